From an optimization exercise on the open Yosys and OpenROAD flow, aimed at small area and a short achievable clock period; shortcuts taken in it are not production practice. Function was checked by simulation only, so behaviour that the tests miss may differ from the original. Order is by start time. A run may have started before the one above it ended, and the first run may already hold edits. Some runs may be left out. An edit can pass the tests and still lose a function that they never use. In runs 4 to 8 the design's own scripts or RTL, not TritonCTS, make the clock network. The clock port is modelled as an ideal driver, which makes a skipped or thinned clock tree look cheaper than it is; a real chip needs a root buffer or a tree. Power figures rest on the tool's default switching activity, not on a simulated workload.

===== design/flow/constraint.sdc =====
create_clock -name core_clock -period 18.0 [get_ports {clk}]
set_input_delay 3.6000 -clock core_clock [delete_from_list [all_inputs] [get_ports {clk}]]
set_output_delay 3.6000 -clock core_clock [all_outputs]
set_load 0.01 [all_outputs]

===== design/flow/design.v =====
module sorter_top (clk, keys, sorted, guard);
    input         clk;
    input  [63:0] keys;
    output [63:0] sorted;
    output        guard;
    reg  [63:0] kin;
    reg  [63:0] sorted;
    reg         guard;
    wire [63:0] v;
    wire        g;
    Sorter u_sorter (.clk(clk), .rst_n(1'b1), .guard(g), .value(v), .reg_0(kin));
    always @(posedge clk) begin
        kin    <= keys;
        sorted <= v;
        guard  <= g;
    end
endmodule

module Sorter (clk, rst_n, guard, value, reg_0);
integer index;  
input clk;
input rst_n;
output guard;
output [63:0] value;
input [63:0] reg_0;
wire  wire0 = 1'b0;
wire  wire1 = 1'b1;
wire  wire2 = 1'b0;
wire [63:0] wire3 = reg_0;
wire [31:0] wire4 = wire3[31:0];
wire [31:0] wire5 = wire3[63:32];
wire [31:0] wire6 = wire5[31:0];
wire [15:0] wire7 = wire4[15:0];
wire [15:0] wire8 = wire4[31:16];
wire [15:0] wire9 = wire8[15:0];
wire [7:0] wire10 = wire7[7:0];
wire [7:0] wire11 = wire7[15:8];
wire [7:0] wire12 = wire11[7:0];
wire [3:0] wire13 = wire10[3:0];
wire [3:0] wire14 = wire10[7:4];
wire [3:0] wire15 = wire14[3:0];
wire [3:0] wire16 = wire12[3:0];
wire [3:0] wire17 = wire12[7:4];
wire [3:0] wire18 = wire17[3:0];
wire [7:0] wire19 = wire9[7:0];
wire [7:0] wire20 = wire9[15:8];
wire [7:0] wire21 = wire20[7:0];
wire [3:0] wire22 = wire19[3:0];
wire [3:0] wire23 = wire19[7:4];
wire [3:0] wire24 = wire23[3:0];
wire [3:0] wire25 = wire21[3:0];
wire [3:0] wire26 = wire21[7:4];
wire [3:0] wire27 = wire26[3:0];
wire [15:0] wire28 = wire6[15:0];
wire [15:0] wire29 = wire6[31:16];
wire [15:0] wire30 = wire29[15:0];
wire [7:0] wire31 = wire28[7:0];
wire [7:0] wire32 = wire28[15:8];
wire [7:0] wire33 = wire32[7:0];
wire [3:0] wire34 = wire31[3:0];
wire [3:0] wire35 = wire31[7:4];
wire [3:0] wire36 = wire35[3:0];
wire [3:0] wire37 = wire33[3:0];
wire [3:0] wire38 = wire33[7:4];
wire [3:0] wire39 = wire38[3:0];
wire [7:0] wire40 = wire30[7:0];
wire [7:0] wire41 = wire30[15:8];
wire [7:0] wire42 = wire41[7:0];
wire [3:0] wire43 = wire40[3:0];
wire [3:0] wire44 = wire40[7:4];
wire [3:0] wire45 = wire44[3:0];
wire [3:0] wire46 = wire42[3:0];
wire [3:0] wire47 = wire42[7:4];
wire [3:0] wire48 = wire47[3:0];
wire [7:0] wire49 = {wire13, wire15};
wire [3:0] wire50 = wire49[7:4];
wire  wire51 = wire13 <= wire15;
wire [3:0] wire52 = wire51 ? wire13 : wire15;
wire [3:0] wire53 = wire51 ? wire15 : wire13;
wire [7:0] wire54 = {wire52, wire53};
wire [3:0] wire55 = wire54[7:4];
wire [7:0] wire56 = {wire16, wire18};
wire [3:0] wire57 = wire56[7:4];
wire  wire58 = wire16 <= wire18;
wire [3:0] wire59 = wire58 ? wire16 : wire18;
wire [3:0] wire60 = wire58 ? wire18 : wire16;
wire [7:0] wire61 = {wire59, wire60};
wire [3:0] wire62 = wire61[7:4];
wire [7:0] wire63 = {wire60, wire59};
wire [15:0] wire64 = {wire54, wire63};
wire [7:0] wire65 = wire64[15:8];
wire [3:0] wire66 = wire63[7:4];
wire  wire67 = wire52 <= wire60;
wire [3:0] wire68 = wire67 ? wire52 : wire60;
wire [3:0] wire69 = wire67 ? wire60 : wire52;
wire [7:0] wire70 = {wire68, wire69};
wire [3:0] wire71 = wire70[7:4];
wire  wire72 = wire53 <= wire59;
wire [3:0] wire73 = wire72 ? wire53 : wire59;
wire [3:0] wire74 = wire72 ? wire59 : wire53;
wire [7:0] wire75 = {wire73, wire74};
wire [3:0] wire76 = wire75[7:4];
wire [7:0] wire77 = {wire68, wire73};
wire [7:0] wire78 = {wire69, wire74};
wire [15:0] wire79 = {wire77, wire78};
wire [7:0] wire80 = wire79[15:8];
wire [3:0] wire81 = wire77[7:4];
wire  wire82 = wire68 <= wire73;
wire [3:0] wire83 = wire82 ? wire68 : wire73;
wire [3:0] wire84 = wire82 ? wire73 : wire68;
wire [7:0] wire85 = {wire83, wire84};
wire [3:0] wire86 = wire85[7:4];
wire  wire87 = wire69 <= wire74;
wire [3:0] wire88 = wire87 ? wire69 : wire74;
wire [3:0] wire89 = wire87 ? wire74 : wire69;
wire [7:0] wire90 = {wire88, wire89};
wire [3:0] wire91 = wire90[7:4];
wire [15:0] wire92 = {wire85, wire90};
wire [7:0] wire93 = {wire22, wire24};
wire [3:0] wire94 = wire93[7:4];
wire  wire95 = wire22 <= wire24;
wire [3:0] wire96 = wire95 ? wire22 : wire24;
wire [3:0] wire97 = wire95 ? wire24 : wire22;
wire [7:0] wire98 = {wire96, wire97};
wire [3:0] wire99 = wire98[7:4];
wire [7:0] wire100 = {wire25, wire27};
wire [3:0] wire101 = wire100[7:4];
wire  wire102 = wire25 <= wire27;
wire [3:0] wire103 = wire102 ? wire25 : wire27;
wire [3:0] wire104 = wire102 ? wire27 : wire25;
wire [7:0] wire105 = {wire103, wire104};
wire [3:0] wire106 = wire105[7:4];
wire [7:0] wire107 = {wire104, wire103};
wire [15:0] wire108 = {wire98, wire107};
wire [7:0] wire109 = wire108[15:8];
wire [3:0] wire110 = wire107[7:4];
wire  wire111 = wire96 <= wire104;
wire [3:0] wire112 = wire111 ? wire96 : wire104;
wire [3:0] wire113 = wire111 ? wire104 : wire96;
wire [7:0] wire114 = {wire112, wire113};
wire [3:0] wire115 = wire114[7:4];
wire  wire116 = wire97 <= wire103;
wire [3:0] wire117 = wire116 ? wire97 : wire103;
wire [3:0] wire118 = wire116 ? wire103 : wire97;
wire [7:0] wire119 = {wire117, wire118};
wire [3:0] wire120 = wire119[7:4];
wire [7:0] wire121 = {wire112, wire117};
wire [7:0] wire122 = {wire113, wire118};
wire [15:0] wire123 = {wire121, wire122};
wire [7:0] wire124 = wire123[15:8];
wire [3:0] wire125 = wire121[7:4];
wire  wire126 = wire112 <= wire117;
wire [3:0] wire127 = wire126 ? wire112 : wire117;
wire [3:0] wire128 = wire126 ? wire117 : wire112;
wire [7:0] wire129 = {wire127, wire128};
wire [3:0] wire130 = wire129[7:4];
wire  wire131 = wire113 <= wire118;
wire [3:0] wire132 = wire131 ? wire113 : wire118;
wire [3:0] wire133 = wire131 ? wire118 : wire113;
wire [7:0] wire134 = {wire132, wire133};
wire [3:0] wire135 = wire134[7:4];
wire [15:0] wire136 = {wire129, wire134};
wire [7:0] wire137 = wire136[15:8];
wire [7:0] wire138 = {wire133, wire132};
wire [7:0] wire139 = {wire128, wire127};
wire [15:0] wire140 = {wire138, wire139};
wire [31:0] wire141 = {wire92, wire140};
wire [15:0] wire142 = wire141[31:16];
wire [7:0] wire143 = wire92[15:8];
wire [7:0] wire144 = wire140[15:8];
wire [3:0] wire145 = wire138[7:4];
wire [3:0] wire146 = wire139[7:4];
wire  wire147 = wire83 <= wire133;
wire [3:0] wire148 = wire147 ? wire83 : wire133;
wire [3:0] wire149 = wire147 ? wire133 : wire83;
wire [7:0] wire150 = {wire148, wire149};
wire [3:0] wire151 = wire150[7:4];
wire  wire152 = wire84 <= wire132;
wire [3:0] wire153 = wire152 ? wire84 : wire132;
wire [3:0] wire154 = wire152 ? wire132 : wire84;
wire [7:0] wire155 = {wire153, wire154};
wire [3:0] wire156 = wire155[7:4];
wire [7:0] wire157 = {wire148, wire153};
wire [7:0] wire158 = {wire149, wire154};
wire [15:0] wire159 = {wire157, wire158};
wire [7:0] wire160 = wire159[15:8];
wire  wire161 = wire88 <= wire128;
wire [3:0] wire162 = wire161 ? wire88 : wire128;
wire [3:0] wire163 = wire161 ? wire128 : wire88;
wire [7:0] wire164 = {wire162, wire163};
wire [3:0] wire165 = wire164[7:4];
wire  wire166 = wire89 <= wire127;
wire [3:0] wire167 = wire166 ? wire89 : wire127;
wire [3:0] wire168 = wire166 ? wire127 : wire89;
wire [7:0] wire169 = {wire167, wire168};
wire [3:0] wire170 = wire169[7:4];
wire [7:0] wire171 = {wire162, wire167};
wire [7:0] wire172 = {wire163, wire168};
wire [15:0] wire173 = {wire171, wire172};
wire [7:0] wire174 = wire173[15:8];
wire [15:0] wire175 = {wire157, wire171};
wire [15:0] wire176 = {wire158, wire172};
wire [31:0] wire177 = {wire175, wire176};
wire [15:0] wire178 = wire177[31:16];
wire [7:0] wire179 = wire175[15:8];
wire [3:0] wire180 = wire157[7:4];
wire [3:0] wire181 = wire171[7:4];
wire  wire182 = wire148 <= wire162;
wire [3:0] wire183 = wire182 ? wire148 : wire162;
wire [3:0] wire184 = wire182 ? wire162 : wire148;
wire [7:0] wire185 = {wire183, wire184};
wire [3:0] wire186 = wire185[7:4];
wire  wire187 = wire153 <= wire167;
wire [3:0] wire188 = wire187 ? wire153 : wire167;
wire [3:0] wire189 = wire187 ? wire167 : wire153;
wire [7:0] wire190 = {wire188, wire189};
wire [3:0] wire191 = wire190[7:4];
wire [7:0] wire192 = {wire183, wire188};
wire [7:0] wire193 = {wire184, wire189};
wire [15:0] wire194 = {wire192, wire193};
wire [7:0] wire195 = wire194[15:8];
wire [3:0] wire196 = wire192[7:4];
wire  wire197 = wire183 <= wire188;
wire [3:0] wire198 = wire197 ? wire183 : wire188;
wire [3:0] wire199 = wire197 ? wire188 : wire183;
wire [7:0] wire200 = {wire198, wire199};
wire [3:0] wire201 = wire200[7:4];
wire  wire202 = wire184 <= wire189;
wire [3:0] wire203 = wire202 ? wire184 : wire189;
wire [3:0] wire204 = wire202 ? wire189 : wire184;
wire [7:0] wire205 = {wire203, wire204};
wire [3:0] wire206 = wire205[7:4];
wire [15:0] wire207 = {wire200, wire205};
wire  wire208 = wire149 <= wire163;
wire [3:0] wire209 = wire208 ? wire149 : wire163;
wire [3:0] wire210 = wire208 ? wire163 : wire149;
wire [7:0] wire211 = {wire209, wire210};
wire [3:0] wire212 = wire211[7:4];
wire  wire213 = wire154 <= wire168;
wire [3:0] wire214 = wire213 ? wire154 : wire168;
wire [3:0] wire215 = wire213 ? wire168 : wire154;
wire [7:0] wire216 = {wire214, wire215};
wire [3:0] wire217 = wire216[7:4];
wire [7:0] wire218 = {wire209, wire214};
wire [7:0] wire219 = {wire210, wire215};
wire [15:0] wire220 = {wire218, wire219};
wire [7:0] wire221 = wire220[15:8];
wire [3:0] wire222 = wire218[7:4];
wire  wire223 = wire209 <= wire214;
wire [3:0] wire224 = wire223 ? wire209 : wire214;
wire [3:0] wire225 = wire223 ? wire214 : wire209;
wire [7:0] wire226 = {wire224, wire225};
wire [3:0] wire227 = wire226[7:4];
wire  wire228 = wire210 <= wire215;
wire [3:0] wire229 = wire228 ? wire210 : wire215;
wire [3:0] wire230 = wire228 ? wire215 : wire210;
wire [7:0] wire231 = {wire229, wire230};
wire [3:0] wire232 = wire231[7:4];
wire [15:0] wire233 = {wire226, wire231};
wire [31:0] wire234 = {wire207, wire233};
wire [7:0] wire235 = {wire34, wire36};
wire [3:0] wire236 = wire235[7:4];
wire  wire237 = wire34 <= wire36;
wire [3:0] wire238 = wire237 ? wire34 : wire36;
wire [3:0] wire239 = wire237 ? wire36 : wire34;
wire [7:0] wire240 = {wire238, wire239};
wire [3:0] wire241 = wire240[7:4];
wire [7:0] wire242 = {wire37, wire39};
wire [3:0] wire243 = wire242[7:4];
wire  wire244 = wire37 <= wire39;
wire [3:0] wire245 = wire244 ? wire37 : wire39;
wire [3:0] wire246 = wire244 ? wire39 : wire37;
wire [7:0] wire247 = {wire245, wire246};
wire [3:0] wire248 = wire247[7:4];
wire [7:0] wire249 = {wire246, wire245};
wire [15:0] wire250 = {wire240, wire249};
wire [7:0] wire251 = wire250[15:8];
wire [3:0] wire252 = wire249[7:4];
wire  wire253 = wire238 <= wire246;
wire [3:0] wire254 = wire253 ? wire238 : wire246;
wire [3:0] wire255 = wire253 ? wire246 : wire238;
wire [7:0] wire256 = {wire254, wire255};
wire [3:0] wire257 = wire256[7:4];
wire  wire258 = wire239 <= wire245;
wire [3:0] wire259 = wire258 ? wire239 : wire245;
wire [3:0] wire260 = wire258 ? wire245 : wire239;
wire [7:0] wire261 = {wire259, wire260};
wire [3:0] wire262 = wire261[7:4];
wire [7:0] wire263 = {wire254, wire259};
wire [7:0] wire264 = {wire255, wire260};
wire [15:0] wire265 = {wire263, wire264};
wire [7:0] wire266 = wire265[15:8];
wire [3:0] wire267 = wire263[7:4];
wire  wire268 = wire254 <= wire259;
wire [3:0] wire269 = wire268 ? wire254 : wire259;
wire [3:0] wire270 = wire268 ? wire259 : wire254;
wire [7:0] wire271 = {wire269, wire270};
wire [3:0] wire272 = wire271[7:4];
wire  wire273 = wire255 <= wire260;
wire [3:0] wire274 = wire273 ? wire255 : wire260;
wire [3:0] wire275 = wire273 ? wire260 : wire255;
wire [7:0] wire276 = {wire274, wire275};
wire [3:0] wire277 = wire276[7:4];
wire [15:0] wire278 = {wire271, wire276};
wire [7:0] wire279 = {wire43, wire45};
wire [3:0] wire280 = wire279[7:4];
wire  wire281 = wire43 <= wire45;
wire [3:0] wire282 = wire281 ? wire43 : wire45;
wire [3:0] wire283 = wire281 ? wire45 : wire43;
wire [7:0] wire284 = {wire282, wire283};
wire [3:0] wire285 = wire284[7:4];
wire [7:0] wire286 = {wire46, wire48};
wire [3:0] wire287 = wire286[7:4];
wire  wire288 = wire46 <= wire48;
wire [3:0] wire289 = wire288 ? wire46 : wire48;
wire [3:0] wire290 = wire288 ? wire48 : wire46;
wire [7:0] wire291 = {wire289, wire290};
wire [3:0] wire292 = wire291[7:4];
wire [7:0] wire293 = {wire290, wire289};
wire [15:0] wire294 = {wire284, wire293};
wire [7:0] wire295 = wire294[15:8];
wire [3:0] wire296 = wire293[7:4];
wire  wire297 = wire282 <= wire290;
wire [3:0] wire298 = wire297 ? wire282 : wire290;
wire [3:0] wire299 = wire297 ? wire290 : wire282;
wire [7:0] wire300 = {wire298, wire299};
wire [3:0] wire301 = wire300[7:4];
wire  wire302 = wire283 <= wire289;
wire [3:0] wire303 = wire302 ? wire283 : wire289;
wire [3:0] wire304 = wire302 ? wire289 : wire283;
wire [7:0] wire305 = {wire303, wire304};
wire [3:0] wire306 = wire305[7:4];
wire [7:0] wire307 = {wire298, wire303};
wire [7:0] wire308 = {wire299, wire304};
wire [15:0] wire309 = {wire307, wire308};
wire [7:0] wire310 = wire309[15:8];
wire [3:0] wire311 = wire307[7:4];
wire  wire312 = wire298 <= wire303;
wire [3:0] wire313 = wire312 ? wire298 : wire303;
wire [3:0] wire314 = wire312 ? wire303 : wire298;
wire [7:0] wire315 = {wire313, wire314};
wire [3:0] wire316 = wire315[7:4];
wire  wire317 = wire299 <= wire304;
wire [3:0] wire318 = wire317 ? wire299 : wire304;
wire [3:0] wire319 = wire317 ? wire304 : wire299;
wire [7:0] wire320 = {wire318, wire319};
wire [3:0] wire321 = wire320[7:4];
wire [15:0] wire322 = {wire315, wire320};
wire [7:0] wire323 = wire322[15:8];
wire [7:0] wire324 = {wire319, wire318};
wire [7:0] wire325 = {wire314, wire313};
wire [15:0] wire326 = {wire324, wire325};
wire [31:0] wire327 = {wire278, wire326};
wire [15:0] wire328 = wire327[31:16];
wire [7:0] wire329 = wire278[15:8];
wire [7:0] wire330 = wire326[15:8];
wire [3:0] wire331 = wire324[7:4];
wire [3:0] wire332 = wire325[7:4];
wire  wire333 = wire269 <= wire319;
wire [3:0] wire334 = wire333 ? wire269 : wire319;
wire [3:0] wire335 = wire333 ? wire319 : wire269;
wire [7:0] wire336 = {wire334, wire335};
wire [3:0] wire337 = wire336[7:4];
wire  wire338 = wire270 <= wire318;
wire [3:0] wire339 = wire338 ? wire270 : wire318;
wire [3:0] wire340 = wire338 ? wire318 : wire270;
wire [7:0] wire341 = {wire339, wire340};
wire [3:0] wire342 = wire341[7:4];
wire [7:0] wire343 = {wire334, wire339};
wire [7:0] wire344 = {wire335, wire340};
wire [15:0] wire345 = {wire343, wire344};
wire [7:0] wire346 = wire345[15:8];
wire  wire347 = wire274 <= wire314;
wire [3:0] wire348 = wire347 ? wire274 : wire314;
wire [3:0] wire349 = wire347 ? wire314 : wire274;
wire [7:0] wire350 = {wire348, wire349};
wire [3:0] wire351 = wire350[7:4];
wire  wire352 = wire275 <= wire313;
wire [3:0] wire353 = wire352 ? wire275 : wire313;
wire [3:0] wire354 = wire352 ? wire313 : wire275;
wire [7:0] wire355 = {wire353, wire354};
wire [3:0] wire356 = wire355[7:4];
wire [7:0] wire357 = {wire348, wire353};
wire [7:0] wire358 = {wire349, wire354};
wire [15:0] wire359 = {wire357, wire358};
wire [7:0] wire360 = wire359[15:8];
wire [15:0] wire361 = {wire343, wire357};
wire [15:0] wire362 = {wire344, wire358};
wire [31:0] wire363 = {wire361, wire362};
wire [15:0] wire364 = wire363[31:16];
wire [7:0] wire365 = wire361[15:8];
wire [3:0] wire366 = wire343[7:4];
wire [3:0] wire367 = wire357[7:4];
wire  wire368 = wire334 <= wire348;
wire [3:0] wire369 = wire368 ? wire334 : wire348;
wire [3:0] wire370 = wire368 ? wire348 : wire334;
wire [7:0] wire371 = {wire369, wire370};
wire [3:0] wire372 = wire371[7:4];
wire  wire373 = wire339 <= wire353;
wire [3:0] wire374 = wire373 ? wire339 : wire353;
wire [3:0] wire375 = wire373 ? wire353 : wire339;
wire [7:0] wire376 = {wire374, wire375};
wire [3:0] wire377 = wire376[7:4];
wire [7:0] wire378 = {wire369, wire374};
wire [7:0] wire379 = {wire370, wire375};
wire [15:0] wire380 = {wire378, wire379};
wire [7:0] wire381 = wire380[15:8];
wire [3:0] wire382 = wire378[7:4];
wire  wire383 = wire369 <= wire374;
wire [3:0] wire384 = wire383 ? wire369 : wire374;
wire [3:0] wire385 = wire383 ? wire374 : wire369;
wire [7:0] wire386 = {wire384, wire385};
wire [3:0] wire387 = wire386[7:4];
wire  wire388 = wire370 <= wire375;
wire [3:0] wire389 = wire388 ? wire370 : wire375;
wire [3:0] wire390 = wire388 ? wire375 : wire370;
wire [7:0] wire391 = {wire389, wire390};
wire [3:0] wire392 = wire391[7:4];
wire [15:0] wire393 = {wire386, wire391};
wire  wire394 = wire335 <= wire349;
wire [3:0] wire395 = wire394 ? wire335 : wire349;
wire [3:0] wire396 = wire394 ? wire349 : wire335;
wire [7:0] wire397 = {wire395, wire396};
wire [3:0] wire398 = wire397[7:4];
wire  wire399 = wire340 <= wire354;
wire [3:0] wire400 = wire399 ? wire340 : wire354;
wire [3:0] wire401 = wire399 ? wire354 : wire340;
wire [7:0] wire402 = {wire400, wire401};
wire [3:0] wire403 = wire402[7:4];
wire [7:0] wire404 = {wire395, wire400};
wire [7:0] wire405 = {wire396, wire401};
wire [15:0] wire406 = {wire404, wire405};
wire [7:0] wire407 = wire406[15:8];
wire [3:0] wire408 = wire404[7:4];
wire  wire409 = wire395 <= wire400;
wire [3:0] wire410 = wire409 ? wire395 : wire400;
wire [3:0] wire411 = wire409 ? wire400 : wire395;
wire [7:0] wire412 = {wire410, wire411};
wire [3:0] wire413 = wire412[7:4];
wire  wire414 = wire396 <= wire401;
wire [3:0] wire415 = wire414 ? wire396 : wire401;
wire [3:0] wire416 = wire414 ? wire401 : wire396;
wire [7:0] wire417 = {wire415, wire416};
wire [3:0] wire418 = wire417[7:4];
wire [15:0] wire419 = {wire412, wire417};
wire [31:0] wire420 = {wire393, wire419};
wire [15:0] wire421 = wire420[31:16];
wire [7:0] wire422 = wire393[15:8];
wire [7:0] wire423 = wire419[15:8];
wire [7:0] wire424 = {wire416, wire415};
wire [7:0] wire425 = {wire411, wire410};
wire [15:0] wire426 = {wire424, wire425};
wire [7:0] wire427 = {wire390, wire389};
wire [7:0] wire428 = {wire385, wire384};
wire [15:0] wire429 = {wire427, wire428};
wire [31:0] wire430 = {wire426, wire429};
wire [63:0] wire431 = {wire234, wire430};
wire [31:0] wire432 = wire431[63:32];
wire [15:0] wire433 = wire234[31:16];
wire [7:0] wire434 = wire207[15:8];
wire [7:0] wire435 = wire233[15:8];
wire [15:0] wire436 = wire430[31:16];
wire [7:0] wire437 = wire426[15:8];
wire [3:0] wire438 = wire424[7:4];
wire [3:0] wire439 = wire425[7:4];
wire [7:0] wire440 = wire429[15:8];
wire [3:0] wire441 = wire427[7:4];
wire [3:0] wire442 = wire428[7:4];
wire  wire443 = wire198 <= wire416;
wire [3:0] wire444 = wire443 ? wire198 : wire416;
wire [3:0] wire445 = wire443 ? wire416 : wire198;
wire [7:0] wire446 = {wire444, wire445};
wire [3:0] wire447 = wire446[7:4];
wire  wire448 = wire199 <= wire415;
wire [3:0] wire449 = wire448 ? wire199 : wire415;
wire [3:0] wire450 = wire448 ? wire415 : wire199;
wire [7:0] wire451 = {wire449, wire450};
wire [3:0] wire452 = wire451[7:4];
wire [7:0] wire453 = {wire444, wire449};
wire [7:0] wire454 = {wire445, wire450};
wire [15:0] wire455 = {wire453, wire454};
wire [7:0] wire456 = wire455[15:8];
wire  wire457 = wire203 <= wire411;
wire [3:0] wire458 = wire457 ? wire203 : wire411;
wire [3:0] wire459 = wire457 ? wire411 : wire203;
wire [7:0] wire460 = {wire458, wire459};
wire [3:0] wire461 = wire460[7:4];
wire  wire462 = wire204 <= wire410;
wire [3:0] wire463 = wire462 ? wire204 : wire410;
wire [3:0] wire464 = wire462 ? wire410 : wire204;
wire [7:0] wire465 = {wire463, wire464};
wire [3:0] wire466 = wire465[7:4];
wire [7:0] wire467 = {wire458, wire463};
wire [7:0] wire468 = {wire459, wire464};
wire [15:0] wire469 = {wire467, wire468};
wire [7:0] wire470 = wire469[15:8];
wire [15:0] wire471 = {wire453, wire467};
wire [15:0] wire472 = {wire454, wire468};
wire [31:0] wire473 = {wire471, wire472};
wire [15:0] wire474 = wire473[31:16];
wire  wire475 = wire224 <= wire390;
wire [3:0] wire476 = wire475 ? wire224 : wire390;
wire [3:0] wire477 = wire475 ? wire390 : wire224;
wire [7:0] wire478 = {wire476, wire477};
wire [3:0] wire479 = wire478[7:4];
wire  wire480 = wire225 <= wire389;
wire [3:0] wire481 = wire480 ? wire225 : wire389;
wire [3:0] wire482 = wire480 ? wire389 : wire225;
wire [7:0] wire483 = {wire481, wire482};
wire [3:0] wire484 = wire483[7:4];
wire [7:0] wire485 = {wire476, wire481};
wire [7:0] wire486 = {wire477, wire482};
wire [15:0] wire487 = {wire485, wire486};
wire [7:0] wire488 = wire487[15:8];
wire  wire489 = wire229 <= wire385;
wire [3:0] wire490 = wire489 ? wire229 : wire385;
wire [3:0] wire491 = wire489 ? wire385 : wire229;
wire [7:0] wire492 = {wire490, wire491};
wire [3:0] wire493 = wire492[7:4];
wire  wire494 = wire230 <= wire384;
wire [3:0] wire495 = wire494 ? wire230 : wire384;
wire [3:0] wire496 = wire494 ? wire384 : wire230;
wire [7:0] wire497 = {wire495, wire496};
wire [3:0] wire498 = wire497[7:4];
wire [7:0] wire499 = {wire490, wire495};
wire [7:0] wire500 = {wire491, wire496};
wire [15:0] wire501 = {wire499, wire500};
wire [7:0] wire502 = wire501[15:8];
wire [15:0] wire503 = {wire485, wire499};
wire [15:0] wire504 = {wire486, wire500};
wire [31:0] wire505 = {wire503, wire504};
wire [15:0] wire506 = wire505[31:16];
wire [31:0] wire507 = {wire471, wire503};
wire [31:0] wire508 = {wire472, wire504};
wire [63:0] wire509 = {wire507, wire508};
wire [31:0] wire510 = wire509[63:32];
wire [15:0] wire511 = wire507[31:16];
wire [7:0] wire512 = wire471[15:8];
wire [3:0] wire513 = wire453[7:4];
wire [3:0] wire514 = wire467[7:4];
wire [7:0] wire515 = wire503[15:8];
wire [3:0] wire516 = wire485[7:4];
wire [3:0] wire517 = wire499[7:4];
wire  wire518 = wire444 <= wire476;
wire [3:0] wire519 = wire518 ? wire444 : wire476;
wire [3:0] wire520 = wire518 ? wire476 : wire444;
wire [7:0] wire521 = {wire519, wire520};
wire [3:0] wire522 = wire521[7:4];
wire  wire523 = wire449 <= wire481;
wire [3:0] wire524 = wire523 ? wire449 : wire481;
wire [3:0] wire525 = wire523 ? wire481 : wire449;
wire [7:0] wire526 = {wire524, wire525};
wire [3:0] wire527 = wire526[7:4];
wire [7:0] wire528 = {wire519, wire524};
wire [7:0] wire529 = {wire520, wire525};
wire [15:0] wire530 = {wire528, wire529};
wire [7:0] wire531 = wire530[15:8];
wire  wire532 = wire458 <= wire490;
wire [3:0] wire533 = wire532 ? wire458 : wire490;
wire [3:0] wire534 = wire532 ? wire490 : wire458;
wire [7:0] wire535 = {wire533, wire534};
wire [3:0] wire536 = wire535[7:4];
wire  wire537 = wire463 <= wire495;
wire [3:0] wire538 = wire537 ? wire463 : wire495;
wire [3:0] wire539 = wire537 ? wire495 : wire463;
wire [7:0] wire540 = {wire538, wire539};
wire [3:0] wire541 = wire540[7:4];
wire [7:0] wire542 = {wire533, wire538};
wire [7:0] wire543 = {wire534, wire539};
wire [15:0] wire544 = {wire542, wire543};
wire [7:0] wire545 = wire544[15:8];
wire [15:0] wire546 = {wire528, wire542};
wire [15:0] wire547 = {wire529, wire543};
wire [31:0] wire548 = {wire546, wire547};
wire [15:0] wire549 = wire548[31:16];
wire [7:0] wire550 = wire546[15:8];
wire [3:0] wire551 = wire528[7:4];
wire [3:0] wire552 = wire542[7:4];
wire  wire553 = wire519 <= wire533;
wire [3:0] wire554 = wire553 ? wire519 : wire533;
wire [3:0] wire555 = wire553 ? wire533 : wire519;
wire [7:0] wire556 = {wire554, wire555};
wire [3:0] wire557 = wire556[7:4];
wire  wire558 = wire524 <= wire538;
wire [3:0] wire559 = wire558 ? wire524 : wire538;
wire [3:0] wire560 = wire558 ? wire538 : wire524;
wire [7:0] wire561 = {wire559, wire560};
wire [3:0] wire562 = wire561[7:4];
wire [7:0] wire563 = {wire554, wire559};
wire [7:0] wire564 = {wire555, wire560};
wire [15:0] wire565 = {wire563, wire564};
wire [7:0] wire566 = wire565[15:8];
wire [3:0] wire567 = wire563[7:4];
wire  wire568 = wire554 <= wire559;
wire [3:0] wire569 = wire568 ? wire554 : wire559;
wire [3:0] wire570 = wire568 ? wire559 : wire554;
wire [7:0] wire571 = {wire569, wire570};
wire [3:0] wire572 = wire571[7:4];
wire  wire573 = wire555 <= wire560;
wire [3:0] wire574 = wire573 ? wire555 : wire560;
wire [3:0] wire575 = wire573 ? wire560 : wire555;
wire [7:0] wire576 = {wire574, wire575};
wire [3:0] wire577 = wire576[7:4];
wire [15:0] wire578 = {wire571, wire576};
wire  wire579 = wire520 <= wire534;
wire [3:0] wire580 = wire579 ? wire520 : wire534;
wire [3:0] wire581 = wire579 ? wire534 : wire520;
wire [7:0] wire582 = {wire580, wire581};
wire [3:0] wire583 = wire582[7:4];
wire  wire584 = wire525 <= wire539;
wire [3:0] wire585 = wire584 ? wire525 : wire539;
wire [3:0] wire586 = wire584 ? wire539 : wire525;
wire [7:0] wire587 = {wire585, wire586};
wire [3:0] wire588 = wire587[7:4];
wire [7:0] wire589 = {wire580, wire585};
wire [7:0] wire590 = {wire581, wire586};
wire [15:0] wire591 = {wire589, wire590};
wire [7:0] wire592 = wire591[15:8];
wire [3:0] wire593 = wire589[7:4];
wire  wire594 = wire580 <= wire585;
wire [3:0] wire595 = wire594 ? wire580 : wire585;
wire [3:0] wire596 = wire594 ? wire585 : wire580;
wire [7:0] wire597 = {wire595, wire596};
wire [3:0] wire598 = wire597[7:4];
wire  wire599 = wire581 <= wire586;
wire [3:0] wire600 = wire599 ? wire581 : wire586;
wire [3:0] wire601 = wire599 ? wire586 : wire581;
wire [7:0] wire602 = {wire600, wire601};
wire [3:0] wire603 = wire602[7:4];
wire [15:0] wire604 = {wire597, wire602};
wire [31:0] wire605 = {wire578, wire604};
wire  wire606 = wire445 <= wire477;
wire [3:0] wire607 = wire606 ? wire445 : wire477;
wire [3:0] wire608 = wire606 ? wire477 : wire445;
wire [7:0] wire609 = {wire607, wire608};
wire [3:0] wire610 = wire609[7:4];
wire  wire611 = wire450 <= wire482;
wire [3:0] wire612 = wire611 ? wire450 : wire482;
wire [3:0] wire613 = wire611 ? wire482 : wire450;
wire [7:0] wire614 = {wire612, wire613};
wire [3:0] wire615 = wire614[7:4];
wire [7:0] wire616 = {wire607, wire612};
wire [7:0] wire617 = {wire608, wire613};
wire [15:0] wire618 = {wire616, wire617};
wire [7:0] wire619 = wire618[15:8];
wire  wire620 = wire459 <= wire491;
wire [3:0] wire621 = wire620 ? wire459 : wire491;
wire [3:0] wire622 = wire620 ? wire491 : wire459;
wire [7:0] wire623 = {wire621, wire622};
wire [3:0] wire624 = wire623[7:4];
wire  wire625 = wire464 <= wire496;
wire [3:0] wire626 = wire625 ? wire464 : wire496;
wire [3:0] wire627 = wire625 ? wire496 : wire464;
wire [7:0] wire628 = {wire626, wire627};
wire [3:0] wire629 = wire628[7:4];
wire [7:0] wire630 = {wire621, wire626};
wire [7:0] wire631 = {wire622, wire627};
wire [15:0] wire632 = {wire630, wire631};
wire [7:0] wire633 = wire632[15:8];
wire [15:0] wire634 = {wire616, wire630};
wire [15:0] wire635 = {wire617, wire631};
wire [31:0] wire636 = {wire634, wire635};
wire [15:0] wire637 = wire636[31:16];
wire [7:0] wire638 = wire634[15:8];
wire [3:0] wire639 = wire616[7:4];
wire [3:0] wire640 = wire630[7:4];
wire  wire641 = wire607 <= wire621;
wire [3:0] wire642 = wire641 ? wire607 : wire621;
wire [3:0] wire643 = wire641 ? wire621 : wire607;
wire [7:0] wire644 = {wire642, wire643};
wire [3:0] wire645 = wire644[7:4];
wire  wire646 = wire612 <= wire626;
wire [3:0] wire647 = wire646 ? wire612 : wire626;
wire [3:0] wire648 = wire646 ? wire626 : wire612;
wire [7:0] wire649 = {wire647, wire648};
wire [3:0] wire650 = wire649[7:4];
wire [7:0] wire651 = {wire642, wire647};
wire [7:0] wire652 = {wire643, wire648};
wire [15:0] wire653 = {wire651, wire652};
wire [7:0] wire654 = wire653[15:8];
wire [3:0] wire655 = wire651[7:4];
wire  wire656 = wire642 <= wire647;
wire [3:0] wire657 = wire656 ? wire642 : wire647;
wire [3:0] wire658 = wire656 ? wire647 : wire642;
wire [7:0] wire659 = {wire657, wire658};
wire [3:0] wire660 = wire659[7:4];
wire  wire661 = wire643 <= wire648;
wire [3:0] wire662 = wire661 ? wire643 : wire648;
wire [3:0] wire663 = wire661 ? wire648 : wire643;
wire [7:0] wire664 = {wire662, wire663};
wire [3:0] wire665 = wire664[7:4];
wire [15:0] wire666 = {wire659, wire664};
wire  wire667 = wire608 <= wire622;
wire [3:0] wire668 = wire667 ? wire608 : wire622;
wire [3:0] wire669 = wire667 ? wire622 : wire608;
wire [7:0] wire670 = {wire668, wire669};
wire [3:0] wire671 = wire670[7:4];
wire  wire672 = wire613 <= wire627;
wire [3:0] wire673 = wire672 ? wire613 : wire627;
wire [3:0] wire674 = wire672 ? wire627 : wire613;
wire [7:0] wire675 = {wire673, wire674};
wire [3:0] wire676 = wire675[7:4];
wire [7:0] wire677 = {wire668, wire673};
wire [7:0] wire678 = {wire669, wire674};
wire [15:0] wire679 = {wire677, wire678};
wire [7:0] wire680 = wire679[15:8];
wire [3:0] wire681 = wire677[7:4];
wire  wire682 = wire668 <= wire673;
wire [3:0] wire683 = wire682 ? wire668 : wire673;
wire [3:0] wire684 = wire682 ? wire673 : wire668;
wire [7:0] wire685 = {wire683, wire684};
wire [3:0] wire686 = wire685[7:4];
wire  wire687 = wire669 <= wire674;
wire [3:0] wire688 = wire687 ? wire669 : wire674;
wire [3:0] wire689 = wire687 ? wire674 : wire669;
wire [7:0] wire690 = {wire688, wire689};
wire [3:0] wire691 = wire690[7:4];
wire [15:0] wire692 = {wire685, wire690};
wire [31:0] wire693 = {wire666, wire692};
wire [63:0] wire694 = {wire605, wire693};
assign guard = wire1;
assign value = wire694;
always@(posedge clk)
begin
	if(rst_n)
		begin
		end
	else
		begin
	if(wire1)
		begin
		end
		end
end
endmodule

===== design/flow/run.sh =====
#!/bin/bash
# synth_recipe.tcl (not shown) runs the flow's synth.tcl, then flattens the netlist and writes it again
# the make line also repeats each setting of config.mk as NAME=value (left out here)
make -C /OpenROAD-flow-scripts/flow DESIGN_CONFIG=/design/flow/config.mk WORK_HOME=/design/flow/orfs CLKGATE_MAP_FILE= SYNTH_SCRIPT=/design/flow/synth_recipe.tcl finish

===== design/flow/config.mk =====
export PLATFORM = sky130hd
export DESIGN_NAME = sorter_top
export DESIGN_NICKNAME = sorter_top
export VERILOG_FILES = /design/flow/design.v
export SDC_FILE = /design/flow/constraint.sdc
export NUM_CORES = 4
export LEC_CHECK = 0
export CAP_MARGIN = 20
export CORE_MARGIN = 2
export CORE_UTILIZATION = 40
export SLEW_MARGIN = 20

==> flow_summary.yaml, run 1 <==
die:
  die_h_um: 234
  io_pins: 130
  die_area_um2: 54900
  coreArea_um2: 52400
  start_util_pct: 40.4
  rows: 84
  die_w_um: 234
place:
  hpwlAfterDp_um: 56100
  place.gp.congestion: 0.962
  dp_slack_ns: -0.736
  port_buffers: 128
  placedCellCount: 3583
  dpl_cell_area_um2: 23500
clock_network:
  cts_tree: "built"
  clk_pin_slew_ns: 0.06
  cts_htree_levels: 4
  cts_sinks: 128
  cts_buffers: 17
  clockBufferDepth: 2
  insertion_delay_ns: 0.49
  cts_root_buf: "clkbuf_16"
global_route:
  grt_max_degree: 17
  grtUsageMet1_pct: 30.7
  gr-total-overflow: 0
  grt_usage_pct: 24.2
  grt.busiest_layer: "met2"
  use_met2_pct: 41.3
  grt_first_pass_wirelength_um: 106000
  grt_pass1_vias: 20681
  antenna_found_initial: 0
  use_met3_pct: 3.67
sta:
  final.setup.worst_slack_ns: 0.781
  finClkSkew_ns: 0.00814
  fmaxAchievable_mhz: 58.1
  worstMarginPinSlew_ns: 1.07
  finalMaxSlewViolations: 0
  min_period_ns: 17.22
  rsz0062_at_grt: "true"
  relSlewSlack_pct: 28.1
  finalHoldViolCount: 0
  finalSetupViolations: 0
  setup_tns_ns: 0
  period_share_pct: 95.7
synthesis:
  synth_top_area_cell: "ha_1"
  syn_nets: 3068
  synth_area_per_cell_um2: 7.66
  synthCells: 2770
  synth_cell_types: 119
  ys_seq_area_share_pct: 12.1
  synth_ff_type: "dfxtp_1"
  synthTopCellsByArea: "ha_1 (14%), mux2i_1 (13%), dfxtp_1 (12%)"
  yosysWarnings: 2
  synth_edf_count: 0
  async_reset_ff_share_pct: 0
  synth_area_um2: 21200
  ys_ff_latch: 128
  yosys.area.top_type_share_pct: 13.7
detailed_routing:
  drc_errors: 0
  vias: 22585
  antenna_left: 0
  post_drt_wl_per_cell_um: 19.0
  firstDrtPassIters: 7
  routed_wl_um: 69400
  avgViaCountPerCell: 6.18
  drt_iter0_markers: 1668
run:
  maxCapViolCount: 0
layout:
  fin_nets: 3253
  fin_area_um2: 25300
  drive_gt1_share_pct: 14.8
  nFillCells: 5047
  antennaDiodeCount: 0
  fin_cells: 3655
  area_growth_pct: 19.3
worst_setup_path:
  cpPeakStageDelay_ns: 0.45
  start_kind: "flip-flop"
  slowest_stage: "a221o_2"
  cp_data_required_time_ns: 18.41
  crit_fanout: 7
  crit_type: "reg2reg"
  endpoint_kind: "flip-flop"
  crit_arrival_ns: 17.63
  crit_top_cell: "ha_1"
outcome:
  status: "complete, no violations"
worst_hold_path:
  hold_class: "reg2reg"
==> through the flow <==
step,utilization (%),hold WS (ns)
floorplan,-,1.65
global placement,44.8,2.22
detailed placement,44.8,2.27
CTS,46.0,2.32
global route,48.2,2.29
finish,48.2,2.18
==> kinds of logic (layout without fill, tap and decap cells) <==
logic type	Yosys count	after routing	synth area share, %
mux	323	323	15.8
other cells	1	1	0.0177
xor+xnor	16	16	0.661
buf+inv	305	501	5.71
compound gates	977	978	33.4
simple gates	780	780	18.3
fa+ha+maj	240	240	14.1
flops	128	128	12.1
==> cell usage after synthesis, types with 12 or more instances <==
master and instances:
mux2i_1 267, inv_1 245, ha_1 233, nand2_1 221, a21oi_1 214, nor2_1 192, o21ai_0 134, dfxtp_1 128
nor3_1 57, nand3_1 56, mux2_2 46, a21o_1 42, o21a_1 40, and2_1 39, a31oi_1 38, o211ai_1 38
a211oi_1 37, clkbuf_1 35, a32oi_1 32, o31ai_1 28, o22ai_1 27, or3_1 27, nand2b_1 26, nor2b_1 25
nand4_1 24, and3_1 22, o21ai_1 21, a22oi_1 19, or2_2 19, a41oi_1 18, a41o_1 15, a21boi_0 14
a22o_1 14, o2111ai_1 14, o22a_1 14, a21boi_1 13, nor3b_1 13, a211o_1 12, o31a_1 12, xnor2_1 12
==> metal layers <==
layer | part of all wire (%) | up-vias
met1 | 45 | 10805
li1 | - | 11017
met4 | 2.8 | 0
met3 | 4.9 | 113
met5 | 0 | -
met2 | 48 | 650
==> worst max-delay path, delay by kind of cell, from the launching register on <==
kind,cells,cell delay (ns)
compound gates,35,7.07
mux,9,2.74
flops,1,0.38
fa+ha+maj,11,3.55
simple gates,10,1.94
buf+inv,10,1.42
==> flip-flops by register name, summed over array words and instances (netlist names) <==
signal,flops
kin,64
sorted,64
==> final cells by class <==
class | count | area [um^2] | share of cell area, %
multi-input cells | 2338 | 18300 | 72.4
flip-flops and latches | 128 | 2560 | 10.1
repair buffers | 224 | 2020 | 7.98
inverters | 246 | 923 | 3.65
well taps | 688 | 861 | 3.40
clock buffers | 19 | 443 | 1.75
clock inverters | 12 | 183 | 0.722
==> placed cells by master (no fill, tap or decap), drive strengths merged, types with 42 or more instances in the layout <==
cell type	instances
nor2	194
nor3	61
clkdlybuf4s50	128
a21oi	218
o211ai	42
dfxtp	128
inv	248
nand3	58
ha	233
mux2	52
mux2i	271
buf	95
o21ai	159
nand2	221
a21o	42
==> worst paths after layout <==
check	startpoint	cells past startpoint	endpoint	slack, ns
min reg2reg	kin[20]	12	sorted[60]	2.18
max	kin[37]	75	sorted[14]	0.78
min	kin[20]	12	sorted[60]	2.18
max reg2reg	kin[37]	75	sorted[14]	0.78
==> what timing repair did <==
action	in CTS	in global routing
resized for setup	6	192
hold buffers	0	0
buffers inserted	1	38
pin swaps	0	18
endpoints found under the setup margin	64	64
gates cloned	0	2
Power of run 1 is not shown: default switching activity piles up to over one toggle a cycle in this logic, so the estimate is an artifact.
==> run 2: changes to the inputs <==
==> design/flow/design.v (replaced) <==
module sorter_top (clk, keys, sorted, guard);
    input         clk;
    input  [63:0] keys;
    output [63:0] sorted;
    output        guard;
    reg  [63:0] kin;
    reg  [63:0] sorted;
    reg         guard;
    wire [63:0] v;
    wire        g;
    Sorter u_sorter (.clk(clk), .rst_n(1'b1), .guard(g), .value(v), .reg_0(kin));
    always @(posedge clk) begin
        kin    <= keys;
        sorted <= v;
        guard  <= g;
    end
endmodule

module Sorter (clk, rst_n, guard, value, reg_0);
input clk;
input rst_n;
output guard;
output [63:0] value;
input [63:0] reg_0;
assign guard = 1'b1;
function [14:0] therm;
  input [3:0] k;
  integer t;
  begin
    for (t = 0; t < 15; t = t + 1) therm[t] = (k > t);
  end
endfunction
function [3:0] bin;
  input [14:0] g;
  begin
    bin[3] = g[7];
    bin[2] = g[11] | (g[3] & ~g[7]);
    bin[1] = g[13] | (g[9] & ~g[11]) | (g[5] & ~g[7]) | (g[1] & ~g[3]);
    bin[0] = g[14] | (g[12] & ~g[13]) | (g[10] & ~g[11]) | (g[8] & ~g[9]) | (g[6] & ~g[7]) | (g[4] & ~g[5]) | (g[2] & ~g[3]) | (g[0] & ~g[1]);
  end
endfunction
wire [14:0] s0_0 = therm(reg_0[3:0]);
wire [14:0] s0_1 = therm(reg_0[7:4]);
wire [14:0] s0_2 = therm(reg_0[11:8]);
wire [14:0] s0_3 = therm(reg_0[15:12]);
wire [14:0] s0_4 = therm(reg_0[19:16]);
wire [14:0] s0_5 = therm(reg_0[23:20]);
wire [14:0] s0_6 = therm(reg_0[27:24]);
wire [14:0] s0_7 = therm(reg_0[31:28]);
wire [14:0] s0_8 = therm(reg_0[35:32]);
wire [14:0] s0_9 = therm(reg_0[39:36]);
wire [14:0] s0_10 = therm(reg_0[43:40]);
wire [14:0] s0_11 = therm(reg_0[47:44]);
wire [14:0] s0_12 = therm(reg_0[51:48]);
wire [14:0] s0_13 = therm(reg_0[55:52]);
wire [14:0] s0_14 = therm(reg_0[59:56]);
wire [14:0] s0_15 = therm(reg_0[63:60]);
wire [14:0] s1_0 = s0_0 & s0_13;
wire [14:0] s1_13 = s0_0 | s0_13;
wire [14:0] s1_1 = s0_1 & s0_12;
wire [14:0] s1_12 = s0_1 | s0_12;
wire [14:0] s1_2 = s0_2 & s0_15;
wire [14:0] s1_15 = s0_2 | s0_15;
wire [14:0] s1_3 = s0_3 & s0_14;
wire [14:0] s1_14 = s0_3 | s0_14;
wire [14:0] s1_4 = s0_4 & s0_8;
wire [14:0] s1_8 = s0_4 | s0_8;
wire [14:0] s1_5 = s0_5 & s0_6;
wire [14:0] s1_6 = s0_5 | s0_6;
wire [14:0] s1_7 = s0_7 & s0_11;
wire [14:0] s1_11 = s0_7 | s0_11;
wire [14:0] s1_9 = s0_9 & s0_10;
wire [14:0] s1_10 = s0_9 | s0_10;
wire [14:0] s2_0 = s1_0 & s1_5;
wire [14:0] s2_5 = s1_0 | s1_5;
wire [14:0] s2_1 = s1_1 & s1_7;
wire [14:0] s2_7 = s1_1 | s1_7;
wire [14:0] s2_2 = s1_2 & s1_9;
wire [14:0] s2_9 = s1_2 | s1_9;
wire [14:0] s2_3 = s1_3 & s1_4;
wire [14:0] s2_4 = s1_3 | s1_4;
wire [14:0] s2_6 = s1_6 & s1_13;
wire [14:0] s2_13 = s1_6 | s1_13;
wire [14:0] s2_8 = s1_8 & s1_14;
wire [14:0] s2_14 = s1_8 | s1_14;
wire [14:0] s2_10 = s1_10 & s1_15;
wire [14:0] s2_15 = s1_10 | s1_15;
wire [14:0] s2_11 = s1_11 & s1_12;
wire [14:0] s2_12 = s1_11 | s1_12;
wire [14:0] s3_0 = s2_0 & s2_1;
wire [14:0] s3_1 = s2_0 | s2_1;
wire [14:0] s3_2 = s2_2 & s2_3;
wire [14:0] s3_3 = s2_2 | s2_3;
wire [14:0] s3_4 = s2_4 & s2_5;
wire [14:0] s3_5 = s2_4 | s2_5;
wire [14:0] s3_6 = s2_6 & s2_8;
wire [14:0] s3_8 = s2_6 | s2_8;
wire [14:0] s3_7 = s2_7 & s2_9;
wire [14:0] s3_9 = s2_7 | s2_9;
wire [14:0] s3_10 = s2_10 & s2_11;
wire [14:0] s3_11 = s2_10 | s2_11;
wire [14:0] s3_12 = s2_12 & s2_13;
wire [14:0] s3_13 = s2_12 | s2_13;
wire [14:0] s3_14 = s2_14 & s2_15;
wire [14:0] s3_15 = s2_14 | s2_15;
wire [14:0] s4_0 = s3_0 & s3_2;
wire [14:0] s4_2 = s3_0 | s3_2;
wire [14:0] s4_1 = s3_1 & s3_3;
wire [14:0] s4_3 = s3_1 | s3_3;
wire [14:0] s4_4 = s3_4 & s3_10;
wire [14:0] s4_10 = s3_4 | s3_10;
wire [14:0] s4_5 = s3_5 & s3_11;
wire [14:0] s4_11 = s3_5 | s3_11;
wire [14:0] s4_6 = s3_6 & s3_7;
wire [14:0] s4_7 = s3_6 | s3_7;
wire [14:0] s4_8 = s3_8 & s3_9;
wire [14:0] s4_9 = s3_8 | s3_9;
wire [14:0] s4_12 = s3_12 & s3_14;
wire [14:0] s4_14 = s3_12 | s3_14;
wire [14:0] s4_13 = s3_13 & s3_15;
wire [14:0] s4_15 = s3_13 | s3_15;
wire [14:0] s5_1 = s4_1 & s4_2;
wire [14:0] s5_2 = s4_1 | s4_2;
wire [14:0] s5_3 = s4_3 & s4_12;
wire [14:0] s5_12 = s4_3 | s4_12;
wire [14:0] s5_4 = s4_4 & s4_6;
wire [14:0] s5_6 = s4_4 | s4_6;
wire [14:0] s5_5 = s4_5 & s4_7;
wire [14:0] s5_7 = s4_5 | s4_7;
wire [14:0] s5_8 = s4_8 & s4_10;
wire [14:0] s5_10 = s4_8 | s4_10;
wire [14:0] s5_9 = s4_9 & s4_11;
wire [14:0] s5_11 = s4_9 | s4_11;
wire [14:0] s5_13 = s4_13 & s4_14;
wire [14:0] s5_14 = s4_13 | s4_14;
wire [14:0] s6_1 = s5_1 & s5_4;
wire [14:0] s6_4 = s5_1 | s5_4;
wire [14:0] s6_2 = s5_2 & s5_6;
wire [14:0] s6_6 = s5_2 | s5_6;
wire [14:0] s6_5 = s5_5 & s5_8;
wire [14:0] s6_8 = s5_5 | s5_8;
wire [14:0] s6_7 = s5_7 & s5_10;
wire [14:0] s6_10 = s5_7 | s5_10;
wire [14:0] s6_9 = s5_9 & s5_13;
wire [14:0] s6_13 = s5_9 | s5_13;
wire [14:0] s6_11 = s5_11 & s5_14;
wire [14:0] s6_14 = s5_11 | s5_14;
wire [14:0] s7_2 = s6_2 & s6_4;
wire [14:0] s7_4 = s6_2 | s6_4;
wire [14:0] s7_3 = s5_3 & s6_6;
wire [14:0] s7_6 = s5_3 | s6_6;
wire [14:0] s7_9 = s6_9 & s5_12;
wire [14:0] s7_12 = s6_9 | s5_12;
wire [14:0] s7_11 = s6_11 & s6_13;
wire [14:0] s7_13 = s6_11 | s6_13;
wire [14:0] s8_3 = s7_3 & s6_5;
wire [14:0] s8_5 = s7_3 | s6_5;
wire [14:0] s8_6 = s7_6 & s6_8;
wire [14:0] s8_8 = s7_6 | s6_8;
wire [14:0] s8_7 = s6_7 & s7_9;
wire [14:0] s8_9 = s6_7 | s7_9;
wire [14:0] s8_10 = s6_10 & s7_12;
wire [14:0] s8_12 = s6_10 | s7_12;
wire [14:0] s9_3 = s8_3 & s7_4;
wire [14:0] s9_4 = s8_3 | s7_4;
wire [14:0] s9_5 = s8_5 & s8_6;
wire [14:0] s9_6 = s8_5 | s8_6;
wire [14:0] s9_7 = s8_7 & s8_8;
wire [14:0] s9_8 = s8_7 | s8_8;
wire [14:0] s9_9 = s8_9 & s8_10;
wire [14:0] s9_10 = s8_9 | s8_10;
wire [14:0] s9_11 = s7_11 & s8_12;
wire [14:0] s9_12 = s7_11 | s8_12;
wire [14:0] s10_6 = s9_6 & s9_7;
wire [14:0] s10_7 = s9_6 | s9_7;
wire [14:0] s10_8 = s9_8 & s9_9;
wire [14:0] s10_9 = s9_8 | s9_9;
assign value[63:60] = bin(s4_0);
assign value[59:56] = bin(s6_1);
assign value[55:52] = bin(s7_2);
assign value[51:48] = bin(s9_3);
assign value[47:44] = bin(s9_4);
assign value[43:40] = bin(s9_5);
assign value[39:36] = bin(s10_6);
assign value[35:32] = bin(s10_7);
assign value[31:28] = bin(s10_8);
assign value[27:24] = bin(s10_9);
assign value[23:20] = bin(s9_10);
assign value[19:16] = bin(s9_11);
assign value[15:12] = bin(s9_12);
assign value[11:8] = bin(s7_13);
assign value[7:4] = bin(s6_14);
assign value[3:0] = bin(s4_15);
endmodule
==> flow_summary.yaml, run 2 <==
outcome:
  status: "complete, no violations"
worst_setup_path:
  crit_fanout: 1
  crit_path_cell_trace: "clkdlybuf4s50_1"
  rr_worst_depth: 10
  crit_family: "buffers and inverters"
  slowest_stage: "clkdlybuf4s50_1"
  endpoint_kind: "output pin"
  crit_type: "reg2out"
  reg2reg_to: "sorted[24]"
  r2r_setup_slack_ns: 13.20
  reg2reg_from: "kin[59]"
  critical_path_buf_inv_count: 1
  crit_arrival_ns: 1.32
  cp_data_required_time_ns: 14.40
  start_kind: "flip-flop"
  cpPeakStageDelay_ns: 0.53
worst_hold_path:
  hold_class: "reg2reg"
  hp-start: "kin[19]"
  holdPathStages: 4
  min_to: "sorted[63]"
global_route:
  antenna_found_initial: 6
  use_met2_pct: 67.0
  grt.busiest_layer: "met2"
  grt_pass1_vias: 18406
  grtUsageMet1_pct: 53.8
  grt_first_pass_wirelength_um: 127000
  grt_max_degree: 29
  gr-total-overflow: 0
  grt_usage_pct: 45.8
  use_met3_pct: 18.4
place:
  hpwlAfterDp_um: 67600
  place.gp.congestion: 1.07
  port_buffers: 128
  dpl_cell_area_um2: 16500
  placedCellCount: 2649
die:
  coreArea_um2: 36500
  die_h_um: 196
  io_pins: 130
  start_util_pct: 40.4
  die_w_um: 196
  rows: 70
  die_area_um2: 38500
power_and_ir_drop:
  worst_ir_drop_vdd_v: 0.0000988
  p_leak_uw: 0.00555
  power-per-cell-area_nw_per_um2: 71.4
synthesis:
  synthCells: 2126
  synth_fa_ha_area_share_pct: 2.85
  synth_cell_types: 87
  synthSimpleGateAreaFrac_pct: 34.9
  yosys.area.top_type_share_pct: 17.3
  synth_ff_type: "dfxtp_1"
  ys_seq_area_share_pct: 17.3
  synth.area.mux_share_pct: 0
  synth_top_area_cell: "dfxtp_1"
  synth_compound_area_share_pct: 39.8
  syn_nets: 2191
  synthTopCellsByArea: "dfxtp_1 (17%), a22oi_1 (7.3%), nand4_1 (6.7%)"
  synth_xor_area_share_pct: 0
  ys_ff_latch: 128
  yosysMostFrequentCell: "nor2_1"
  synth_edf_count: 0
  synth_area_um2: 14800
  synth_commonest_cells: "nor2_1 (186), nand2_1 (177), nand4_1 (159)"
  synth_area_per_cell_um2: 6.95
  synth_top_family_by_area: "compound AO/OA/AOI/OAI gates"
  yosysWarnings: 2
  async_reset_ff_share_pct: 0
clock_network:
  cts_hold_buf: 0
  clk_pin_slew_ns: 0.07
  cts_htree_levels: 4
  cts_tree: "built"
  cts_root_buf: "clkbuf_16"
  insertion_delay_ns: 0.47
  cts_setup_buffers: 0
  cts_resized: 0
  cts_buffers: 17
  clockBufferDepth: 2
  cts_sinks: 128
layout:
  fin_area_um2: 17100
  multiInputGateArea_um2: 11500
  fin_cells: 2685
  fin_nets: 2265
  final_common_cell: "nor2_1"
  final_cell_mix: "nor2_1 (186), nand2_1 (177), nand4_1 (159)"
  area_growth_pct: 15.9
  regArea_um2: 2570
  drive_gt1_share_pct: 7.69
  top_regs: "kin (64), sorted (64)"
  nFillCells: 3701
sta:
  period_share_pct: 27.3
  finalMaxSlewViolations: 0
  setup_tns_ns: 0
  finalSetupViolations: 0
  relSlewSlack_pct: 16.9
  finalHoldViolCount: 0
  min_period_ns: 4.92
  fmaxAchievable_mhz: 203
  hold_ws_ns: 0.980
  rsz0062_at_grt: "false"
  worstMarginPinSlew_ns: 1.24
  finClkSkew_ns: 0.0242
detailed_routing:
  drt_iter0_markers: 3749
  antenna_left: 0
  avgViaCountPerCell: 7.81
  drc_errors: 0
  firstDrtPassIters: 10
  routed_wl_um: 90700
  vias: 20977
  post_drt_wl_per_cell_um: 33.8
run:
  maxCapViolCount: 0
run 2: layout make-up:
type	count	area share, %
Inverter	24	0.526
Clock buffer	20	2.73
Multi-Input combinational cell	1839	67.3
Antenna cell	5	0.0731
Sequential cell	128	15.0
Timing Repair Buffer	190	10.2
Tap cell	468	3.42
Clock inverter	11	0.767
run 2: logic make-up (layout without fill, tap and decap cells):
kind of cell	after synthesis	in the layout
simple gates	947	947
compound gates	849	849
buf+inv	159	245
flops	128	128
fa+ha+maj	42	42
other cells	1	6
run 2: metrics by stage:
stage	setup WS (ns)	util [%]	power [uW]
2_1_floorplan	14.07	-	618
3_3_place_gp	13.58	45.1	833
3_5_place_dp	13.55	45.1	838
4_1_cts	13.06	46.8	1200
5_1_grt	13.04	46.8	1260
6_report	13.08	46.9	1220
run 2: per-layer routing:
metal,share of wire (%),vias to the layer above
met5,0.19,-
met4,10,10
met3,15,536
met2,40,1849
met1,35,9668
li1,-,8914
run 2: power breakdown:
| part | internal, uW | total (uW) | switching (uW) | leakage (uW) |
|---|---|---|---|---|
| clock network | 215 | 359 | 144 | 0.000285 |
| registers | 324 | 347 | 22.4 | 0.00107 |
| logic | 178 | 516 | 338 | 0.00419 |
run 2: worst max-delay path by stage:
stage	start	end	slack, ns	cells past startpoint
3_5_place_dp	kin[59]	sorted[24]	13.55	10
4_1_cts	sorted[5]	sorted[5]	13.06	1
6_report	sorted[5]	sorted[5]	13.08	1
5_1_grt	sorted[5]	sorted[5]	13.04	1
3_3_place_gp	sorted[17]	sorted[17]	13.58	1
2_1_floorplan	sorted[0]	sorted[0]	14.07	0
==> run 3: changes to the inputs <==
==> design/flow/flow/run.sh (new file) <==
#!/bin/bash
# Own layout flow: the standard ORFS flow, except that synthesis maps the logic with an
# area-oriented ABC script (flow/area.abc) and ports are buffered with buf_1.
set -euo pipefail
W=$(pwd)
F=$W/flow
cat > $W/own_synth.tcl <<TCL
proc abc {args} {
  set i [lsearch -exact \$args -script]
  if {\$i >= 0} { lset args [expr {\$i + 1}] $F/area.abc }
  yosys abc {*}\$args
}
source $W/synth_recipe.tcl
TCL
bash standard.sh SYNTH_SCRIPT=$W/own_synth.tcl synth > $W/own_synth.log 2>&1
bash standard.sh "BUFFER_PORTS_ARGS=-buffer_cell sky130_fd_sc_hd__buf_1" > $W/own_layout.log 2>&1
==> design/flow/flow/area.abc (new file) <==
strash
&get -n
&fraig -x
&put
scorr
dc2
dretime
strash
&get -n
&dch -f
&nf
&put
==> design/flow/standard.sh (new file) <==
#!/bin/bash
# synth_recipe.tcl (not shown) runs the flow's synth.tcl, then flattens the netlist and writes it again
# the make line also repeats each setting of config.mk as NAME=value (left out here)
make -C /OpenROAD-flow-scripts/flow DESIGN_CONFIG=/design/flow/config.mk WORK_HOME=/design/flow/orfs CLKGATE_MAP_FILE= SYNTH_SCRIPT=/design/flow/synth_recipe.tcl "${@:-finish}"
removed: design/flow/run.sh
==> flow_summary.yaml, run 3 <==
global_route:
  grt_max_degree: 23
  grt.busiest_layer: "met2"
  use_met3_pct: 22.5
  grt_first_pass_wirelength_um: 96300
  gr-total-overflow: 0
  grtUsageMet1_pct: 56.7
  grt_usage_pct: 46.2
  use_met2_pct: 64.7
  grt_pass1_vias: 14352
  antenna_found_initial: 2
die:
  coreArea_um2: 27800
  die_w_um: 172
  io_pins: 130
  die_h_um: 172
  die_area_um2: 29600
  rows: 61
  start_util_pct: 40.7
layout:
  top_regs: "kin (64), sorted (64)"
  drive_gt1_share_pct: 3.42
  regArea_um2: 2560
  area_growth_pct: 15.4
  final_cell_mix: "nand4_1 (159), nor4_1 (151), a22oi_1 (149)"
  nFillCells: 2946
  final_common_cell: "nand4_1"
  multiInputGateArea_um2: 8720
  fin_area_um2: 13100
  fin_nets: 1838
clock_network:
  clk_pin_slew_ns: 0.07
  cts_hold_buf: 0
  cts_sinks: 128
  cts_htree_levels: 4
  insertion_delay_ns: 0.45
  clockBufferDepth: 2
  cts_resized: 0
  cts_root_buf: "clkbuf_16"
  cts_tree: "built"
  cts_setup_buffers: 0
  cts_buffers: 17
worst_setup_path:
  rr_worst_depth: 9
  slowest_stage: "dfxtp_1"
  reg2reg_to: "sorted[32]"
  crit_family: "flip-flops"
  crit_fanout: 1
  start_kind: "flip-flop"
  crit_path_cell_trace: "buf_1"
  reg2reg_from: "kin[10]"
  cpPeakStageDelay_ns: 0.32
  cp_data_required_time_ns: 14.40
  crit_type: "reg2out"
  endpoint_kind: "output pin"
  r2r_setup_slack_ns: 13.58
  critical_path_buf_inv_count: 1
  crit_arrival_ns: 0.92
synthesis:
  synthCells: 1598
  ys_seq_area_share_pct: 22.7
  yosysMostFrequentCell: "nand4_1"
  synth_area_per_cell_um2: 7.08
  yosys.area.top_type_share_pct: 22.7
  syn_nets: 1663
  synth_top_area_cell: "dfxtp_1"
  ys_ff_latch: 128
  synth_cell_types: 51
  synth_area_um2: 11300
  synth_ff_type: "dfxtp_1"
  async_reset_ff_share_pct: 0
  synth_edf_count: 0
  yosysWarnings: 2
  synth_commonest_cells: "nand4_1 (159), nor4_1 (151), a22oi_1 (149)"
  synthTopCellsByArea: "dfxtp_1 (23%), a22oi_1 (9.9%), nand4_1 (8.8%)"
sta:
  relSlewSlack_pct: 17.6
  worstMarginPinSlew_ns: 1.23
  finalMaxSlewViolations: 0
  min_period_ns: 4.52
  period_share_pct: 25.1
  finalSetupViolations: 0
  finalHoldViolCount: 0
  finClkSkew_ns: 0.0137
  setup_tns_ns: 0
  fmaxAchievable_mhz: 221
  rsz0062_at_grt: "false"
power_and_ir_drop:
  switchingPower_uw: 451
  pwr-share-comb_pct: 33.5
  p_seq_share_pct: 33.7
  power-per-cell-area_nw_per_um2: 82.3
  finalPower_uw: 1070
  switching_share_pct: 42.0
  p_leak_uw: 0.00384
  clockPowerShare_pct: 32.9
  worst_ir_drop_vdd_v: 0.0000912
  p_int_uw: 624
detailed_routing:
  vias: 17088
  post_drt_wl_per_cell_um: 32.3
  drc_errors: 0
  firstDrtPassIters: 10
  antenna_left: 0
  drt_iter0_markers: 3082
  avgViaCountPerCell: 7.89
  routed_wl_um: 70000
place:
  place.gp.congestion: 1.15
  hpwlAfterDp_um: 50900
  port_buffers: 128
  dpl_cell_area_um2: 12500
worst_hold_path:
  holdPathStages: 4
  min_to: "sorted[63]"
  hp-start: "kin[7]"
  hold_class: "reg2reg"
run:
  maxCapViolCount: 0
outcome:
  status: "complete, no violations"
run 3: cell count changes after synthesis, moves of 25 or more:
cell | previous run | this run
o211ai_1 | 49 | 74
nand2_1 | 177 | 139
clkbuf_1 | 33 | 0
nor2_1 | 186 | 129
buf_2 | 79 | 0
maj3_1 | 41 | 0
o21ai_0 | 96 | 70
run 3: per-stage QoR:
| step | util, % | hold WS [ns] | std cells | setup WS (ns) |
|---|---|---|---|---|
| final | 47.0 | 1.01 | 2166 | 13.48 |
| after CTS | 47.0 | 0.983 | 2164 | 13.48 |
| after global routing | 47.0 | 1.06 | 2164 | 13.41 |
| after detailed placement | 44.9 | 0.977 | 2132 | 13.95 |
| after floorplan | - | 0.782 | 1598 | 14.07 |
| after global placement | 44.9 | 0.967 | 2132 | 13.97 |
run 3: final cells by class:
class / count / area share, %
Multi-Input combinational cell: 1463 / 66.8
Sequential cell: 128 / 19.6
Timing Repair Buffer: 157 / 5.35
Tap cell: 378 / 3.62
Clock buffer: 17 / 3.26
Clock inverter: 15 / 1.16
Inverter: 6 / 0.172
Antenna cell: 2 / 0.0383
run 3: kinds of logic (layout without fill, tap and decap cells):
kind of cell,Yosys count,in the layout,share of synthesized area [%]
AND/OR/NAND/NOR,784,784,36.3
AO/OA/AOI/OAI,678,678,40.7
flip-flops,128,128,22.7
buffers and inverters,7,195,0.265
other,1,3,0.0332
run 3: worst max-delay path by stage:
stage	end	from	depth (start not counted)
after global routing	sorted[32]	kin[10]	8
after CTS	sorted[7]	sorted[7]	1
after global placement	sorted[10]	sorted[10]	1
final	sorted[7]	sorted[7]	1
after floorplan	sorted[0]	sorted[0]	0
after detailed placement	sorted[7]	sorted[7]	1
run 3: routing by layer:
layer | wire length [um] | part of all wire, % | vias to the layer above
li1 | - | - | 7266
met4 | 6010 | 8.6 | 2
met5 | 13 | 0.019 | -
met1 | 25200 | 36 | 7783
met3 | 12200 | 17 | 465
met2 | 26600 | 38 | 1572
run 3: power groups by stage:
stage	combinational (uW)	clock (uW)	sequential [uW]
floorplan	183	0	378
global placement	335	0	362
detailed placement	337	0	364
CTS	338	353	357
global route	381	365	364
finish	360	353	362
==> run 4: changes to the inputs <==
==> design/flow/flow/run.sh (replaced) <==
#!/bin/bash
# Own layout flow: the standard ORFS flow (standard.sh), except that
#  - synthesis maps the logic with an area-oriented ABC script (flow/area.abc);
#  - ports are buffered with buf_1;
#  - the clock tree is one level of four clkbuf_16 (flow/own_cts.tcl) instead of TritonCTS.
set -euo pipefail
W=$(pwd)
F=$W/flow
cat > $W/own_synth.tcl <<TCL
proc abc {args} {
  set i [lsearch -exact \$args -script]
  if {\$i >= 0} { lset args [expr {\$i + 1}] $F/area.abc }
  yosys abc {*}\$args
}
source $W/synth_recipe.tcl
TCL
bash standard.sh SYNTH_SCRIPT=$W/own_synth.tcl synth > $W/own_synth.log 2>&1
bash standard.sh "BUFFER_PORTS_ARGS=-buffer_cell sky130_fd_sc_hd__buf_1" "PRE_CTS_TCL=$F/own_cts.tcl" > $W/own_layout.log 2>&1
==> design/flow/flow/own_cts.tcl (new file) <==
# Sourced by ORFS's cts.tcl (PRE_CTS_TCL). Replaces TritonCTS with a one-level clock tree:
# the clock port drives four clkbuf_16, each driving a quarter of the flip-flops, grouped
# by location so that the four groups have equal loads and short wires.
proc own_clock_tree {nb} {
  set db [ord::get_db]
  set block [ord::get_db_block]
  set clknet [$block findNet clk]
  set master [$db findMaster sky130_fd_sc_hd__clkbuf_16]
  set sinks {}
  foreach it [$clknet getITerms] {
    set inst [$it getInst]
    set loc [$inst getLocation]
    lappend sinks [list $it [lindex $loc 0] [lindex $loc 1]]
  }
  # split by x into halves, then each half by y into nb/2 groups
  set sinks [lsort -integer -index 1 $sinks]
  set n [llength $sinks]
  set half [expr {$n / 2}]
  set groups {}
  foreach part [list [lrange $sinks 0 [expr {$half - 1}]] [lrange $sinks $half end]] {
    set part [lsort -integer -index 2 $part]
    set m [llength $part]
    set k [expr {$nb / 2}]
    for {set g 0} {$g < $k} {incr g} {
      lappend groups [lrange $part [expr {$g * $m / $k}] [expr {($g + 1) * $m / $k - 1}]]
    }
  }
  set i 0
  foreach grp $groups {
    set sx 0; set sy 0
    foreach s $grp { incr sx [lindex $s 1]; incr sy [lindex $s 2] }
    set cx [expr {$sx / [llength $grp]}]; set cy [expr {$sy / [llength $grp]}]
    set buf [odb::dbInst_create $block $master clkbuf_own_$i]
    set net [odb::dbNet_create $block clknet_own_$i]
    $net setSigType CLOCK
    [$buf findITerm A] connect $clknet
    [$buf findITerm X] connect $net
    foreach s $grp { set it [lindex $s 0]; $it disconnect; $it connect $net }
    $buf setLocation $cx $cy
    $buf setPlacementStatus PLACED
    incr i
  }
}

proc clock_tree_synthesis {args} {
  own_clock_tree 4
  set_propagated_clock [all_clocks]
}
==> flow_summary.yaml, run 4 <==
worst_hold_path:
  hold_class: "reg2reg"
clock_network:
  insertion_delay_ns: 0.19
  cts_resized: 0
  cts_hold_buf: 0
  cts_setup_buffers: 0
  clk_pin_slew_ns: 0.12
synthesis:
  synth_cell_types: 51
  async_reset_ff_share_pct: 0
  yosysMostFrequentCell: "nand4_1"
  yosysWarnings: 2
  synth_edf_count: 0
  synthTopCellsByArea: "dfxtp_1 (23%), a22oi_1 (9.9%), nand4_1 (8.8%)"
  synth_commonest_cells: "nand4_1 (159), nor4_1 (151), a22oi_1 (149)"
  synth_area_um2: 11300
  synthCells: 1598
  synth_area_per_cell_um2: 7.08
  synth_top_area_cell: "dfxtp_1"
  syn_nets: 1663
  yosys.area.top_type_share_pct: 22.7
  ys_seq_area_share_pct: 22.7
  synth_ff_type: "dfxtp_1"
  ys_ff_latch: 128
global_route:
  grt_pass1_vias: 14158
  gr-total-overflow: 0
  grt_first_pass_wirelength_um: 94800
  grt_usage_pct: 44.8
  antenna_found_initial: 2
  grt_max_degree: 33
detailed_routing:
  vias: 16846
  drt_iter0_markers: 3013
  met1Wirelength_um: 25100
  drc_errors: 0
  met2_length_um: 26400
  routed_wl_um: 69000
  firstDrtPassIters: 10
  antenna_left: 0
  routed.top_layer: "met4"
  post_drt_wl_per_cell_um: 32.2
  dr_wl_met3_um: 11600
  avgViaCountPerCell: 7.87
sta:
  worstMarginPinSlew_ns: 1.16
  finalSetupViolations: 0
  setup_tns_ns: 0
  relSlewSlack_pct: 21.6
  min_period_ns: 4.53
  finalMaxSlewViolations: 0
  finalHoldViolCount: 0
  finClkSkew_ns: 0.0228
  fmaxAchievable_mhz: 221
  rsz0062_at_grt: "false"
  period_share_pct: 25.1
die:
  coreArea_um2: 27800
  die_area_um2: 29600
  io_pins: 130
  die_w_um: 172
  die_h_um: 172
  start_util_pct: 40.7
  rows: 61
worst_setup_path:
  start_kind: "flip-flop"
  cp_data_required_time_ns: 18.03
  crit_arrival_ns: 4.55
  crit_fanout: 16
  r2r_setup_slack_ns: 13.47
  endpoint_kind: "flip-flop"
  crit_type: "reg2reg"
outcome:
  status: "complete, no violations"
place:
  port_buffers: 128
  placedCellCount: 2132
  place.gp.congestion: 1.15
  hpwlAfterDp_um: 50900
layout:
  drive_gt1_share_pct: 1.88
  fin_util_pct: 45.3
  fin_nets: 1825
  top_regs: "kin (64), sorted (64)"
  final_common_cell: "nand4_1"
  area_growth_pct: 11.3
  fin_cells: 2141
  final_cell_mix: "nand4_1 (159), nor4_1 (151), a22oi_1 (149)"
power_and_ir_drop:
  p_leak_uw: 0.00362
  worst_ir_drop_vdd_v: 0.0000743
  power-per-cell-area_nw_per_um2: 66.1
run:
  maxCapViolCount: 0
## run 4: cell counts after synthesis
No cell type changed its count.
## run 4: where the power goes
part	internal (uW)	leakage (uW)	total [uW]	switching [uW]
combinational	104	0.00250	359	254
sequential	324	0.00107	361	36.4
clock	41.6	0.0000493	113	71.2
total	470	0.00362	832	362
## run 4: worst max-delay path, stage by stage (launching register included)
cell and delay (ns):
dfxtp_1 1.07, a21oi_1 0.31, nor4_1 0.64, a22oi_1 0.27
nor4_1 1.03, nor3_1 0.18, a21oi_1 0.63, nand4b_1 0.23
## run 4: cells by family (layout without fill, tap and decap cells)
logic type / after synthesis / after routing / share of synthesized area (%)
AO/OA/AOI/OAI: 678 / 678 / 40.7
AND/OR/NAND/NOR: 784 / 784 / 36.3
flip-flops: 128 / 128 / 22.7
other: 1 / 6 / 0.0332
buffers and inverters: 7 / 167 / 0.265
## run 4: final cells by class
cell class                      count  area, um^2
Buffer                              4         100
Sequential cell                   128        2560
Timing Repair Buffer              157         698
Inverter                            6        22.5
Tap cell                          378         473
Multi-Input combinational cell   1463        8720
Antenna cell                        5        12.5
Fill cell                        2976       15200
## run 4: metal layers
layer	vias to the layer above	track usage, %
met5	-	0.696
met4	0	25.3
met3	435	19.9
met2	1518	63.6
met1	7671	56.1
li1	7222	-
## run 4: worst paths after layout
kind                               from          to  depth (start not counted)
worst min-delay path             kin[7]  sorted[63]                          4
worst min register to register   kin[7]  sorted[63]                          4
worst max register to register  kin[30]  sorted[56]                          7
worst max-delay path            kin[30]  sorted[56]                          7
## run 4: per-stage QoR
stage                     hold WS, ns  cell area (um^2)  power [uW]  setup WS, ns
after detailed placement        0.977             12500         701         13.95
after global placement          0.967             12500         698         13.97
after floorplan                 0.782             11300         561         14.07
after CTS                       0.980             12600         810         13.73
after global routing             1.04             12600         870         13.52
final                            1.02             12600         832         13.47
==> run 5: changes to the inputs <==
--- a/design/flow/flow/run.sh
+++ b/design/flow/flow/run.sh
@@ -17,2 +17,2 @@
 bash standard.sh SYNTH_SCRIPT=$W/own_synth.tcl synth > $W/own_synth.log 2>&1
-bash standard.sh "BUFFER_PORTS_ARGS=-buffer_cell sky130_fd_sc_hd__buf_1" "PRE_CTS_TCL=$F/own_cts.tcl" > $W/own_layout.log 2>&1
+bash standard.sh "BUFFER_PORTS_ARGS=-buffer_cell sky130_fd_sc_hd__buf_1" "PRE_CTS_TCL=$F/own_cts.tcl" SETUP_SLACK_MARGIN=13.8 > $W/own_layout.log 2>&1
==> flow_summary.yaml, run 5 <==
sta:
  setup_tns_ns: 0
  min_period_ns: 4.30
  finalHoldViolCount: 0
  finClkSkew_ns: 0.0207
  worstMarginPinSlew_ns: 1.14
  final.setup.worst_slack_ns: 13.70
  finalMaxSlewViolations: 0
  relSlewSlack_pct: 23.3
  fmaxAchievable_mhz: 233
  rsz0062_at_grt: "true"
  finalSetupViolations: 0
  period_share_pct: 23.9
outcome:
  status: "complete, no violations"
worst_setup_path:
  crit_arrival_ns: 4.32
  reg2reg_to: "sorted[56]"
  crit_type: "reg2reg"
  endpoint_kind: "flip-flop"
  crit_path_cell_trace: "a21oi_1, nor4_1, o22ai_1, nor4_1, nor3_1, a21oi_1, nand4b_1"
  crit_fanout: 12
  cpPeakStageDelay_ns: 0.97
  cp_data_required_time_ns: 18.03
  r2r_setup_slack_ns: 13.70
  reg2reg_from: "kin[17]"
  start_kind: "flip-flop"
  worstSetupEndpoint: "sorted[56]"
  crit_path_start: "kin[17]"
  rr_worst_depth: 7
  slowest_stage: "dfxtp_1"
synthesis:
  synth_area_um2: 11300
  synthCells: 1598
  synth_cell_types: 51
  synth_edf_count: 0
  ys_seq_area_share_pct: 22.7
  async_reset_ff_share_pct: 0
  synth_ff_type: "dfxtp_1"
  yosysWarnings: 2
  ys_ff_latch: 128
  syn_nets: 1663
  synth_area_per_cell_um2: 7.08
  synthTopCellsByArea: "dfxtp_1 (23%), a22oi_1 (9.9%), nand4_1 (8.8%)"
  synth_top_area_cell: "dfxtp_1"
  yosysMostFrequentCell: "nand4_1"
  synth_commonest_cells: "nand4_1 (159), nor4_1 (151), a22oi_1 (149)"
  yosys.area.top_type_share_pct: 22.7
layout:
  fin_util_pct: 46.2
  nFillCells: 2960
  fin_nets: 1825
  final_common_cell: "nand4_1"
  fin_cells: 2141
  final_cell_mix: "nand4_1 (159), nor4_1 (151), a22oi_1 (149)"
  area_growth_pct: 13.5
  drive_gt1_share_pct: 7.74
  top_regs: "kin (64), sorted (64)"
place:
  port_buffers: 128
  place.gp.congestion: 1.15
  dp_slack_ns: 13.95
  placedCellCount: 2132
  hpwlAfterDp_um: 50900
clock_network:
  clk_pin_slew_ns: 0.12
  insertion_delay_ns: 0.19
  cts_hold_buf: 0
  cts_setup_buffers: 0
die:
  start_util_pct: 40.7
  coreArea_um2: 27800
  die_h_um: 172
  io_pins: 130
  die_area_um2: 29600
  die_w_um: 172
  rows: 61
power_and_ir_drop:
  clockPowerShare_pct: 13.2
  switchingPower_uw: 365
  p_int_uw: 493
  p_seq_share_pct: 42.6
  pwr-share-comb_pct: 44.3
  worst_ir_drop_vdd_v: 0.0000742
  switching_share_pct: 42.5
  p_leak_uw: 0.00384
  power-per-cell-area_nw_per_um2: 66.8
global_route:
  use_met3_pct: 19.9
  grt_first_pass_wirelength_um: 94900
  grt_usage_pct: 44.9
  use_met2_pct: 63.6
  antenna_found_initial: 2
  gr-total-overflow: 0
  grt.busiest_layer: "met2"
  grt_max_degree: 33
  grtUsageMet1_pct: 56.1
  grt_pass1_vias: 14157
detailed_routing:
  post_drt_wl_per_cell_um: 32.3
  firstDrtPassIters: 10
  drc_errors: 0
  drt_iter0_markers: 3228
  avgViaCountPerCell: 7.86
  vias: 16829
  routed_wl_um: 69200
  antenna_left: 0
worst_hold_path:
  hold_class: "reg2reg"
  holdPathStages: 4
run:
  maxCapViolCount: 0
## run 5: logic make-up after synthesis
family | after synthesis | share of synthesized area [%]
compound gates | 678 | 40.7
buf+inv | 7 | 0.265
flops | 128 | 22.7
other cells | 1 | 0.0332
simple gates | 784 | 36.3
## run 5: worst min-delay path by stage
| stage | slack, ns | end | from |
|---|---|---|---|
| floorplan | 0.78 | sorted[63] | kin[59] |
| global placement | 0.97 | sorted[63] | kin[7] |
| detailed placement | 0.98 | sorted[63] | kin[3] |
| CTS | 0.98 | sorted[63] | kin[7] |
| global route | 1.04 | sorted[63] | kin[3] |
| finish | 1.02 | sorted[63] | kin[3] |
## run 5: layer usage
| metal | wire, um | vias to the layer above | part of all wire, % |
|---|---|---|---|
| met5 | 0 | - | 0 |
| met3 | 11700 | 452 | 17 |
| met2 | 26400 | 1565 | 38 |
| met1 | 25100 | 7593 | 36 |
| li1 | - | 7219 | - |
| met4 | 5920 | 0 | 8.6 |
## run 5: stage by stage
step / hold slack [ns] / power, uW / area (um^2)
final: 1.02 / 858 / 12800
after global routing: 1.04 / 895 / 12800
after CTS: 0.980 / 818 / 12700
after detailed placement: 0.977 / 701 / 12500
after global placement: 0.967 / 698 / 12500
after floorplan: 0.782 / 561 / 11300
## run 5: worst max-delay path, delay by kind of cell, from the launching register on
family | cells | cell delay (ns)
AO/OA/AOI/OAI | 3 | 1.16
flip-flops | 1 | 0.97
AND/OR/NAND/NOR | 4 | 2.01
## run 5: power groups by stage
stage | logic (uW) | registers [uW] | clock network (uW)
3_5_place_dp | 337 | 364 | 0
5_1_grt | 401 | 367 | 126
2_1_floorplan | 183 | 378 | 0
6_report | 380 | 365 | 113
4_1_cts | 347 | 356 | 115
3_3_place_gp | 335 | 362 | 0
## run 5: timing repair
item	in CTS	in global routing
setup endpoints to repair	64	67
pin swaps	0	0
gates resized for setup	64	60
## run 5: final cells by class
class,count,area (um^2),share of cell area (%)
diodes,5,12.5,0.0974
plain buffers,4,100,0.779
inverters,6,22.5,0.175
multi-input cells,1463,8720,67.9
flip-flops and latches,128,2610,20.3
well taps,378,473,3.68
repair buffers,157,903,7.03
==> run 6: changes to the inputs <==
--- a/design/flow/flow/run.sh
+++ b/design/flow/flow/run.sh
@@ -4,3 +4,3 @@
 #  - ports are buffered with buf_1;
-#  - the clock tree is one level of four clkbuf_16 (flow/own_cts.tcl) instead of TritonCTS.
+#  - the clock tree is two levels (4 clkbuf_8, then 8 clkbuf_16) (flow/own_cts.tcl) instead of TritonCTS.
 set -euo pipefail
@@ -17,2 +17,2 @@
 bash standard.sh SYNTH_SCRIPT=$W/own_synth.tcl synth > $W/own_synth.log 2>&1
-bash standard.sh "BUFFER_PORTS_ARGS=-buffer_cell sky130_fd_sc_hd__buf_1" "PRE_CTS_TCL=$F/own_cts.tcl" SETUP_SLACK_MARGIN=13.8 > $W/own_layout.log 2>&1
+bash standard.sh "BUFFER_PORTS_ARGS=-buffer_cell sky130_fd_sc_hd__buf_1" "PRE_CTS_TCL=$F/own_cts.tcl" SETUP_SLACK_MARGIN=13.9 > $W/own_layout.log 2>&1
==> design/flow/flow/own_cts.tcl (replaced) <==
# Sourced by ORFS's cts.tcl (PRE_CTS_TCL). Replaces TritonCTS with a balanced two-level clock
# tree: the clock port drives four clkbuf_8, each of which drives two clkbuf_16, each of which
# drives one eighth of the flip-flops (16), grouped by location.

# Split items {obj x y} into n groups of equal size: halves by x, then each half by y.
proc own_split {items n} {
  set items [lsort -integer -index 1 $items]
  set m [llength $items]
  set h [expr {$m / 2}]
  set k [expr {$n / 2}]
  set groups {}
  foreach part [list [lrange $items 0 [expr {$h - 1}]] [lrange $items $h end]] {
    set part [lsort -integer -index 2 $part]
    set p [llength $part]
    for {set g 0} {$g < $k} {incr g} {
      lappend groups [lrange $part [expr {$g * $p / $k}] [expr {($g + 1) * $p / $k - 1}]]
    }
  }
  return $groups
}

proc own_centroid {grp} {
  set sx 0; set sy 0
  foreach s $grp { incr sx [lindex $s 1]; incr sy [lindex $s 2] }
  return [list [expr {$sx / [llength $grp]}] [expr {$sy / [llength $grp]}]]
}

# Create a buffer of master at (x, y) driving a new net; its input joins net in.
proc own_buffer {name master in x y} {
  set block [ord::get_db_block]
  set buf [odb::dbInst_create $block $master $name]
  set net [odb::dbNet_create $block net_$name]
  $net setSigType CLOCK
  [$buf findITerm A] connect $in
  [$buf findITerm X] connect $net
  $buf setLocation $x $y
  $buf setPlacementStatus PLACED
  return $net
}

proc own_clock_tree {} {
  set db [ord::get_db]
  set block [ord::get_db_block]
  set clknet [$block findNet clk]
  set leafm [$db findMaster sky130_fd_sc_hd__clkbuf_16]
  set rootm [$db findMaster sky130_fd_sc_hd__clkbuf_8]
  set sinks {}
  foreach it [$clknet getITerms] {
    set loc [[$it getInst] getLocation]
    lappend sinks [list $it [lindex $loc 0] [lindex $loc 1]]
  }
  # Eight leaf groups: x halves, each cut into four by y; consecutive pairs share a root.
  set leaves [own_split $sinks 8]
  for {set r 0} {$r < 4} {incr r} {
    set pair [lrange $leaves [expr {2 * $r}] [expr {2 * $r + 1}]]
    set c0 [own_centroid [lindex $pair 0]]
    set c1 [own_centroid [lindex $pair 1]]
    set rx [expr {([lindex $c0 0] + [lindex $c1 0]) / 2}]
    set ry [expr {([lindex $c0 1] + [lindex $c1 1]) / 2}]
    set rnet [own_buffer clkroot_own_$r $rootm $clknet $rx $ry]
    foreach grp $pair c [list $c0 $c1] l {0 1} {
      set lnet [own_buffer clkleaf_own_${r}_$l $leafm $rnet [lindex $c 0] [lindex $c 1]]
      foreach s $grp { set it [lindex $s 0]; $it disconnect; $it connect $lnet }
    }
  }
}

proc clock_tree_synthesis {args} {
  own_clock_tree
  set_propagated_clock [all_clocks]
}
--- a/design/flow/config.mk
+++ b/design/flow/config.mk
@@ -9,3 +9,3 @@
 export CORE_MARGIN = 2
-export CORE_UTILIZATION = 40
+export CORE_UTILIZATION = 50
 export SLEW_MARGIN = 20
==> flow_summary.yaml, run 6 <==
outcome:
  status: "complete, no violations"
worst_setup_path:
  reg2reg_from: "kin[34]"
  r2r_setup_slack_ns: 13.80
  crit_path_cell_trace: "buf_6"
  endpoint_kind: "output pin"
  crit_family: "flip-flops"
  critical_path_buf_inv_count: 1
  slowest_stage: "dfxtp_2"
  cp_data_required_time_ns: 14.40
  crit_arrival_ns: 0.76
  cp.depth: 1
  crit_path_start: "sorted[44]"
  rr_worst_depth: 9
  worstSetupEndpoint: "sorted[44]"
  crit_fanout: 1
  start_kind: "flip-flop"
  reg2reg_to: "sorted[28]"
  crit_type: "reg2out"
  cpPeakStageDelay_ns: 0.35
sta:
  finalHoldViolCount: 0
  fmaxAchievable_mhz: 229
  final.setup.worst_slack_ns: 13.64
  finalMaxSlewViolations: 0
  period_share_pct: 24.2
  rsz0062_at_grt: "true"
  setup_tns_ns: 0
  relSlewSlack_pct: 17.8
  worstMarginPinSlew_ns: 1.22
  finalSetupViolations: 0
  min_period_ns: 4.36
  finClkSkew_ns: 0.0453
clock_network:
  insertion_delay_ns: 0.31
  clk_pin_slew_ns: 0.08
  cts_hold_buf: 0
synthesis:
  synth_ff_type: "dfxtp_1"
  synth_commonest_cells: "nand4_1 (159), nor4_1 (151), a22oi_1 (149)"
  async_reset_ff_share_pct: 0
  synth_top_area_cell: "dfxtp_1"
  syn_nets: 1663
  synth_edf_count: 0
  synth_area_um2: 11300
  synthTopCellsByArea: "dfxtp_1 (23%), a22oi_1 (9.9%), nand4_1 (8.8%)"
  ys_ff_latch: 128
  yosys.area.top_type_share_pct: 22.7
  yosysWarnings: 2
  yosysMostFrequentCell: "nand4_1"
  synth_cell_types: 51
  synthCells: 1598
  ys_seq_area_share_pct: 22.7
  synth_area_per_cell_um2: 7.08
global_route:
  grt_usage_pct: 50.1
  grt_first_pass_wirelength_um: 89100
  gr-total-overflow: 0
  antenna_found_initial: 3
  grt_max_degree: 23
  grt_pass1_vias: 14264
layout:
  nFillCells: 2217
  antennaDiodeCount: 0
  final_common_cell: "nand4_1"
  fin_nets: 1819
  area_growth_pct: 12.2
  final_cell_mix: "nand4_1 (159), a22oi_1 (149), nor4_1 (147)"
  fin_util_pct: 56.6
  top_regs: "kin (64), sorted (64)"
  drive_gt1_share_pct: 6.68
die:
  coreArea_um2: 22400
  die_area_um2: 23800
  die_w_um: 154
  start_util_pct: 50.4
  rows: 55
  io_pins: 130
  die_h_um: 154
place:
  port_buffers: 128
  hpwlAfterDp_um: 47000
  dp_slack_ns: 13.91
  place.gp.congestion: 1.19
detailed_routing:
  post_drt_wl_per_cell_um: 31.0
  antenna_left: 0
  firstDrtPassIters: 10
  vias: 16909
  avgViaCountPerCell: 8.30
  drt_iter0_markers: 3482
  drc_errors: 0
  routed_wl_um: 63200
power_and_ir_drop:
  power-per-cell-area_nw_per_um2: 72.6
  p_leak_uw: 0.00382
  worst_ir_drop_vdd_v: 0.0000900
worst_hold_path:
  hold_class: "reg2reg"
  holdPathStages: 4
run:
  maxCapViolCount: 0
[run 6: layout make-up]
| type | count | area (um^2) | share of cell area, % |
|---|---|---|---|
| buffer | 12 | 255 | 2.01 |
| inverter | 6 | 22.5 | 0.177 |
| multi-input combinational | 1463 | 8740 | 68.9 |
| sequential | 128 | 2590 | 20.4 |
| tap | 285 | 357 | 2.81 |
| timing repair buffer | 143 | 723 | 5.70 |
[run 6: worst min-delay path by stage]
stage | startpoint | to | slack (ns)
finish | kin[3] | sorted[63] | 1.0
global route | kin[3] | sorted[63] | 0.98
CTS | kin[3] | sorted[63] | 0.95
detailed placement | kin[7] | sorted[63] | 0.96
global placement | kin[3] | sorted[63] | 0.94
floorplan | kin[59] | sorted[63] | 0.78
[run 6: worst reg2reg max path, stage by stage, from the launching register on]
cell      delay, ns
dfxtp_1        0.95
a21oi_1        0.32
a22oi_1        0.43
nor4_1         0.17
nor4_1         0.80
o21ai_0        0.47
a211oi_1       0.49
nor3_1         0.12
a311oi_1       0.25
nand3_1        0.09
[run 6: routing by layer]
metal  track usage [%]  vias to the layer above  routed length (um)
met1              62.5                     7545               22300
li1                  -                     7200                   -
met3              24.1                      490               11500
met2              68.2                     1666               23100
met4              33.0                        8                6280
met5                 0                        -                  48
[run 6: cell families (layout without fill, tap and decap cells)]
family | after synthesis | after routing | share of synthesized area (%)
compound gates | 678 | 678 | 40.7
flops | 128 | 128 | 22.7
buf+inv | 7 | 161 | 0.265
other cells | 1 | 1 | 0.0332
simple gates | 784 | 784 | 36.3
[run 6: where the power goes]
| group | total, uW | switching [uW] | internal (uW) |
|---|---|---|---|
| registers | 374 | 47.7 | 326 |
| clock network | 194 | 95.1 | 99.3 |
| logic | 354 | 236 | 117 |
| total | 921 | 379 | 542 |
[run 6: repair_timing]
item	in CTS	in global routing
setup buffers	0	0
pin swaps	0	0
endpoints found under the setup margin	64	72
gates resized for setup	66	30
hold endpoints to repair	0	0
[run 6: stage by stage]
step	power [uW]	instance area [um^2]	hold WS [ns]	instances
finish	921	12700	0.997	2037
global route	947	12700	0.985	2037
CTS	885	12600	0.952	2037
detailed placement	687	12300	0.961	2025
global placement	682	12300	0.943	2025
floorplan	561	11300	0.782	1598
==> run 7: changes to the inputs <==
--- a/design/flow/flow/run.sh
+++ b/design/flow/flow/run.sh
@@ -4,3 +4,3 @@
 #  - ports are buffered with buf_1;
-#  - the clock tree is two levels (4 clkbuf_8, then 8 clkbuf_16) (flow/own_cts.tcl) instead of TritonCTS.
+#  - the clock tree is two levels (4 clkbuf_16, then 8 clkbuf_16) (flow/own_cts.tcl) instead of TritonCTS.
 set -euo pipefail
--- a/design/flow/flow/own_cts.tcl
+++ b/design/flow/flow/own_cts.tcl
@@ -1,3 +1,3 @@
 # Sourced by ORFS's cts.tcl (PRE_CTS_TCL). Replaces TritonCTS with a balanced two-level clock
-# tree: the clock port drives four clkbuf_8, each of which drives two clkbuf_16, each of which
+# tree: the clock port drives four clkbuf_16, each of which drives two more clkbuf_16, each of which
 # drives one eighth of the flip-flops (16), grouped by location.
@@ -45,3 +45,3 @@
   set leafm [$db findMaster sky130_fd_sc_hd__clkbuf_16]
-  set rootm [$db findMaster sky130_fd_sc_hd__clkbuf_8]
+  set rootm [$db findMaster sky130_fd_sc_hd__clkbuf_16]
   set sinks {}
--- a/design/flow/config.mk
+++ b/design/flow/config.mk
@@ -9,3 +9,3 @@
 export CORE_MARGIN = 2
-export CORE_UTILIZATION = 50
+export CORE_UTILIZATION = 55
 export SLEW_MARGIN = 20
==> flow_summary.yaml, run 7 <==
sta:
  rsz0062_at_grt: "true"
  finClkSkew_ns: 0.0346
  finalSetupViolations: 0
  finalMaxSlewViolations: 0
  fmaxAchievable_mhz: 231
  setup_tns_ns: 0
  relSlewSlack_pct: 10.3
  finalHoldViolCount: 0
  worstMarginPinSlew_ns: 1.33
  min_period_ns: 4.33
  period_share_pct: 24.1
synthesis:
  async_reset_ff_share_pct: 0
  synthCells: 1598
  synth_cell_types: 51
  synthSimpleGateAreaFrac_pct: 36.3
  synth_edf_count: 0
  synth_commonest_cells: "nand4_1 (159), nor4_1 (151), a22oi_1 (149)"
  synth_area_um2: 11300
  synth.area.mux_share_pct: 0
  yosys.area.top_type_share_pct: 22.7
  yosysWarnings: 2
  synth_top_family_by_area: "compound AO/OA/AOI/OAI gates"
  synth_compound_area_share_pct: 40.7
  ys_ff_latch: 128
  synth_top_area_cell: "dfxtp_1"
  synth_xor_area_share_pct: 0
  yosysMostFrequentCell: "nand4_1"
  synth_ff_type: "dfxtp_1"
  synth_area_per_cell_um2: 7.08
  synth_fa_ha_area_share_pct: 0
  ys_seq_area_share_pct: 22.7
  synthTopCellsByArea: "dfxtp_1 (23%), a22oi_1 (9.9%), nand4_1 (8.8%)"
  syn_nets: 1663
worst_setup_path:
  crit_path_start: "sorted[4]"
  critical_path_buf_inv_count: 1
  cpPeakStageDelay_ns: 0.33
  crit_path_cell_trace: "buf_6"
  start_kind: "flip-flop"
  endpoint_kind: "output pin"
  reg2reg_from: "kin[61]"
  r2r_setup_slack_ns: 13.69
  cp_data_required_time_ns: 14.40
  crit_arrival_ns: 0.73
  slowest_stage: "dfxtp_2"
  crit_type: "reg2out"
  crit_fanout: 1
  crit_family: "flip-flops"
die:
  die_area_um2: 21700
  rows: 52
  die_w_um: 147
  die_h_um: 147
  io_pins: 130
  coreArea_um2: 20200
  start_util_pct: 55.9
layout:
  final_common_cell: "nand4_1"
  fin_area_um2: 12900
  fin_nets: 1835
  final_cell_mix: "nand4_1 (159), a22oi_1 (149), o22ai_1 (144)"
  drive_gt1_share_pct: 7.98
  area_growth_pct: 14.3
  fin_util_pct: 63.9
  top_regs: "kin (64), sorted (64)"
detailed_routing:
  antenna_left: 0
  avgViaCountPerCell: 8.50
  routed_wl_um: 61800
  firstDrtPassIters: 22
  drt_iter0_markers: 3877
  vias: 17323
  drc_errors: 0
  post_drt_wl_per_cell_um: 30.3
place:
  place.gp.congestion: 1.22
  port_buffers: 128
  hpwlAfterDp_um: 45400
  dpl_cell_area_um2: 12400
outcome:
  status: "complete, no violations"
power_and_ir_drop:
  p_leak_uw: 0.00394
  switchingPower_uw: 375
  p_int_uw: 567
  clockPowerShare_pct: 22.7
  worst_ir_drop_vdd_v: 0.0000939
  power-per-cell-area_nw_per_um2: 72.9
  switching_share_pct: 39.8
  p_seq_share_pct: 38.0
  finalPower_uw: 942
  pwr-share-comb_pct: 39.2
global_route:
  antenna_found_initial: 0
  grt_first_pass_wirelength_um: 88200
  gr-total-overflow: 0
  grt_pass1_vias: 14859
  grt_usage_pct: 53.5
  grt_max_degree: 23
run:
  maxCapViolCount: 0
worst_hold_path:
  hp-start: "kin[7]"
  hold_class: "reg2reg"
clock_network:
  clk_pin_slew_ns: 0.09
  insertion_delay_ns: 0.29
  cts_hold_buf: 0
[run 7: metal layers]
layer / GRT usage, % / vias up / wire length (um)
met1: 64.6 / 7693 / 20500
met5: 0.909 / - / 116
met4: 36.0 / 6 / 6670
li1: - / 7233 / -
met3: 28.1 / 600 / 11900
met2: 73.2 / 1791 / 22600
[run 7: layout make-up]
type / instances / area (um^2)
well taps: 270 / 338
fillers: 1884 / 7310
repair buffers: 159 / 893
diodes: 1 / 2.50
multi-input cells: 1463 / 8780
inverters: 6 / 22.5
plain buffers: 12 / 300
flip-flops and latches: 128 / 2590
[run 7: final timing paths]
check,cells past startpoint,end
worst min-delay path,4,sorted[63]
worst max-delay path,1,sorted[4]
worst max register to register,9,sorted[16]
worst min register to register,4,sorted[63]
[run 7: kinds of logic (layout without fill, tap and decap cells)]
kind of cell	count (synthesis)	after routing
flops	128	128
buf+inv	7	177
other cells	1	2
simple gates	784	784
compound gates	678	678
[run 7: repair_timing]
item                       CTS  global route
setup endpoints to repair   64            70
pin swaps                    0             0
gates resized for setup     74            40
setup buffers                0             0
[run 7: power groups by stage]
stage	Sequential (uW)	Combinational, uW	Clock, uW
3_5_place_dp	358	325	0
2_1_floorplan	378	183	0
4_1_cts	352	339	211
3_3_place_gp	356	319	0
5_1_grt	359	385	224
6_report	358	370	214
[run 7: through the flow]
stage,instances,hold slack [ns],setup slack (ns)
floorplan,1598,0.782,14.07
global placement,2026,0.948,13.96
detailed placement,2026,0.964,13.94
CTS,2038,0.938,13.67
global route,2038,1.02,13.66
finish,2039,0.972,13.67
==> run 8: changes to the inputs <==
--- a/design/flow/config.mk
+++ b/design/flow/config.mk
@@ -9,3 +9,3 @@
 export CORE_MARGIN = 2
-export CORE_UTILIZATION = 55
+export CORE_UTILIZATION = 50
 export SLEW_MARGIN = 20
==> flow_summary.yaml, run 8 <==
sta:
  min_period_ns: 4.33
  finalSetupViolations: 0
  relSlewSlack_pct: 26.9
  worstMarginPinSlew_ns: 1.09
  hold_ws_ns: 0.997
  final.setup.worst_slack_ns: 13.67
  fmaxAchievable_mhz: 231
  setup_tns_ns: 0
  period_share_pct: 24.1
  rsz0062_at_grt: "true"
  finClkSkew_ns: 0.0380
  finalMaxSlewViolations: 0
  finalHoldViolCount: 0
worst_setup_path:
  critical_path_buf_inv_count: 1
  slowest_stage: "dfxtp_2"
  r2r_setup_slack_ns: 13.70
  start_kind: "flip-flop"
  crit_fanout: 1
  reg2reg_from: "kin[34]"
  crit_family: "flip-flops"
  crit_path_start: "sorted[44]"
  cpPeakStageDelay_ns: 0.35
  cp_data_required_time_ns: 14.40
  crit_path_cell_trace: "buf_6"
  endpoint_kind: "output pin"
  crit_type: "reg2out"
  crit_arrival_ns: 0.73
layout:
  top_regs: "kin (64), sorted (64)"
  fin_util_pct: 56.8
  drive_gt1_share_pct: 6.74
  fin_nets: 1819
  area_growth_pct: 12.6
  nFillCells: 2215
  final_cell_mix: "nand4_1 (159), a22oi_1 (149), nor4_1 (147)"
  antennaDiodeCount: 0
  final_common_cell: "nand4_1"
global_route:
  gr-total-overflow: 0
  antenna_found_initial: 3
  grt_pass1_vias: 14195
  grt_usage_pct: 50.1
  grt_max_degree: 23
  grt_first_pass_wirelength_um: 89300
synthesis:
  synth_commonest_cells: "nand4_1 (159), nor4_1 (151), a22oi_1 (149)"
  synth_cell_types: 51
  syn_nets: 1663
  synth_edf_count: 0
  synth_area_per_cell_um2: 7.08
  yosys.area.top_type_share_pct: 22.7
  yosysWarnings: 2
  ys_seq_area_share_pct: 22.7
  synth_top_area_cell: "dfxtp_1"
  synthCells: 1598
  async_reset_ff_share_pct: 0
  ys_ff_latch: 128
  synth_ff_type: "dfxtp_1"
  synthTopCellsByArea: "dfxtp_1 (23%), a22oi_1 (9.9%), nand4_1 (8.8%)"
  yosysMostFrequentCell: "nand4_1"
  synth_area_um2: 11300
detailed_routing:
  routed_wl_um: 62800
  firstDrtPassIters: 13
  avgViaCountPerCell: 8.27
  drc_errors: 0
  drt_iter0_markers: 3386
  post_drt_wl_per_cell_um: 30.8
  antenna_left: 0
  vias: 16838
place:
  dp_slack_ns: 13.91
  place.gp.congestion: 1.19
  port_buffers: 128
  hpwlAfterDp_um: 47000
clock_network:
  clk_pin_slew_ns: 0.08
  insertion_delay_ns: 0.29
  cts_hold_buf: 0
die:
  start_util_pct: 50.4
  die_w_um: 154
  rows: 55
  coreArea_um2: 22400
  die_area_um2: 23800
  die_h_um: 154
  io_pins: 130
run:
  maxCapViolCount: 0
worst_hold_path:
  hp-start: "kin[3]"
  hold_class: "reg2reg"
outcome:
  status: "complete, no violations"
power_and_ir_drop:
  p_leak_uw: 0.00384
  worst_ir_drop_vdd_v: 0.0000893
  power-per-cell-area_nw_per_um2: 73.8
==> run 8: cell type report <==
cell class                 instances  area [um^2]  area share, %
tap                              285          357           2.80
sequential                       128         2590           20.3
buffer                            12          300           2.36
timing repair buffer             143          723           5.68
multi-input combinational       1463         8740           68.6
inverter                           6         22.5          0.177
==> run 8: report_power, final <==
part	leakage (uW)	switching (uW)	internal [uW]
registers	0.00107	47.5	326
logic	0.00262	236	117
clock network	0.000148	95.4	119
total	0.00384	379	562
==> run 8: cells by family after synthesis <==
family          count (synthesis)  synth area share [%]
simple gates                  784                  36.3
other cells                     1                0.0332
compound gates                678                  40.7
buf+inv                         7                 0.265
flops                         128                  22.7
==> run 8: repair_timing <==
action / 4_1_cts / 5_1_grt
setup endpoints to repair: 64 / 71
hold endpoints to repair: 0 / 0
setup buffers: 0 / 0
gates resized for setup: 66 / 31
==> run 8: through the flow <==
step                      cell area (um^2)  std cells  power [uW]
after global routing                 12700       2037         966
after CTS                            12600       2037         905
after detailed placement             12300       2025         687
final                                12700       2037         940
after global placement               12300       2025         682
after floorplan                      11300       1598         561
==> run 8: routing by layer <==
metal  vias to the layer above  track usage (%)  wire length, um
met5                         -                0               49
met4                         4             31.9             6220
met3                       468             24.5            11800
met2                      1705             68.6            23000
met1                      7462             62.3            21700
li1                       7199                -                -
==> run 8: worst paths after layout <==
path	to	cells after the start
setup / recovery	sorted[44]	1
hold / removal	sorted[63]	4
setup reg to reg	sorted[28]	9
hold reg to reg	sorted[63]	4
==> run 8: worst register-to-register path, stage by stage, from the launching register on <==
cell      delay, ns
dfxtp_1        0.96
a21oi_1        0.31
a22oi_1        0.46
nor4_1         0.17
nor4_1         0.86
o21ai_0        0.46
a211oi_1       0.51
nor3_1         0.12
a311oi_1       0.26
nand3_1        0.09

[static timing again, ports no longer ideal]
How much do the figures lean on ideal ports? The routed layouts below were timed once more, with nothing changed but the port constraints. Step 1: set_driving_cell puts a clkbuf_16 on clk and a buf_2 on each other input, an assumption about the parent block. Step 2 adds t to the input delays and takes it off the output delays; t is the mean of the earliest and latest rising clock arrival at the registers after step 1. Input paths then give back, and output paths get back, about the clock's delay inside the block. Three values: no drivers, after step 1, after step 2; two values: the first two.
run | t, ns | setup WS [ns] | worst setup path at the end | latest minus earliest clock arrival (ns)
run 1 | 0.546 | 0.781 / 0.781 / 0.781 | register to register | 0.011 / 0.011
run 2 | 0.515 | 13.082 / 13.026 / 13.197 | register to register | 0.024 / 0.024
run 3 | 0.493 | 13.478 / 13.424 / 13.580 | register to register | 0.014 / 0.015
run 4 | 0.302 | 13.474 / 13.474 / 13.474 | register to register | 0.022 / 0.023
run 5 | 0.301 | 13.703 / 13.639 / 13.703 | register to register | 0.021 / 0.021
run 6 | 0.395 | 13.641 / 13.535 / 13.798 | register to register | 0.046 / 0.045
run 7 | 0.384 | 13.669 / 13.557 / 13.687 | register to register | 0.034 / 0.034
run 8 | 0.390 | 13.666 / 13.550 / 13.697 | register to register | 0.038 / 0.038
After both steps setup and hold are still met in every run listed.
